Source: an optimization exercise on an open RTL-to-GDS flow (aim: small area). Production flows keep margins and buffers that such runs may drop.
RTL that was checked went through simulation tests only; none was proved equivalent to the original.
Runs are listed by start time; runs that overlapped did not see each other's results, and the first one shown may already differ from the original design.
The series may have gaps, and a smaller design here may also do less where the tests do not look.
No functional check of the RTL was part of runs 3 and 4.
Power and IR drop assume default switching activity.

$ cat flow/config.mk
export PLATFORM = sky130hd
export DESIGN_NAME = i2c_counter_slave
export DESIGN_NICKNAME = i2c_counter_slave
export VERILOG_FILES = /design/flow/design.v
export SDC_FILE = /design/flow/constraint.sdc
export NUM_CORES = 4
export LEC_CHECK = 0
export CAP_MARGIN = 20
export CORE_MARGIN = 2
export CORE_UTILIZATION = 30
export PLACE_DENSITY = 0.45
export SLEW_MARGIN = 20
$ cat flow/constraint.sdc
create_clock -name core_clock -period 150.0 [get_ports {clk}]
set_input_delay 30.0000 -clock core_clock [delete_from_list [all_inputs] [get_ports {clk}]]
set_output_delay 30.0000 -clock core_clock [all_outputs]
set_load 0.01 [all_outputs]
$ cat flow/design.v
`timescale 1ns / 1ps
module counter_dp (
    input clk,
    input reset,
    input  logic run,      
    input  logic updn,     
    input  logic clr_cmd,   
    input  logic load_cmd,  
    input  logic [31:0]set_tim_num,
    output logic [31:0] counter  
);
    wire tick;  
    tick_10hz U_TICK_10HZ (
    .clk(clk),
    .reset(reset),
    .tick(tick)
);
cnt_max U_CNT_MAX (
    .clk(clk),
    .reset(reset),
    .run(run),
    .updn(updn),
    .clr_cmd(clr_cmd),
    .load_cmd(load_cmd),
    .set_tim_num(set_tim_num),
    .tick(tick),
    .counter(counter)
);
endmodule
module cnt_max(
    input  logic clk,
    input  logic reset,
    input  logic run,      
    input  logic updn,     
    input  logic clr_cmd,   
    input  logic load_cmd,  
    input  logic [31:0]set_tim_num,
    input  logic tick,  
    output logic [31:0] counter
);
parameter int MAX_NUM = 65535 * 10000 + 9999;   
always_ff @(posedge clk or posedge reset) begin
        if (reset) begin
            counter   <= 32'd0;
        end else begin
            if (clr_cmd) begin
                counter <= 32'd0;
            end else if (load_cmd) begin
                if( set_tim_num < MAX_NUM)
                    counter <= set_tim_num; 
                else begin  
                    counter <= MAX_NUM;
                end
            end else if (run) begin
                if(tick) begin
                    if (updn == 1) begin
                        if (counter == MAX_NUM) counter <= 0;
                        else counter <= counter + 1;
                    end else begin
                        if (counter == 0) counter <= MAX_NUM;
                        else counter <= counter - 1;
                    end
                end
            end
        end
    end
endmodule
module tick_10hz (
    input clk,
    input reset,
    output reg tick
);
reg [$clog2(1000)-1:0]cnt_reg ;
 always @(posedge clk or posedge reset) begin
    if(reset)begin
        tick <=0;
        cnt_reg <=0;
    end else begin
        if (cnt_reg ==1000 -1 ) begin
            cnt_reg <=0;
            tick <=1'b1;
        end else begin
            cnt_reg <= cnt_reg +1;
            tick <=0;
        end
    end 
 end
endmodule
`timescale 1ns / 1ps
module fnd_controller (
    input clk,
    input rst,
    input  [13:0]cnt10000,
    output [7:0] fnd_data,
    output [3:0] fnd_com
);
wire tick_1khz;
reg [3:0] fnd_data_4pick;
wire [3:0]digit1,digit10,digit100,digit1000;
wire [1:0]w_4_cnt;
tick_1khz U_1khz(
    .clk(clk),
    .rst(rst),
    .tick_1khz(tick_1khz)
);
    digit_spliter U_digit_splite(
    .cnt(cnt10000),
    .digit1(digit1),
    .digit10(digit10),
    .digit100(digit100),
    .digit1000(digit1000)
);
    always @(*) begin
        case (w_4_cnt)
          2'b00  : fnd_data_4pick = digit1;
          2'b01  : fnd_data_4pick = digit10;
          2'b10  : fnd_data_4pick = digit100;
          2'b11  : fnd_data_4pick = digit1000;
            default: fnd_data_4pick = digit1;
        endcase
    end
    bcd_docoder U_BCD_DECODER(
    .bcd(fnd_data_4pick),
    .fnd_data(fnd_data)
    );
    seg_com_sel U_SEGCOM(
    .cnt(w_4_cnt),
    .seg_com(fnd_com)
    );
    cnt_4 U_CNT_4(
    .clk(clk),
    .rst(rst),
    .tick(tick_1khz),  
    .cnt(w_4_cnt)
    );
endmodule
module cnt_4(
    input clk,
    input rst,
    input tick,
    output reg [1:0]cnt 
    );
    always @(posedge clk, posedge rst) begin
        if(rst) begin
            cnt <= 0;
        end else if(tick)begin
            if(cnt == 2'd3) begin
                cnt <= 0;
            end else begin
                cnt <= cnt +1;
            end
        end
    end
endmodule
module seg_com_sel (
    input [1:0]     cnt,
    output reg [3:0]seg_com
);
always @(*) begin
    case (cnt)
        2'b00: seg_com = 4'b1110;
        2'b01: seg_com = 4'b1101;
        2'b10: seg_com = 4'b1011;
        2'b11: seg_com = 4'b0110;
        default: seg_com = 4'b1110;
    endcase
end
endmodule
module tick_1khz (
    input clk,
    input rst,
    output reg tick_1khz
);
reg [$clog2(10)-1:0]cnt_reg ;
 always @(posedge clk, posedge rst) begin
    if(rst)begin
        tick_1khz <=0;
        cnt_reg <=0;
    end else begin
        if (cnt_reg ==10-1) begin
            cnt_reg <=0;
            tick_1khz <=1'b1;
        end else begin
            cnt_reg <= cnt_reg +1;
            tick_1khz <=0;
        end
    end
 end
endmodule
module digit_spliter (
    input  [13:0]cnt,
    output [3:0] digit1,
    output [3:0] digit10,
    output [3:0] digit100,
    output [3:0] digit1000
);
    assign digit1 = cnt%10 ;
    assign digit10 = (cnt/10)%10 ;
    assign digit100 = (cnt/100)%10 ;
    assign digit1000 = (cnt/1000)%10 ;
endmodule
module  bcd_docoder (
    input [3:0]bcd,
    output reg [7:0]fnd_data
);
    always @(*) begin
        case (bcd)
            4'd0: fnd_data = 8'hc0;
            4'd1: fnd_data = 8'hF9;
            4'd2: fnd_data = 8'hA4;
            4'd3: fnd_data = 8'hB0;
            4'd4: fnd_data = 8'h99;
            4'd5: fnd_data = 8'h92;
            4'd6: fnd_data = 8'h82;
            4'd7: fnd_data = 8'hF8;
            4'd8: fnd_data = 8'h80;
            4'd9: fnd_data = 8'h90;
            default: fnd_data = 8'hc0;
        endcase
    end
endmodule
`timescale 1ns / 1ps
module counter_slave(
    input  logic clk,
    input  logic reset,    
    output logic [31:0] counter,  
    input  logic run,     
    input  logic updn,     
    input  logic clr_cmd,  
    input  logic load_cmd, 
    input  logic [31:0] set_tim_num,
    output [7:0]  fnd_data,
    output [3:0]  fnd_com,
    output [15:0] led
);
    counter_dp U_counter_DP(
        .clk(clk),
        .reset(reset),
        .run(run),
        .updn(updn),
        .clr_cmd(clr_cmd),
        .load_cmd(load_cmd),
        .set_tim_num(set_tim_num),
        .counter(counter)
    );
    logic [13:0] cnt_fnd;    
    logic [15:0] cnt_led;    
    assign cnt_fnd = counter % 10000;    
    assign cnt_led = counter / 10000;
    assign led = cnt_led;    
    fnd_controller U_FND_CONTROLLER(
        .clk(clk),
        .rst(reset),
        .cnt10000(cnt_fnd),
        .fnd_data(fnd_data),
        .fnd_com(fnd_com)
    );
endmodule
`timescale 1ns / 1ps
module i2c_counter_slave_interface #(
    parameter [6:0] I2C_ADDR = 7'b111_1111   
) (
    input  logic clk,
    input  logic reset,    
    input  logic SCL,
    input  logic sda_i,    
    output logic sda_o,    
    output logic sda_oe,   
    input  logic [31:0]counter,  
    output logic run,      
    output logic updn,     
    output logic clr_cmd,  
    output logic load_cmd,
    output logic [31:0]set_tim_num
);
    logic  [7:0] temp_rx_data_reg, temp_rx_data_next;
    logic  [7:0] temp_tx_data_reg, temp_tx_data_next;
    logic  [7:0] temp_addr_reg,    temp_addr_next;
    logic  [7:0] reg_addr_reg,     reg_addr_next;
    logic  [3:0] bit_counter_reg,  bit_counter_next;
    logic  [1:0] byte_cnt_reg,     byte_cnt_next;
    logic        read_ack_reg,     read_ack_next;
    logic        o_data;
    logic [31:0] temp_reg_0_next,temp_reg_0_reg;  
    logic [31:0] temp_reg_1_next,temp_reg_1_reg;
    logic [31:0] temp_reg_2_next,temp_reg_2_reg;
logic [2:0] scl_pipe, sda_pipe;    
logic       scl_sync, sda_sync;    
logic       scl_prev, sda_prev;    
function automatic logic majority3(input logic [2:0] v);
    majority3 = (v[0] & v[1]) | (v[1] & v[2]) | (v[0] & v[2]);
endfunction
always_ff @(posedge clk or posedge reset) begin
    if (reset) begin
        scl_pipe <= 3'b111;
        sda_pipe <= 3'b111;
        scl_sync <= 1'b1;
        sda_sync <= 1'b1;
        scl_prev <= 1'b1;
        sda_prev <= 1'b1;
    end else begin
        scl_pipe <= {scl_pipe[1:0], SCL};
        sda_pipe <= {sda_pipe[1:0], sda_i};
        scl_sync <= majority3(scl_pipe);
        sda_sync <= majority3(sda_pipe);
        scl_prev <= scl_sync;
        sda_prev <= sda_sync;
    end
end
wire scl_rise = (scl_sync == 1'b1 && scl_prev == 1'b0);
wire scl_fall = (scl_sync == 1'b0 && scl_prev == 1'b1);
wire start_cond = (scl_sync == 1'b1 && sda_prev == 1'b1 && sda_sync == 1'b0);
wire stop_cond  = (scl_sync == 1'b1 && sda_prev == 1'b0 && sda_sync == 1'b1);
    logic sda_en;
    assign sda_oe = sda_en;
    assign sda_o  = o_data;
    logic [31:0] reg0_cr_reg, reg0_cr_next;    
    logic [31:0] reg1_set_reg, reg1_set_next;  
    logic [31:0] reg2_time;                    
    logic [31:0] reg0_cr, reg1_set;
    assign reg0_cr = reg0_cr_reg;
    assign reg1_set = reg1_set_reg;
    assign run      = reg0_cr[0];
    assign updn     = reg0_cr[1];
    assign clr_cmd  = reg0_cr[2];
    assign load_cmd = reg0_cr[3];
    assign set_tim_num = reg1_set;
    typedef enum logic [3:0] {
        ST_IDLE,
        ST_ADDR,       
        ST_ACK_ADDR,   
        ST_REG,        
        ST_ACK_REG,    
        ST_RX,         
        ST_ACK_RX,     
        ST_TX,         
        ST_MACK        
    } i2c_state_t;
    i2c_state_t state, state_next;
    always_ff @(posedge clk or posedge reset) begin
        if (reset) begin
            reg2_time <= 32'd0;
        end else begin
            reg2_time <= counter;  
        end
    end
    always_ff @(posedge clk or posedge reset) begin
        if (reset) begin
            state           <= ST_IDLE;
            temp_rx_data_reg <= 8'd0;
            temp_tx_data_reg <= 8'd0;
            temp_addr_reg    <= 8'd0;
            reg_addr_reg     <= 8'd0;
            bit_counter_reg  <= 4'd0;
            byte_cnt_reg     <= 2'd0;
            read_ack_reg     <= 1'b0;
            reg0_cr_reg      <= 32'd0;
            reg1_set_reg     <= 32'd0;
            temp_reg_0_reg <=32'd0;
            temp_reg_1_reg <=32'd0;
            temp_reg_2_reg <=32'd0;
        end else begin
            state           <= state_next;
            temp_rx_data_reg <= temp_rx_data_next;
            temp_tx_data_reg <= temp_tx_data_next;
            temp_addr_reg    <= temp_addr_next;
            reg_addr_reg     <= reg_addr_next;
            bit_counter_reg  <= bit_counter_next;
            byte_cnt_reg     <= byte_cnt_next;
            read_ack_reg     <= read_ack_next;
            reg0_cr_reg      <= reg0_cr_next;
            reg1_set_reg     <= reg1_set_next;
            temp_reg_0_reg <= temp_reg_0_next;
            temp_reg_1_reg <= temp_reg_1_next;
            temp_reg_2_reg <= temp_reg_2_next;
        end
    end
    always_comb begin
        state_next         = state;
        sda_en             = 1'b0;
        o_data             = 1'b0;
        temp_rx_data_next  = temp_rx_data_reg;
        temp_tx_data_next  = temp_tx_data_reg;
        temp_addr_next     = temp_addr_reg;
        reg_addr_next      = reg_addr_reg;
        bit_counter_next   = bit_counter_reg;
        byte_cnt_next      = byte_cnt_reg;
        read_ack_next      = read_ack_reg;
        reg0_cr_next       = reg0_cr_reg;
        reg1_set_next      = reg1_set_reg;
        temp_reg_0_next = temp_reg_0_reg;
        temp_reg_1_next = temp_reg_1_reg;
        temp_reg_2_next = temp_reg_2_reg;
        if (start_cond) begin
            state_next        = ST_ADDR;
            bit_counter_next  = 4'd0;
            byte_cnt_next     = 2'd0;
            temp_addr_next    = 8'd0;
            temp_rx_data_next = 8'd0;
            temp_tx_data_next = 8'd0;
            sda_en            = 1'b0;
            temp_reg_0_next = reg0_cr_reg;
            temp_reg_1_next = reg1_set_reg;
            temp_reg_2_next = reg2_time;
        end
        else if (stop_cond) begin
            state_next        = ST_IDLE;
            sda_en            = 1'b0;
        end
        else begin
            case (state)
                ST_IDLE: begin
                    sda_en  = 1'b0;
                end
                ST_ADDR: begin
                    sda_en = 1'b0;  
                    if (scl_rise) begin
                        temp_addr_next = {temp_addr_reg[6:0], sda_i};
                    end
                    if (scl_fall) begin
                        if (bit_counter_reg == 4'd8) begin  
                            bit_counter_next = 4'd0;
                            state_next       = ST_ACK_ADDR;
                        end else begin
                            bit_counter_next = bit_counter_reg + 4'd1;
                        end
                    end
                end
                ST_ACK_ADDR: begin
                    if (temp_addr_reg[7:1] == I2C_ADDR) begin
                        sda_en = 1'b1;
                        o_data = 1'b0;    
                        if (scl_fall) begin
                            byte_cnt_next = 2'd0;
                            if (temp_addr_reg[0] == 1'b1) begin  
                                state_next       = ST_TX;
                                bit_counter_next = 4'd0;
                                case (reg_addr_reg[1:0])
                                    2'd0: temp_tx_data_next = temp_reg_0_reg[31:24];
                                    2'd1: temp_tx_data_next = temp_reg_1_reg[31:24];
                                    2'd2: temp_tx_data_next = temp_reg_2_reg[31:24];
                                    default: temp_tx_data_next = 8'h00;
                                endcase
                                byte_cnt_next = byte_cnt_reg + 2'd1;
                            end else begin
                                state_next = ST_REG;
                            end
                        end
                    end else begin
                        state_next = ST_IDLE;
                    end
                end
                ST_REG: begin
                    sda_en = 1'b0;
                    if (scl_rise) begin
                        reg_addr_next = {reg_addr_reg[6:0], sda_i};
                    end
                    if (scl_fall) begin
                        if (bit_counter_reg == 4'd7) begin
                            bit_counter_next = 4'd0;
                            state_next       = ST_ACK_REG;
                        end else begin
                            bit_counter_next = bit_counter_reg + 4'd1;
                        end
                    end
                end
                ST_ACK_REG: begin
                    sda_en = 1'b1;
                    o_data = 1'b0;   
                    if (scl_fall) begin
                        state_next       = ST_RX;  
                        byte_cnt_next    = 2'd0;
                        bit_counter_next = 4'd0;
                    end
                end
                ST_RX: begin
                    sda_en = 1'b0;
                    if (scl_rise) begin
                        temp_rx_data_next = {temp_rx_data_reg[6:0], sda_i};
                    end
                    if (scl_fall) begin
                        if (bit_counter_reg == 4'd7) begin
                            bit_counter_next = 4'd0;
                            state_next       = ST_ACK_RX;
                            case (reg_addr_reg[1:0])
                                2'd0: begin
                                    case (byte_cnt_reg)
                                        2'd0: reg0_cr_next[31:24] = temp_rx_data_reg;
                                        2'd1: reg0_cr_next[23:16] = temp_rx_data_reg;
                                        2'd2: reg0_cr_next[15:8 ] = temp_rx_data_reg;
                                        2'd3: reg0_cr_next[7:0  ] = temp_rx_data_reg;
                                    endcase
                                end
                                2'd1: begin
                                    case (byte_cnt_reg)
                                        2'd0: reg1_set_next[31:24] = temp_rx_data_reg;
                                        2'd1: reg1_set_next[23:16] = temp_rx_data_reg;
                                        2'd2: reg1_set_next[15:8 ] = temp_rx_data_reg;
                                        2'd3: reg1_set_next[7:0  ] = temp_rx_data_reg;
                                    endcase
                                end
                                2'd2: begin
                                end
                            endcase
                            byte_cnt_next = byte_cnt_reg + 2'd1;
                        end else begin
                            bit_counter_next = bit_counter_reg + 4'd1;
                        end
                    end
                end
                ST_ACK_RX: begin
                    sda_en = 1'b1;
                    o_data = 1'b0;  
                    if (scl_fall) begin
                        state_next = ST_RX;  
                    end
                end
                ST_TX: begin
                    sda_en = 1'b1;
                    o_data = temp_tx_data_reg[7];
                    if (scl_fall) begin
                        if (bit_counter_reg == 4'd7) begin
                            bit_counter_next = 4'd0;
                            state_next       = ST_MACK;  
                        end else begin
                            temp_tx_data_next = {temp_tx_data_reg[6:0], 1'b0};
                            bit_counter_next  = bit_counter_reg + 4'd1;
                        end
                    end
                end
                ST_MACK: begin
                    sda_en = 1'b0;
                    if (scl_rise) begin
                        read_ack_next = sda_i;  
                    end
                    if (scl_fall) begin
                        if (read_ack_reg == 1'b1) begin
                            read_ack_next = 1'b0;
                            state_next    = ST_IDLE;
                        end else if (read_ack_reg == 1'b0) begin
                            read_ack_next  = 1'b0;
                            state_next     = ST_TX;
                            bit_counter_next = 4'd0;
                            case (reg_addr_reg[1:0])
                                2'd0: begin
                                    case (byte_cnt_reg)
                                        2'd0: temp_tx_data_next = temp_reg_0_reg[31:24];
                                        2'd1: temp_tx_data_next = temp_reg_0_reg[23:16];
                                        2'd2: temp_tx_data_next = temp_reg_0_reg[15:8 ];
                                        2'd3: temp_tx_data_next = temp_reg_0_reg[7:0  ];
                                        default: temp_tx_data_next = 8'h00;
                                    endcase
                                end
                                2'd1: begin
                                    case (byte_cnt_reg)
                                        2'd0: temp_tx_data_next = temp_reg_1_reg[31:24];
                                        2'd1: temp_tx_data_next = temp_reg_1_reg[23:16];
                                        2'd2: temp_tx_data_next = temp_reg_1_reg[15:8 ];
                                        2'd3: temp_tx_data_next = temp_reg_1_reg[7:0  ];
                                        default: temp_tx_data_next = 8'h00;
                                    endcase
                                end
                                2'd2: begin
                                    case (byte_cnt_reg)
                                        2'd0: temp_tx_data_next = temp_reg_2_reg[31:24];
                                        2'd1: temp_tx_data_next = temp_reg_2_reg[23:16];
                                        2'd2: temp_tx_data_next = temp_reg_2_reg[15:8 ];
                                        2'd3: temp_tx_data_next = temp_reg_2_reg[7:0  ];
                                        default: temp_tx_data_next = 8'h00;
                                    endcase
                                end
                                default: temp_tx_data_next = 8'h00;
                            endcase
                            byte_cnt_next = byte_cnt_reg + 2'd1;
                        end
                    end
                end
                default: begin
                    state_next = ST_IDLE;
                end
            endcase
        end
        if (reg0_cr[2])  reg0_cr_next[2] = 1'b0;  
        if (reg0_cr[3]) reg0_cr_next[3] = 1'b0;  
    end
endmodule
`timescale 1ns / 1ps
module    i2c_counter_slave #(
    parameter [6:0] I2C_ADDR = 7'b111_1111   
) (
    input  logic clk,
    input  logic reset,    
    input  logic SCL,
    input  logic sda_i,
    output logic sda_o,
    output logic sda_oe,
    output [7:0]  fnd_data,
    output [3:0]  fnd_com,
    output [15:0] led
);
    logic [31:0] counter;  
    logic run;     
    logic updn;    
    logic clr_cmd;  
    logic load_cmd; 
    logic [31:0] set_tim_num;
    counter_slave U_CNT(
        .clk(clk), .reset(reset), .counter(counter), .run(run), .updn(updn),
        .clr_cmd(clr_cmd), .load_cmd(load_cmd), .set_tim_num(set_tim_num),
        .fnd_data(fnd_data), .fnd_com(fnd_com), .led(led)
    );
    i2c_counter_slave_interface #(.I2C_ADDR(I2C_ADDR)) U_I2C_CNT_INF(
        .clk(clk), .reset(reset), .SCL(SCL), .sda_i(sda_i), .sda_o(sda_o), .sda_oe(sda_oe),
        .counter(counter), .run(run), .updn(updn), .clr_cmd(clr_cmd),
        .load_cmd(load_cmd), .set_tim_num(set_tim_num)
    );
endmodule
$ cat flow/run.sh
#!/bin/bash
# synth_recipe.tcl (not shown) runs the flow's synth.tcl, then flattens the netlist and writes it again
# the make line also repeats each setting of config.mk as NAME=value (left out here)
make -C /OpenROAD-flow-scripts/flow DESIGN_CONFIG=/design/flow/config.mk WORK_HOME=/design/flow/orfs CLKGATE_MAP_FILE= SYNTH_SCRIPT=/design/flow/synth_recipe.tcl finish
==> flow_summary.toml, run 1 <==
[synth]
yosys.cell_count.top_type = "nand2_1"
synth_seq_cells = 289
synth_top_cells_by_count = "766 x nand2_1, 621 x nor2_1, 384 x a21oi_1, 295 x o21ai_0, 279 x dfrtp_1"
synthFlopType = "dfrtp_1"
synth.avg_cell_area_sq_um = 7.886
synth.top_cell.area_share = 0.1402
seq_area_frac_synth = 0.1455
yosys_warnings = 8
syn_inst = 6315
synth_edf_count = 0
synthesis.area_sq_um = 49800
synth_area_leader_cell = "dfrtp_1"
synthDistinctLibCells = 218
async_flop_share = 1.000
yosys-top-cells-area = "dfrtp_1 14%, ha_1 6.1%, nand2_1 5.8%"

[floorplan]
dieWidth_um = 411.4
pin_count = 34
core.rowCount = 149
die_area_sq_um = 169300
coreArea_sq_um = 165000
initial_core_util = 0.3018
fp.dieH_um = 411.4

[hold_path]
min_from = "U_I2C_CNT_INF.scl_pipe[1]$_DFF_PP1_"
hold_path_depth = 0
min-delay-path-class = "flip-flop to flip-flop"
min_to = "U_I2C_CNT_INF.scl_pipe[2]$_DFF_PP1_"

[global_route]
grt_first_pass_wirelength_um = 263700
first_global_vias = 45837
grt_max_degree = 140
grt_overflow = 0
grt_antenna_before_repair = 2
grt_util_all_layers = 0.1874

[timing]
report.final.slew_viol_count = 0
min_period_ps = 116710
rsz0062_at_grt = "false"
fin_skew_ps = 28.08
relSlewSlack = 0.2946
worstMarginPinSlew_ps = 1055
finalHoldViolations = 0
period_share = 0.7781
setup_viol = 0
max_clock_freq_mhz = 8.568
finalSetupTns_ps = 0

[routing]
wl_per_cell_um = 19.68
drc_errors = 0
ant_nets = 0
vias_per_cell = 5.727
drtIter0Drc = 3523
vias = 48246
dr.pass1.iters = 25
totalWireLength_um = 165800

[critical_path]
reg2reg_depth = 15
cp_common_cell = "ha_1"
r2r_slack_ps = 144670
crit_arrival_ps = 86710
required_ps = 120000
reg2reg_from = "U_CNT.U_counter_DP.U_CNT_MAX.counter[6]$_DFFE_PP0P_"
cp_max_fo = 23
timing.rr.end = "U_CNT.U_counter_DP.U_CNT_MAX.counter[29]$_DFFE_PP0P_"
path_class = "flip-flop to primary output"
critical_path.slowest_cell = "xor2_1"
end_kind = "primary output"
critPathLaunchType = "flip-flop"
cpPeakStageDelay_ps = 860

[clock_network]
cts_root_buf = "clkbuf_16"
numCtsBuffers = 37
post_cts_resized = 0
hold_buffers = 0
clk-insertion-delay-late_ps = 560
clkTransAtPathRegs_ps = 60
cts_buffer_depth = 3
cts.sinks = 289
htreeDepth = 2
cts_tree = "yes"
cts_setup_buffers = 0

[finish]
fin_nets = 6455
n_antenna_cell = 0
syn_to_final_growth_pct = 5.852
layout-drive-gt1-share = 0.1726

[place]
portBuffers = 32
hpwlAfterDp_um = 128200
globalplace.congestion = 0.8658

[status]
outcome = "complete, no violations"

[flow_run]
cap_violations = 0
stage by stage:
step	setup WS (ps)	std cells	util	hold WS (ps)	area, sq um
finish	33290	8424	0.3195	360.0	52710
CTS	33770	8422	0.3193	359.9	52680
detailed placement	34640	8357	0.3120	359.2	51470
floorplan	47890	6333	-	351.9	49870
global route	26670	8424	0.3195	361.2	52710
global placement	36140	8357	0.3119	357.1	51460
logic make-up (layout without fill, tap and decap cells):
kind of cell	Yosys count	in the layout	synth area share
xor+xnor	410	410	0.07678
compound gates	1981	1981	0.3132
buf+inv	437	339	0.05289
mux	271	271	0.06193
fa+ha+maj	257	257	0.06384
other cells	2	20	0.0001508
flops	289	289	0.1455
simple gates	2668	2668	0.2857
routing by layer:
| metal | GRT usage | vias up | share of wire |
|---|---|---|---|
| met5 | 0 | - | 0.000078 |
| met4 | 0.02810 | 2 | 0.011 |
| met3 | 0.009929 | 128 | 0.033 |
| met2 | 0.3198 | 980 | 0.47 |
| met1 | 0.2638 | 23451 | 0.48 |
| li1 | - | 23685 | - |
worst max-delay path, delay by kind of cell (launching register included):
| kind | cells | cell delay [ps] |
|---|---|---|
| AO/OA/AOI/OAI | 147 | 39400 |
| AND/OR/NAND/NOR | 106 | 30270 |
| adder cells (fa/ha/maj) | 24 | 7730 |
| multiplexers | 10 | 3500 |
| XOR/XNOR | 4 | 2290 |
| buffers and inverters | 13 | 2200 |
| flip-flops | 1 | 600 |
layout make-up:
type | instances | area, sq um
fill | 17709 | 112300
multi-input combinational | 5607 | 40030
sequential | 289 | 7244
tap | 2189 | 2739
clock buffer | 54 | 1112
timing repair buffer | 92 | 792.0
inverter | 182 | 704.4
clock inverter | 11 | 93.84
cells in the final DEF, fill, tap and decap left out, types with 57 or more instances in the layout:
cell	instances
a21o_1	64
a21oi_1	384
a31oi_1	83
buf_4	57
dfrtp_1	279
ha_1	240
inv_1	157
mux2_2	134
mux2i_1	96
nand2_1	766
nand2b_1	63
nand3_1	176
nand4_1	99
nor2_1	619
nor3_1	206
o211ai_1	64
o21a_1	81
o21ai_0	293
xnor2_1	264
xor2_1	121
how the worst max path moves through the flow:
stage	start	end	cells after the start
after floorplan	U_CNT.U_counter_DP.U_CNT_MAX.counter[24]$_DFFE_PP0P_	fnd_data[4]	323
after global placement	U_CNT.U_counter_DP.U_CNT_MAX.counter[24]$_DFFE_PP0P_	fnd_data[4]	303
after detailed placement	U_CNT.U_counter_DP.U_CNT_MAX.counter[24]$_DFFE_PP0P_	fnd_data[3]	303
after CTS	U_CNT.U_counter_DP.U_CNT_MAX.counter[24]$_DFFE_PP0P_	fnd_data[3]	303
after global routing	U_CNT.U_counter_DP.U_CNT_MAX.counter[24]$_DFFE_PP0P_	fnd_data[0]	296
final	U_CNT.U_counter_DP.U_CNT_MAX.counter[24]$_DFFE_PP0P_	fnd_data[3]	304
Power of run 1 is not shown: default switching activity piles up to over one toggle a cycle in this logic, so the estimate is an artifact.
==> run 2: changes to the inputs <==
==> flow/design.v (replaced) <==
`timescale 1ns / 1ps
module i2c_counter_slave #(
    parameter [6:0] I2C_ADDR = 7'b111_1111
) (
    input  logic clk,
    input  logic reset,    
    input  logic SCL,
    input  logic sda_i,
    output logic sda_o,
    output logic sda_oe,
    output [7:0]  fnd_data,
    output [3:0]  fnd_com,
    output [15:0] led
);
    logic [2:0] scl_pipe, sda_pipe;
    logic       scl_sync, sda_sync, scl_prev, sda_prev;
    function automatic logic maj3(input logic [2:0] v);
        maj3 = (v[0] & v[1]) | (v[1] & v[2]) | (v[0] & v[2]);
    endfunction
    always_ff @(posedge clk or posedge reset) begin
        if (reset) begin
            scl_pipe <= 3'b111;
            sda_pipe <= 3'b111;
            scl_sync <= 1'b1;
            sda_sync <= 1'b1;
            scl_prev <= 1'b1;
            sda_prev <= 1'b1;
        end else begin
            scl_pipe <= {scl_pipe[1:0], SCL};
            sda_pipe <= {sda_pipe[1:0], sda_i};
            scl_sync <= maj3(scl_pipe);
            sda_sync <= maj3(sda_pipe);
            scl_prev <= scl_sync;
            sda_prev <= sda_sync;
        end
    end
    wire scl_rise = scl_sync & ~scl_prev;
    wire scl_fall = ~scl_sync & scl_prev;
    wire start    = scl_sync & sda_prev & ~sda_sync;
    wire stop     = scl_sync & ~sda_prev & sda_sync;
    wire start_nx = maj3(scl_pipe) & sda_sync & ~maj3(sda_pipe);
    localparam logic [3:0] S_IDLE = 4'd0, S_ADDR0 = 4'd1, S_ADDR = 4'd2,
                           S_ACKA = 4'd3, S_REG = 4'd4, S_ACKR = 4'd5,
                           S_RX = 4'd6, S_ACKX = 4'd7, S_TX = 4'd8,
                           S_MACK = 4'd9;
    logic [3:0]  state;
    logic [2:0]  bc;         
    logic [1:0]  bytec;      
    logic [7:0]  sh;         
    logic [1:0]  ra;         
    logic [31:0] reg0, reg1;
    logic [1:0]  snap0;      
    logic [32:0] wk;         
    logic [5:0]  wcnt;
    logic        wdiv;
    logic [15:0] hi;         
    logic [15:0] lo;         
    logic [3:0]  pv;         
    logic [6:0]  pw;         
    wire run  = reg0[0];
    wire updn = reg0[1];
    wire clr  = reg0[2];
    wire load = reg0[3];
    wire tick1k = (pv == 4'd10);
    wire tick   = tick1k & (pw == 7'd99);
    wire nss     = ~start & ~stop;
    wire addr_ok = (sh[7:1] == I2C_ADDR);
    wire st_tx   = (state == S_TX);
    assign sda_oe = nss & (((state == S_ACKA) & addr_ok) | (state == S_ACKR) |
                           (state == S_ACKX) | st_tx);
    assign sda_o  = st_tx & sh[7];
    wire wr      = nss & (state == S_RX) & scl_fall & (bc == 3'd7);
    wire txload  = nss & scl_fall & (((state == S_ACKA) & addr_ok & sh[0]) |
                                     ((state == S_MACK) & ~sh[0]));
    wire divgo   = nss & scl_fall & (state == S_ACKA) & addr_ok & ~sh[0];
    wire cap     = start_nx & ~((state == S_RX) & (ra == 2'd0));
    wire [31:0] r0v = {reg0[31:4], snap0, reg0[1:0]};
    logic [7:0] rdb;
    always_comb begin
        case (ra)
            2'd0: rdb = r0v[8*(3-bytec) +: 8];
            2'd1: rdb = reg1[8*(3-bytec) +: 8];
            2'd2: case (bytec)
                      2'd0: rdb = {2'b00, wk[15:10]};
                      2'd1: rdb = wk[9:2];
                      2'd2: rdb = wk[31:24];
                      default: rdb = wk[23:16];
                  endcase
            default: rdb = 8'h00;
        endcase
    end
    always_ff @(posedge clk or posedge reset) begin
        if (reset) begin
            state <= S_IDLE;
            ra    <= 2'd0;
        end else begin
            if (start) begin
                state <= S_ADDR0;
            end else if (stop) begin
                state <= S_IDLE;
            end else begin
                case (state)
                    S_ADDR0: if (scl_fall) state <= S_ADDR;
                    S_ADDR:  if (scl_fall && bc == 3'd7) state <= S_ACKA;
                    S_ACKA:  if (!addr_ok) state <= S_IDLE;
                             else if (scl_fall) state <= sh[0] ? S_TX : S_REG;
                    S_REG: begin
                        if (scl_rise) ra <= {ra[0], sda_i};
                        if (scl_fall && bc == 3'd7) state <= S_ACKR;
                    end
                    S_ACKR:  if (scl_fall) state <= S_RX;
                    S_RX:    if (scl_fall && bc == 3'd7) state <= S_ACKX;
                    S_ACKX:  if (scl_fall) state <= S_RX;
                    S_TX:    if (scl_fall && bc == 3'd7) state <= S_MACK;
                    S_MACK:  if (scl_fall) state <= sh[0] ? S_IDLE : S_TX;
                    default: ;
                endcase
            end
        end
    end
    always_ff @(posedge clk) begin
        if (start) begin
            bc    <= 3'd0;
            bytec <= 2'd0;
            snap0 <= reg0[3:2];
        end else if (!stop) begin
            if (scl_fall && (state == S_ADDR || state == S_REG ||
                             state == S_RX || state == S_TX))
                bc <= bc + 3'd1;
            if (wr || txload) bytec <= bytec + 2'd1;
            if (state == S_ACKR && scl_fall) bytec <= 2'd0;
            if (txload)
                sh <= rdb;
            else if (scl_rise && (state == S_ADDR || state == S_RX ||
                                  state == S_MACK))
                sh <= {sh[6:0], sda_i};
            else if (scl_fall && st_tx && bc != 3'd7)
                sh <= {sh[6:0], 1'b0};
        end
    end
    always_ff @(posedge clk or posedge reset) begin
        if (reset) begin
            reg0 <= 32'd0;
            reg1 <= 32'd0;
        end else begin
            if (wr && ra == 2'd0) reg0[8*(3-bytec) +: 8] <= sh;
            if (wr && ra == 2'd1) reg1[8*(3-bytec) +: 8] <= sh;
            if (reg0[2]) reg0[2] <= 1'b0;
            if (reg0[3]) reg0[3] <= 1'b0;
        end
    end
    function automatic logic [32:0] div_step(input logic [32:0] x, input logic b);
        logic [15:0] a;
        for (int i = 0; i < 4; i++)
            a[4*i +: 4] = (x[4*i +: 4] >= 4'd5) ? x[4*i +: 4] + 4'd3 : x[4*i +: 4];
        div_step = {x[32] | x[31], x[30:16], a[15], a[14:0], b};
    endfunction
    function automatic logic [31:0] half_step(input logic [31:0] x, input logic p1,
                                              input logic [2:0] e);
        logic [31:0] y;
        logic [3:0]  c, en;
        y[31:16] = p1 ? {x[0], x[31:17]} : x[31:16];
        c  = {p1 ? x[16] : x[0], x[12], x[8], x[4]};
        en = {p1, e | {3{p1}}};
        for (int j = 0; j < 4; j++)
            y[4*j +: 4] = en[j] ? ({1'b0, x[4*j+1 +: 3]} + (c[j] ? 4'd5 : 4'd0))
                                : {c[j], x[4*j+1 +: 3]};
        half_step = y;
    endfunction
    wire       p1 = ~wcnt[3];
    wire [2:0] en = {wcnt[3:0] <= 4'd9, wcnt[3:0] <= 4'd11, wcnt[3:0] <= 4'd13};
    always_ff @(posedge clk) begin
        if (cap) begin
            wk[31:0] <= {hi, lo};
            wdiv     <= 1'b0;
            wcnt     <= 6'd0;
        end else if (divgo) begin
            wk       <= 33'd0;
            wdiv     <= 1'b1;
            wcnt     <= 6'd0;
        end else if (wdiv) begin
            if (!wcnt[5]) begin
                wk   <= div_step(wk, reg1[~wcnt[4:0]]);
                wcnt <= wcnt + 6'd1;
            end
        end else if (wcnt[3:0] != 4'd15) begin
            wk[31:0] <= half_step(half_step(wk[31:0], p1, en), p1, en);
            wcnt     <= wcnt + 6'd1;
        end
    end
    logic [15:0] lo_n;
    logic [4:0]  cy;
    always_comb begin
        cy[0] = 1'b1;
        for (int i = 0; i < 4; i++) begin
            if (updn) begin
                lo_n[4*i +: 4] = (lo[4*i +: 4] == 4'd9) ? 4'd0 : lo[4*i +: 4] + 4'd1;
                cy[i+1] = cy[i] & (lo[4*i +: 4] == 4'd9);
            end else begin
                lo_n[4*i +: 4] = (lo[4*i +: 4] == 4'd0) ? 4'd9 : lo[4*i +: 4] - 4'd1;
                cy[i+1] = cy[i] & (lo[4*i +: 4] == 4'd0);
            end
        end
    end
    always_ff @(posedge clk or posedge reset) begin
        if (reset) begin
            hi <= 16'd0;
            lo <= 16'd0;
        end else if (clr) begin
            hi <= 16'd0;
            lo <= 16'd0;
        end else if (load) begin
            hi <= wk[32] ? 16'hFFFF : wk[31:16];
            lo <= wk[32] ? 16'h9999 : wk[15:0];
        end else if (run && tick) begin
            for (int i = 0; i < 4; i++)
                if (cy[i]) lo[4*i +: 4] <= lo_n[4*i +: 4];
            if (cy[4]) hi <= updn ? hi + 16'd1 : hi - 16'd1;
        end
    end
    always_ff @(posedge clk or posedge reset) begin
        if (reset) begin
            pv <= 4'd0;
            pw <= 7'd0;
        end else begin
            pv <= tick1k ? 4'd1 : pv + 4'd1;
            if (tick1k) pw <= (pw == 7'd99) ? 7'd0 : pw + 7'd1;
        end
    end
    assign led = hi;
    wire [1:0] dsel = pw[1:0];
    wire [3:0] digit = lo[4*dsel +: 4];
    logic [7:0] seg;
    always_comb begin
        case (digit)
            4'd0: seg = 8'hC0;
            4'd1: seg = 8'hF9;
            4'd2: seg = 8'hA4;
            4'd3: seg = 8'hB0;
            4'd4: seg = 8'h99;
            4'd5: seg = 8'h92;
            4'd6: seg = 8'h82;
            4'd7: seg = 8'hF8;
            4'd8: seg = 8'h80;
            4'd9: seg = 8'h90;
            default: seg = 8'hC0;
        endcase
    end
    assign fnd_data = seg;
    assign fnd_com  = (dsel == 2'd0) ? 4'b1110 :
                      (dsel == 2'd1) ? 4'b1101 :
                      (dsel == 2'd2) ? 4'b1011 : 4'b0110;
endmodule
==> run 2 against run 1 <==
Effect of this change: final cell count decreased by 78%; routed wire length decreased by 77%; worst hold slack improved by 6.0 ps; area after synthesis decreased by 75%; cell area decreased by 74%; die area decreased by 75%; clock-buffer cell count decreased by 36; core utilization increased by 1.9 points; first-iteration DRC count decreased by 77%; register-to-register slack improved by 1700 ps; global-route usage decreased by 0.36 points; critical endpoint unchanged.
==> flow_summary.toml, run 2 <==
[status]
outcome = "complete, no violations"

[timing]
max_clock_freq_mhz = 30.33
setup_slack_ps = 117030
finalHoldViolations = 0
worstMarginPinSlew_ps = 1040
finalSetupTns_ps = 0
period_share = 0.2198
fin_skew_ps = 15.20
report.final.slew_viol_count = 0
rsz0062_at_grt = "false"
min_period_ps = 32970
setup_viol = 0
relSlewSlack = 0.3008

[routing]
wl_per_cell_um = 20.67
vias = 10101
ant_nets = 0
dr.pass1.iters = 8
vias_per_cell = 5.502
drc_errors = 0
totalWireLength_um = 37950
drtIter0Drc = 797

[finish]
fin_nets = 1379
final_common_cell = "nand2_1"
regMostFlops = "wk"
reg_top3 = "wk x33, reg0 x32, reg1 x32"
final_cell_mix = "165 x nand2_1, 122 x nor2_1, 112 x dfrtp_1, 95 x a21oi_1, 93 x o21ai_0"
num-fill-cells = 4156
n_antenna_cell = 0
layout-drive-gt1-share = 0.08848
largest_reg_flops = 33
syn_to_final_growth_pct = 10.72

[pwr]
leakage_nw = 5.509
p_per_area_nw_per_um2 = 12.36
ir_drop_mv = 0.01036

[synth]
synth_seq_cells = 178
synth_simple_gate_area_share = 0.1613
seq_area_frac_synth = 0.3781
syn_inst = 1322
yosys-top-cells-area = "dfrtp_1 23%, edfxtp_1 11%, ha_1 7.8%"
synth_top_cells_by_count = "165 x nand2_1, 122 x nor2_1, 113 x dfrtp_1, 95 x a21oi_1, 94 x o21ai_0"
synthesis.area_sq_um = 12230
synth.avg_cell_area_sq_um = 9.248
synth_xor_area_frac = 0.02579
synth_area_leader_cell = "dfrtp_1"
synthMuxAreaShare = 0.09242
synth_top_family_by_area = "compound AO/OA/AOI/OAI gates"
synthDistinctLibCells = 82
synthAdderAreaFrac = 0.08106
yosys_warnings = 1
synth_compound_area_frac = 0.2159
synth.top_cell.area_share = 0.2313
async_flop_share = 0.6910
synth_edf_count = 43
yosys.cell_count.top_type = "nand2_1"
synthFlopType = "dfrtp_1"

[global_route]
grt_util_all_layers = 0.1838
grt_overflow = 0
grt_antenna_before_repair = 0
grt_max_degree = 73
grt_first_pass_wirelength_um = 59510
first_global_vias = 9790

[clock_network]
hold_buffers = 0
cts.sinks = 178
cts_tree = "yes"
cts_setup_buffers = 0
numCtsBuffers = 17
cts_root_buf = "clkbuf_16"
cts_buffer_depth = 2
clk-insertion-delay-late_ps = 460
clkTransAtPathRegs_ps = 70
post_cts_resized = 0
htreeDepth = 4

[floorplan]
die_area_sq_um = 42380
fp.dieH_um = 205.9
dieWidth_um = 205.9
initial_core_util = 0.3056
pin_count = 34
coreArea_sq_um = 40010
core.rowCount = 73

[place]
globalplace.congestion = 0.8149
pre_cts_slack_ps = 117290
portBuffers = 32
hpwlAfterDp_um = 26260

[critical_path]
critPathLaunchType = "flip-flop"
cp.depth = 6
path_delay_family = "buffers and inverters"
required_ps = 120000
crit_chain = "mux4_2 -> inv_1 -> ha_1 -> or2_2 -> a21oi_1 -> clkdlybuf4s50_1"
path_class = "flip-flop to primary output"
cp_max_fo = 9
reg2reg_depth = 10
end_kind = "primary output"
cpPeakStageDelay_ps = 620
timing.critical_path.buf_inv = 2
critical_path.slowest_cell = "mux4_2"
crit_arrival_ps = 2970

[hold_path]
hold_path_depth = 0
min-delay-path-class = "flip-flop to flip-flop"

[flow_run]
cap_violations = 0
-- run 2: cells by family (layout without fill, tap and decap cells) --
kind of cell             Yosys count  count (layout)
other                              1               1
flip-flops                       178             178
XOR/XNOR                          36              36
multiplexers                      79              79
buffers and inverters            137             126
AO/OA/AOI/OAI                    392             392
AND/OR/NAND/NOR                  420             420
adder cells (fa/ha/maj)           79              79
-- run 2: per-layer routing --
metal / global-route usage / share of wire
met5: 0 / 0
met4: 0.04668 / 0.012
met3: 0.03091 / 0.042
met2: 0.2912 / 0.46
met1: 0.2600 / 0.48
-- run 2: cell type report --
cell class | count | area [sq um] | share of cell area
flip-flops and latches | 178 | 4624 | 0.3417
repair buffers | 47 | 432.9 | 0.03198
well taps | 525 | 656.9 | 0.04853
multi-input cells | 1007 | 7081 | 0.5231
clock inverters | 14 | 130.1 | 0.009614
clock buffers | 18 | 429.2 | 0.03171
inverters | 47 | 181.4 | 0.01340
-- run 2: path summary, 6_finish.rpt --
kind / from / endpoint / slack (ps)
min in group asynchronous: reset / hi[2]$_DFFE_PP0P_ / 30060
min reg2reg: scl_pipe[0]$_DFF_PP1_ / scl_pipe[1]$_DFF_PP1_ / 370
max: pw[0]$_DFFE_PP0N_ / fnd_data[3] / 117030
max in group asynchronous: reset / reg0[3]$_DFFE_PP0P_ / 118720
max reg2reg: wcnt[0]$_SDFFE_PN0P_ / wk[6]$_DFFE_PP_ / 146370
min: scl_pipe[0]$_DFF_PP1_ / scl_pipe[1]$_DFF_PP1_ / 370
-- run 2: power by group --
part / switching (mW) / total [mW] / internal (mW) / leakage [nW]
clock: 0.0224 / 0.0442 / 0.0218 / 0.259
sequential: 0.0124 / 0.0700 / 0.0577 / 2.23
combinational: 0.0285 / 0.0530 / 0.0245 / 3.02
-- run 2: through the flow --
step | area, sq um | total power, mW | instances | util | hold slack (ps)
after detailed placement | 12960 | 0.1239 | 1804 | 0.3239 | 357.8
after global placement | 12960 | 0.1235 | 1804 | 0.3239 | 356.5
after floorplan | 12230 | 0.1084 | 1322 | - | 354.6
final | 13540 | 0.1673 | 1836 | 0.3383 | 366.0
after global routing | 13540 | 0.1792 | 1836 | 0.3383 | 370.6
after CTS | 13520 | 0.1686 | 1836 | 0.3379 | 368.1
-- run 2: worst register-to-register path, delay by kind of cell, from the launching register on --
family / cells / cell delay, ps
mux: 1 / 530
flops: 1 / 790
xor+xnor: 2 / 310
compound gates: 4 / 1210
fa+ha+maj: 2 / 490
simple gates: 1 / 60
==> run 3: changes to the inputs <==
--- a/flow/design.v
+++ b/flow/design.v
@@ -69,25 +69,12 @@
     assign sda_oe = nss & (((state == S_ACKA) & addr_ok) | (state == S_ACKR) |
                            (state == S_ACKX) | st_tx);
-    assign sda_o  = st_tx & sh[7];
+    assign sda_o  = st_tx & wk[31];
     wire wr      = nss & (state == S_RX) & scl_fall & (bc == 3'd7);
-    wire txload  = nss & scl_fall & (((state == S_ACKA) & addr_ok & sh[0]) |
+    wire acka    = nss & scl_fall & (state == S_ACKA) & addr_ok;
+    wire rdcap   = acka & sh[0] & (ra != 2'd2);
+    wire divgo   = acka & ~sh[0];
+    wire txsh    = nss & scl_fall & ((st_tx & (bc != 3'd7)) |
                                      ((state == S_MACK) & ~sh[0]));
-    wire divgo   = nss & scl_fall & (state == S_ACKA) & addr_ok & ~sh[0];
     wire cap     = start_nx & ~((state == S_RX) & (ra == 2'd0));
-    wire [31:0] r0v = {reg0[31:4], snap0, reg0[1:0]};
-    logic [7:0] rdb;
-    always_comb begin
-        case (ra)
-            2'd0: rdb = r0v[8*(3-bytec) +: 8];
-            2'd1: rdb = reg1[8*(3-bytec) +: 8];
-            2'd2: case (bytec)
-                      2'd0: rdb = {2'b00, wk[15:10]};
-                      2'd1: rdb = wk[9:2];
-                      2'd2: rdb = wk[31:24];
-                      default: rdb = wk[23:16];
-                  endcase
-            default: rdb = 8'h00;
-        endcase
-    end
     always_ff @(posedge clk or posedge reset) begin
         if (reset) begin
@@ -128,13 +115,8 @@
                              state == S_RX || state == S_TX))
                 bc <= bc + 3'd1;
-            if (wr || txload) bytec <= bytec + 2'd1;
-            if (state == S_ACKR && scl_fall) bytec <= 2'd0;
-            if (txload)
-                sh <= rdb;
-            else if (scl_rise && (state == S_ADDR || state == S_RX ||
-                                  state == S_MACK))
+            if (wr) bytec <= bytec + 2'd1;
+            if (scl_rise && (state == S_ADDR || state == S_RX ||
+                             state == S_MACK))
                 sh <= {sh[6:0], sda_i};
-            else if (scl_fall && st_tx && bc != 3'd7)
-                sh <= {sh[6:0], 1'b0};
         end
     end
@@ -144,30 +126,47 @@
             reg1 <= 32'd0;
         end else begin
-            if (wr && ra == 2'd0) reg0[8*(3-bytec) +: 8] <= sh;
-            if (wr && ra == 2'd1) reg1[8*(3-bytec) +: 8] <= sh;
+            if (wr && ra == 2'd0 && bytec == 2'd0) reg0[31:24] <= sh;
+            if (wr && ra == 2'd0 && bytec == 2'd1) reg0[23:16] <= sh;
+            if (wr && ra == 2'd0 && bytec == 2'd2) reg0[15:8]  <= sh;
+            if (wr && ra == 2'd0 && bytec == 2'd3) reg0[7:0]   <= sh;
+            if (wr && ra == 2'd1 && bytec == 2'd0) reg1[31:24] <= sh;
+            if (wr && ra == 2'd1 && bytec == 2'd1) reg1[23:16] <= sh;
+            if (wr && ra == 2'd1 && bytec == 2'd2) reg1[15:8]  <= sh;
+            if (wr && ra == 2'd1 && bytec == 2'd3) reg1[7:0]   <= sh;
             if (reg0[2]) reg0[2] <= 1'b0;
             if (reg0[3]) reg0[3] <= 1'b0;
         end
     end
-    function automatic logic [32:0] div_step(input logic [32:0] x, input logic b);
+    function automatic logic [3:0] add3(input logic [3:0] d);
+        logic ge5;
+        ge5 = d[3] | (d[2] & (d[1] | d[0]));
+        add3[3] = ge5;
+        add3[2] = (d[2] & ~d[1] & ~d[0]) | (d[3] & d[0]);
+        add3[1] = ge5 ? ((d[2] & d[1] & d[0]) | (d[3] & ~d[0])) : d[1];
+        add3[0] = d[0] ^ ge5;
+    endfunction
+    function automatic logic [3:0] half_dig(input logic [3:1] d, input logic c, input logic en);
+        logic big;
+        big = d[3] | (d[2] & d[1]);
+        half_dig[3] = c & (~en | big);
+        half_dig[2] = (c & en) ? ~big : d[3];
+        half_dig[1] = (c & en) ? (d[2] ^ d[1]) : d[2];
+        half_dig[0] = d[1] ^ (c & en);
+    endfunction
+    function automatic logic [31:0] half_step(input logic [31:0] x, input logic [3:0] en);
+        logic [31:0] y;
+        y[31:16] = {x[0], x[31:17]};
+        for (int j = 0; j < 4; j++)
+            y[4*j +: 4] = half_dig(x[4*j+1 +: 3], x[4*j+4], en[j]);
+        half_step = y;
+    endfunction
+    function automatic logic [32:0] shl(input logic [32:0] x, input logic b, input logic dv);
         logic [15:0] a;
         for (int i = 0; i < 4; i++)
-            a[4*i +: 4] = (x[4*i +: 4] >= 4'd5) ? x[4*i +: 4] + 4'd3 : x[4*i +: 4];
-        div_step = {x[32] | x[31], x[30:16], a[15], a[14:0], b};
-    endfunction
-    function automatic logic [31:0] half_step(input logic [31:0] x, input logic p1,
-                                              input logic [2:0] e);
-        logic [31:0] y;
-        logic [3:0]  c, en;
-        y[31:16] = p1 ? {x[0], x[31:17]} : x[31:16];
-        c  = {p1 ? x[16] : x[0], x[12], x[8], x[4]};
-        en = {p1, e | {3{p1}}};
-        for (int j = 0; j < 4; j++)
-            y[4*j +: 4] = en[j] ? ({1'b0, x[4*j+1 +: 3]} + (c[j] ? 4'd5 : 4'd0))
-                                : {c[j], x[4*j+1 +: 3]};
-        half_step = y;
-    endfunction
-    wire       p1 = ~wcnt[3];
-    wire [2:0] en = {wcnt[3:0] <= 4'd9, wcnt[3:0] <= 4'd11, wcnt[3:0] <= 4'd13};
+            a[4*i +: 4] = dv ? add3(x[4*i +: 4]) : x[4*i +: 4];
+        shl = {x[32] | x[31], x[30:16], a[15], a[14:0], dv ? b : x[31]};
+    endfunction
+    wire [3:0] en = {~wcnt[3], wcnt[3:0] <= 4'd9, wcnt[3:0] <= 4'd11, wcnt[3:0] <= 4'd13};
+    wire [31:0] r0v = {reg0[31:4], snap0, reg0[1:0]};
     always_ff @(posedge clk) begin
         if (cap) begin
@@ -175,46 +174,68 @@
             wdiv     <= 1'b0;
             wcnt     <= 6'd0;
-        end else if (divgo) begin
-            wk       <= 33'd0;
-            wdiv     <= 1'b1;
-            wcnt     <= 6'd0;
-        end else if (wdiv) begin
-            if (!wcnt[5]) begin
-                wk   <= div_step(wk, reg1[~wcnt[4:0]]);
-                wcnt <= wcnt + 6'd1;
-            end
-        end else if (wcnt[3:0] != 4'd15) begin
-            wk[31:0] <= half_step(half_step(wk[31:0], p1, en), p1, en);
+        end else if (rdcap || divgo) begin
+            wk       <= {1'b0, (ra == 2'd0 && sh[0]) ? r0v :
+                               (ra == 2'd1 && sh[0]) ? reg1 : 32'd0};
+            wdiv     <= divgo;
+            wcnt     <= {1'b0, ~divgo, 4'd0};
+        end else if (txsh) begin
+            wk       <= shl(wk, 1'b0, 1'b0);
+        end else if (wdiv && !wcnt[5]) begin
+            wk       <= shl(wk, reg1[~wcnt[4:0]], 1'b1);
             wcnt     <= wcnt + 6'd1;
-        end
-    end
+        end else if (!wdiv && !wcnt[4]) begin
+            wk[31:0] <= half_step(half_step(wk[31:0], en), en);
+            wcnt     <= wcnt + 6'd1;
+        end
+    end
+    function automatic logic [4:0] bcd_step(input logic [3:0] d, input logic up);
+        logic [3:0] n;
+        logic w;
+        if (up) begin
+            w    = d[3] & d[0];
+            n[0] = ~d[0];
+            n[1] = (d[1] ^ d[0]) & ~w;
+            n[2] = d[2] ^ (d[1] & d[0]);
+            n[3] = (d[3] & ~d[0]) | (d[2] & d[1] & d[0]);
+        end else begin
+            w    = ~(d[3] | d[2] | d[1] | d[0]);
+            n[0] = ~d[0];
+            n[1] = (d[1] ^ ~d[0]) & ~w;
+            n[2] = (d[2] ^ (~d[1] & ~d[0])) & ~w;
+            n[3] = w | (d[3] & d[0]);
+        end
+        bcd_step = {w, n};
+    endfunction
     logic [15:0] lo_n;
     logic [4:0]  cy;
+    logic [15:0] hi_n;
+    logic [16:0] hc;
     always_comb begin
-        cy[0] = 1'b1;
+        cy[0] = run & tick;
         for (int i = 0; i < 4; i++) begin
-            if (updn) begin
-                lo_n[4*i +: 4] = (lo[4*i +: 4] == 4'd9) ? 4'd0 : lo[4*i +: 4] + 4'd1;
-                cy[i+1] = cy[i] & (lo[4*i +: 4] == 4'd9);
-            end else begin
-                lo_n[4*i +: 4] = (lo[4*i +: 4] == 4'd0) ? 4'd9 : lo[4*i +: 4] - 4'd1;
-                cy[i+1] = cy[i] & (lo[4*i +: 4] == 4'd0);
-            end
-        end
-    end
+            logic [4:0] r;
+            r = bcd_step(lo[4*i +: 4], updn);
+            lo_n[4*i +: 4] = cy[i] ? r[3:0] : lo[4*i +: 4];
+            cy[i+1] = cy[i] & r[4];
+        end
+        hc[0] = cy[4];
+        for (int i = 0; i < 16; i++) begin
+            hi_n[i]  = hi[i] ^ hc[i];
+            hc[i+1] = hc[i] & (hi[i] ~^ updn);
+        end
+    end
+    wire        ovf   = wk[32];
+    wire [15:0] ld_hi = {16{~clr}} & (wk[31:16] | {16{ovf}});
+    wire [15:0] ld_lo = {16{~clr}} & ((wk[15:0] & {16{~ovf}}) | ({16{ovf}} & 16'h9999));
     always_ff @(posedge clk or posedge reset) begin
         if (reset) begin
             hi <= 16'd0;
             lo <= 16'd0;
-        end else if (clr) begin
-            hi <= 16'd0;
-            lo <= 16'd0;
-        end else if (load) begin
-            hi <= wk[32] ? 16'hFFFF : wk[31:16];
-            lo <= wk[32] ? 16'h9999 : wk[15:0];
-        end else if (run && tick) begin
-            for (int i = 0; i < 4; i++)
-                if (cy[i]) lo[4*i +: 4] <= lo_n[4*i +: 4];
-            if (cy[4]) hi <= updn ? hi + 16'd1 : hi - 16'd1;
+        end else if (clr || load) begin
+            hi <= ld_hi;
+            lo <= ld_lo;
+        end else begin
+            lo <= lo_n;
+            hi <= hi_n;
         end
     end
--- a/flow/config.mk
+++ b/flow/config.mk
@@ -8,5 +8,6 @@
 export CAP_MARGIN = 20
 export CORE_MARGIN = 2
-export CORE_UTILIZATION = 30
-export PLACE_DENSITY = 0.45
+export CORE_UTILIZATION = 65
+export CTS_BUF_LIST = sky130_fd_sc_hd__clkbuf_8
+export PLACE_DENSITY = 0.75
 export SLEW_MARGIN = 20
==> run 3 against run 2 <==
Effect of this change: sequential share of layout area increased by 4.0 points; via count decreased by 7.9%; highest routed layer unchanged; largest cell class unchanged; register-to-register slack got worse by 20 ps; critical endpoint unchanged; critical path depth increased by 1; global-route usage increased by 15 points; still clean on timing, DRC and antenna; clock skew increased by 9.0 ps; core utilization increased by 37 points; sequential power increased by 1%; routed wire length decreased by 21%; flip-flop and latch count unchanged; critical path type unchanged; setup slack got worse by 4.0 ps.
==> flow_summary.toml, run 3 <==
[status]
outcome = "complete, no violations"

[critical_path]
cpPeakStageDelay_ps = 680
reg2reg_depth = 12
cp.depth = 7
reg2reg_from = "wcnt[0]$_SDFFE_PP0P_"
timing.critical_path.buf_inv = 2
r2r_slack_ps = 146350
path_delay_family = "buffers and inverters"
critPathLaunchType = "flip-flop"
crit_arrival_ps = 2980
cp_max_fo = 11
critical_path.slowest_cell = "mux4_1"
end_kind = "primary output"
required_ps = 120000
crit_chain = "mux4_1 -> inv_1 -> ha_1 -> nand2_1 -> o21ai_0 -> nor2_1 -> clkdlybuf4s50_1"
path_class = "flip-flop to primary output"

[synth]
synth_seq_cells = 178
yosys.cell_count.top_type = "nand2_1"
synth.avg_cell_area_sq_um = 9.529
synth_edf_count = 43
syn_inst = 1186
synth.top_cell.area_share = 0.2502
yosys-top-cells-area = "dfrtp_1 25%, edfxtp_1 11%, mux2_2 8.0%"
synthesis.area_sq_um = 11300
async_flop_share = 0.6910
synth_area_leader_cell = "dfrtp_1"
yosys_warnings = 1
synth_top_cells_by_count = "130 x nand2_1, 113 x dfrtp_1, 94 x o21ai_0, 90 x nor2_1, 80 x mux2_2"
synthFlopType = "dfrtp_1"
seq_area_frac_synth = 0.4090
synthDistinctLibCells = 84

[routing]
vias_per_cell = 6.585
totalWireLength_um = 29960
drc_errors = 0
vias = 9298
wl_per_cell_um = 21.22
dr.pass1.iters = 6
drtIter0Drc = 1065
ant_nets = 0

[global_route]
first_global_vias = 8538
grt_first_pass_wirelength_um = 47320
grt_util_all_layers = 0.3322
grt_overflow = 0
use_met2 = 0.5255
use_met3 = 0.05779
grt_max_degree = 81
busiest_layer = "met2"
gr-usage-met1 = 0.4745
grt_antenna_before_repair = 0

[floorplan]
pin_count = 34
die_area_sq_um = 18460
coreArea_sq_um = 17120
dieWidth_um = 135.9
fp.dieH_um = 135.9
initial_core_util = 0.6602
core.rowCount = 48

[finish]
final_cell_mix = "130 x nand2_1, 111 x dfrtp_1, 94 x o21ai_0, 90 x nor2_1, 80 x mux2_2"
n_antenna_cell = 0
fin_nets = 1217
final_common_cell = "nand2_1"
layout-drive-gt1-share = 0.1508
fin_cells = 1412
reg_top3 = "reg0 x32, reg1 x32, wk x29"
syn_to_final_growth_pct = 7.252

[place]
portBuffers = 32
dp_cells = 1380
hpwlAfterDp_um = 20950
globalplace.congestion = 0.9302

[timing]
finalSetupTns_ps = 0
setup_viol = 0
relSlewSlack = 0.3191
worstMarginPinSlew_ps = 1021
period_share = 0.2198
rsz0062_at_grt = "false"
fin_skew_ps = 24.16
finalHoldViolations = 0
min_period_ps = 32980
max_clock_freq_mhz = 30.32
report.final.slew_viol_count = 0

[hold_path]
hold_path_depth = 0
min-delay-path-class = "flip-flop to flip-flop"
min_from = "scl_pipe[1]$_DFF_PP1_"
min_to = "scl_pipe[2]$_DFF_PP1_"

[pwr]
leakage_nw = 5.175
ir_drop_mv = 0.007977
p_per_area_nw_per_um2 = 12.67

[clock_network]
cts_root_buf = "clkbuf_8"
hold_buffers = 0
numCtsBuffers = 17
clk-insertion-delay-late_ps = 470
htreeDepth = 4
cts_setup_buffers = 0
cts.sinks = 178
clkTransAtPathRegs_ps = 120
cts_buffer_depth = 2
cts_tree = "yes"
post_cts_resized = 0

[flow_run]
cap_violations = 0
## run 3: cell count changes in the layout (fill, tap and decap cells not counted), sizes merged, moves of 31 or more
cell | previous run | this run
a21oi | 95 | 56
a22o | 59 | 2
mux2 | 11 | 80
ha | 76 | 39
nor2 | 122 | 91
nand2 | 165 | 131
## run 3: routing by layer
| metal | share of wire | vias up | wire, um |
|---|---|---|---|
| met4 | 0.019 | 0 | 584 |
| met5 | 0 | - | 0 |
| met2 | 0.47 | 427 | 14130 |
| li1 | - | 4292 | - |
| met3 | 0.078 | 46 | 2325 |
| met1 | 0.43 | 4533 | 12920 |
## run 3: cell families after synthesis
| logic type | after synthesis | share of synthesized area |
|---|---|---|
| AOI/OAI and AO/OA | 291 | 0.1676 |
| DFF | 178 | 0.4090 |
| buffers and inverters | 123 | 0.04395 |
| muxes | 126 | 0.1341 |
| adders and majority gates | 41 | 0.04495 |
| other | 1 | 0.0003318 |
| and+or+nand+nor | 385 | 0.1683 |
| xor gates and xnor gates | 41 | 0.03178 |
## run 3: worst register-to-register path: cells and delay by family (launching register included)
kind                       cells  cell delay [ps]
AOI/OAI and AO/OA              6              980
and+or+nand+nor                3              960
DFF                            1              830
adders and majority gates      2              520
buffers and inverters          1              100
## run 3: worst max path at each step
stage	start	endpoint	slack, ps
2_1_floorplan	reset	async pin	116750
3_3_place_gp	pw[0]$_DFFE_PP0N_	fnd_data[3]	117570
3_5_place_dp	pw[0]$_DFFE_PP0N_	fnd_data[3]	117510
4_1_cts	pw[0]$_DFFE_PP0N_	fnd_data[3]	117000
5_1_grt	pw[0]$_DFFE_PP0N_	fnd_data[3]	116880
6_report	pw[0]$_DFFE_PP0N_	fnd_data[3]	117020
## run 3: report_power, final
| group | switching (mW) | internal [mW] | leakage (nW) | total, mW |
|---|---|---|---|---|
| logic | 0.0257 | 0.0213 | 2.75 | 0.0470 |
| clock network | 0.0199 | 0.0157 | 0.214 | 0.0356 |
| registers | 0.0124 | 0.0585 | 2.21 | 0.0709 |
| total | 0.0581 | 0.0955 | 5.18 | 0.154 |
## run 3: final cells by class
type                    count  area (sq um)
repair buffers             45         421.7
fillers                  1347          4996
clock inverters            15         187.7
flip-flops and latches    178          4624
well taps                 225         281.5
inverters                  47         178.9
clock buffers              17         234.0
multi-input cells         885          6192
## run 3: stage by stage
stage / total power [mW] / cell area (sq um) / utilization / hold WS, ps / setup slack, ps
2_1_floorplan: 0.1042 / 11300 / - / 354.6 / 116750
3_3_place_gp: 0.1164 / 11700 / 0.6833 / 356.8 / 117570
3_5_place_dp: 0.1173 / 11700 / 0.6833 / 357.4 / 117510
4_1_cts: 0.1527 / 12120 / 0.7079 / 359.3 / 117000
5_1_grt: 0.1620 / 12120 / 0.7081 / 362.5 / 116880
6_report: 0.1535 / 12120 / 0.7081 / 351.2 / 117020
==> run 4: changes to the inputs <==
--- a/flow/config.mk
+++ b/flow/config.mk
@@ -9,5 +9,6 @@
 export CORE_MARGIN = 2
 export CORE_UTILIZATION = 65
-export CTS_BUF_LIST = sky130_fd_sc_hd__clkbuf_8
+export CTS_BUF_LIST = sky130_fd_sc_hd__clkbuf_4 sky130_fd_sc_hd__clkbuf_8
+export CTS_CLUSTER_SIZE = 8
 export PLACE_DENSITY = 0.75
 export SLEW_MARGIN = 20
==> run 4 against run 3 <==
Effect of this change: still clean; routed wire length unchanged; final cell count is the same; clock skew unchanged; power unchanged; first-iteration DRC count unchanged; register-to-register slack is essentially flat; die area unchanged; sequential power about the same; core utilization stayed put; combinational power about the same.
==> flow_summary.toml, run 4 <==
[status]
outcome = "complete, no violations"

[timing]
report.final.slew_viol_count = 0
rsz0062_at_grt = "false"
worstMarginPinSlew_ps = 1021
finalHoldViolations = 0
setup_viol = 0
period_share = 0.2198
min_period_ps = 32980
relSlewSlack = 0.3191
finalSetupTns_ps = 0
max_clock_freq_mhz = 30.32
fin_skew_ps = 24.16

[critical_path]
path_class = "flip-flop to primary output"
timing.critical_path.buf_inv = 2
path_delay_family = "buffers and inverters"
critical_path.slowest_cell = "mux4_1"
cpPeakStageDelay_ps = 680
crit_chain = "mux4_1 -> inv_1 -> ha_1 -> nand2_1 -> o21ai_0 -> nor2_1 -> clkdlybuf4s50_1"
critPathLaunchType = "flip-flop"
required_ps = 120000
reg2reg_depth = 12
reg2reg_from = "wcnt[0]$_SDFFE_PP0P_"
cp_max_fo = 11
end_kind = "primary output"
r2r_slack_ps = 146350
crit_arrival_ps = 2980

[finish]
syn_to_final_growth_pct = 7.252
reg_top3 = "reg0 x32, reg1 x32, wk x29"
n_antenna_cell = 0
layout-drive-gt1-share = 0.1508
final_common_cell = "nand2_1"
fin_nets = 1217
final_cell_mix = "130 x nand2_1, 111 x dfrtp_1, 94 x o21ai_0, 90 x nor2_1, 80 x mux2_2"

[clock_network]
numCtsBuffers = 17
cts_root_buf = "clkbuf_8"
cts.sinks = 178
htreeDepth = 4
hold_buffers = 0
cts_setup_buffers = 0
clkTransAtPathRegs_ps = 120
cts_buffer_depth = 2
clk-insertion-delay-late_ps = 470
post_cts_resized = 0
cts_tree = "yes"

[synth]
synth_top_cells_by_count = "130 x nand2_1, 113 x dfrtp_1, 94 x o21ai_0, 90 x nor2_1, 80 x mux2_2"
synth_edf_count = 43
synthDistinctLibCells = 84
seq_area_frac_synth = 0.4090
synth_seq_cells = 178
async_flop_share = 0.6910
yosys-top-cells-area = "dfrtp_1 25%, edfxtp_1 11%, mux2_2 8.0%"
yosys_warnings = 1
synthFlopType = "dfrtp_1"
syn_inst = 1186
synth.avg_cell_area_sq_um = 9.529
synth_area_leader_cell = "dfrtp_1"
synth.top_cell.area_share = 0.2502
yosys.cell_count.top_type = "nand2_1"
synthesis.area_sq_um = 11300

[hold_path]
min_to = "scl_pipe[2]$_DFF_PP1_"
hold_path_depth = 0
min_from = "scl_pipe[1]$_DFF_PP1_"
min-delay-path-class = "flip-flop to flip-flop"

[floorplan]
dieWidth_um = 135.9
pin_count = 34
core.rowCount = 48
initial_core_util = 0.6602
fp.dieH_um = 135.9
die_area_sq_um = 18460
coreArea_sq_um = 17120

[place]
portBuffers = 32
hpwlAfterDp_um = 20950
globalplace.congestion = 0.9302

[pwr]
power_mw = 0.1535
p_per_area_nw_per_um2 = 12.67
ir_drop_mv = 0.007977
leakage_nw = 5.175

[routing]
drc_errors = 0
drtIter0Drc = 1065
totalWireLength_um = 29960
vias_per_cell = 6.585
ant_nets = 0
vias = 9298
wl_per_cell_um = 21.22
dr.pass1.iters = 6

[global_route]
grt_first_pass_wirelength_um = 47320
grt_overflow = 0
grt_antenna_before_repair = 0
grt_max_degree = 81
grt_util_all_layers = 0.3322
first_global_vias = 8538

[flow_run]
cap_violations = 0
==> run 4: cell counts after synthesis <==
No cell type changed its count.
==> run 4: through the flow <==
| stage | utilization | instances | instance area [sq um] | hold WS (ps) | setup slack (ps) |
|---|---|---|---|---|---|
| after floorplan | - | 1186 | 11300 | 354.6 | 116750 |
| after global placement | 0.6833 | 1380 | 11700 | 356.8 | 117570 |
| after detailed placement | 0.6833 | 1380 | 11700 | 357.4 | 117510 |
| after CTS | 0.7079 | 1412 | 12120 | 359.3 | 117000 |
| after global routing | 0.7081 | 1412 | 12120 | 362.5 | 116880 |
| final | 0.7081 | 1412 | 12120 | 351.2 | 117020 |
==> run 4: worst reg2reg max path, stage by stage, from the launching register on <==
cell and delay, ps:
dfxtp_1 830, inv_1 100, ha_1 290, nor4bb_1 570, nand2b_1 300, nor3_1 90
a21o_1 170, ha_1 230, o211ai_1 190, a31oi_1 110, a311o_1 290, o211ai_1 100
a31oi_1 120
==> run 4: worst max-delay path by stage <==
stage	from	endpoint	slack (ps)	depth (start not counted)
4_1_cts	pw[0]$_DFFE_PP0N_	fnd_data[3]	117000	7
3_5_place_dp	pw[0]$_DFFE_PP0N_	fnd_data[3]	117510	7
6_report	pw[0]$_DFFE_PP0N_	fnd_data[3]	117020	7
3_3_place_gp	pw[0]$_DFFE_PP0N_	fnd_data[3]	117570	7
2_1_floorplan	reset	async pin	116750	1
5_1_grt	pw[0]$_DFFE_PP0N_	fnd_data[3]	116880	7
==> run 4: area by class of cell <==
type / count / area (sq um)
fill: 1347 / 4996
inverter: 47 / 178.9
sequential: 178 / 4624
clock buffer: 17 / 234.0
timing repair buffer: 45 / 421.7
multi-input combinational: 885 / 6192
clock inverter: 15 / 187.7
tap: 225 / 281.5
==> run 4: power by group <==
part | internal (mW) | switching, mW | total [mW]
registers | 0.0585 | 0.0124 | 0.0709
clock network | 0.0157 | 0.0199 | 0.0356
logic | 0.0213 | 0.0257 | 0.0470
total | 0.0955 | 0.0581 | 0.154
==> run 4: metal layers <==
metal	global-route usage	share of wire	wire length [um]
met1	0.4745	0.43	12920
met2	0.5255	0.47	14130
met3	0.05779	0.078	2325
met4	0.09433	0.019	584
met5	0	0	0
==> run 4: logic make-up after synthesis <==
logic type | count (synthesis) | synth area share
and+or+nand+nor | 385 | 0.1683
DFF | 178 | 0.4090
adders and majority gates | 41 | 0.04495
AOI/OAI and AO/OA | 291 | 0.1676
other | 1 | 0.0003318
xor gates and xnor gates | 41 | 0.03178
buffers and inverters | 123 | 0.04395
muxes | 126 | 0.1341
==> run 5: changes to the inputs <==
--- a/flow/design.v
+++ b/flow/design.v
@@ -13,6 +13,6 @@
     output [15:0] led
 );
-    logic [2:0] scl_pipe, sda_pipe;
-    logic       scl_sync, sda_sync, scl_prev, sda_prev;
+    logic [2:0] scl_pipe_n, sda_pipe_n;
+    logic       scl_sync_n, sda_sync_n, scl_prev_n, sda_prev_n;
     function automatic logic maj3(input logic [2:0] v);
         maj3 = (v[0] & v[1]) | (v[1] & v[2]) | (v[0] & v[2]);
@@ -20,24 +20,24 @@
     always_ff @(posedge clk or posedge reset) begin
         if (reset) begin
-            scl_pipe <= 3'b111;
-            sda_pipe <= 3'b111;
-            scl_sync <= 1'b1;
-            sda_sync <= 1'b1;
-            scl_prev <= 1'b1;
-            sda_prev <= 1'b1;
-        end else begin
-            scl_pipe <= {scl_pipe[1:0], SCL};
-            sda_pipe <= {sda_pipe[1:0], sda_i};
-            scl_sync <= maj3(scl_pipe);
-            sda_sync <= maj3(sda_pipe);
-            scl_prev <= scl_sync;
-            sda_prev <= sda_sync;
-        end
-    end
-    wire scl_rise = scl_sync & ~scl_prev;
-    wire scl_fall = ~scl_sync & scl_prev;
-    wire start    = scl_sync & sda_prev & ~sda_sync;
-    wire stop     = scl_sync & ~sda_prev & sda_sync;
-    wire start_nx = maj3(scl_pipe) & sda_sync & ~maj3(sda_pipe);
+            scl_pipe_n <= 3'b000;
+            sda_pipe_n <= 3'b000;
+            scl_sync_n <= 1'b0;
+            sda_sync_n <= 1'b0;
+            scl_prev_n <= 1'b0;
+            sda_prev_n <= 1'b0;
+        end else begin
+            scl_pipe_n <= {scl_pipe_n[1:0], ~SCL};
+            sda_pipe_n <= {sda_pipe_n[1:0], ~sda_i};
+            scl_sync_n <= maj3(scl_pipe_n);
+            sda_sync_n <= maj3(sda_pipe_n);
+            scl_prev_n <= scl_sync_n;
+            sda_prev_n <= sda_sync_n;
+        end
+    end
+    wire scl_rise = ~scl_sync_n & scl_prev_n;
+    wire scl_fall = scl_sync_n & ~scl_prev_n;
+    wire start    = ~scl_sync_n & ~sda_prev_n & sda_sync_n;
+    wire stop     = ~scl_sync_n & sda_prev_n & ~sda_sync_n;
+    wire start_nx = ~maj3(scl_pipe_n) & ~sda_sync_n & maj3(sda_pipe_n);
     localparam logic [3:0] S_IDLE = 4'd0, S_ADDR0 = 4'd1, S_ADDR = 4'd2,
                            S_ACKA = 4'd3, S_REG = 4'd4, S_ACKR = 4'd5,
@@ -50,5 +50,4 @@
     logic [1:0]  ra;         
     logic [31:0] reg0, reg1;
-    logic [1:0]  snap0;      
     logic [32:0] wk;         
     logic [5:0]  wcnt;
@@ -72,5 +71,4 @@
     wire wr      = nss & (state == S_RX) & scl_fall & (bc == 3'd7);
     wire acka    = nss & scl_fall & (state == S_ACKA) & addr_ok;
-    wire rdcap   = acka & sh[0] & (ra != 2'd2);
     wire divgo   = acka & ~sh[0];
     wire txsh    = nss & scl_fall & ((st_tx & (bc != 3'd7)) |
@@ -110,5 +108,4 @@
             bc    <= 3'd0;
             bytec <= 2'd0;
-            snap0 <= reg0[3:2];
         end else if (!stop) begin
             if (scl_fall && (state == S_ADDR || state == S_REG ||
@@ -168,15 +165,12 @@
     endfunction
     wire [3:0] en = {~wcnt[3], wcnt[3:0] <= 4'd9, wcnt[3:0] <= 4'd11, wcnt[3:0] <= 4'd13};
-    wire [31:0] r0v = {reg0[31:4], snap0, reg0[1:0]};
+    wire rcap = start & (ra != 2'd2);
     always_ff @(posedge clk) begin
-        if (cap) begin
-            wk[31:0] <= {hi, lo};
-            wdiv     <= 1'b0;
-            wcnt     <= 6'd0;
-        end else if (rdcap || divgo) begin
-            wk       <= {1'b0, (ra == 2'd0 && sh[0]) ? r0v :
-                               (ra == 2'd1 && sh[0]) ? reg1 : 32'd0};
+        if (cap || rcap || divgo) begin
+            wk       <= {1'b0, cap ? {hi, lo} :
+                               (rcap && ra == 2'd0) ? reg0 :
+                               (rcap && ra == 2'd1) ? reg1 : 32'd0};
             wdiv     <= divgo;
-            wcnt     <= {1'b0, ~divgo, 4'd0};
+            wcnt     <= {1'b0, rcap, 4'd0};
         end else if (txsh) begin
             wk       <= shl(wk, 1'b0, 1'b0);
@@ -251,5 +245,13 @@
     assign led = hi;
     wire [1:0] dsel = pw[1:0];
-    wire [3:0] digit = lo[4*dsel +: 4];
+    logic [3:0] digit;
+    always_comb begin
+        case (dsel)
+            2'd0: digit = lo[3:0];
+            2'd1: digit = lo[7:4];
+            2'd2: digit = lo[11:8];
+            default: digit = lo[15:12];
+        endcase
+    end
     logic [7:0] seg;
     always_comb begin
==> flow/config.mk (replaced) <==
export PLATFORM = sky130hd
export DESIGN_NAME = i2c_counter_slave
export DESIGN_NICKNAME = i2c_counter_slave
export VERILOG_FILES = /design/flow/design.v
export SDC_FILE = /design/flow/constraint.sdc
export NUM_CORES = 4
export LEC_CHECK = 0
export ABC_AREA = 1
export CAP_MARGIN = 20
export CORE_MARGIN = 2
export CORE_UTILIZATION = 70
export CTS_BUF_LIST = sky130_fd_sc_hd__clkbuf_8
export PLACE_DENSITY = 0.8
export SLEW_MARGIN = 20
==> run 5 against run 4 <==
Effect of this change: still clean on timing, DRC and antenna; power is 6.9% lower; worst hold slack improved by 32 ps; combinational power shrank 5.3%; synthesized cell count increased by 12%; setup slack worse by 110 ps; register-to-register slack worse by 260 ps; maximum frequency shrank 0.32%; highest routed layer unchanged.
==> flow_summary.toml, run 5 <==
[critical_path]
r2r_slack_ps = 146090
end_kind = "primary output"
crit_arrival_ps = 3080
reg2reg_depth = 14
required_ps = 120000
critPathLaunchType = "flip-flop"
reg2reg_from = "state[3]$_DFFE_PP0P_"
path_class = "flip-flop to primary output"
cp_max_fo = 8

[synth]
yosys_warnings = 1
synth.avg_cell_area_sq_um = 7.874
yosys-top-cells-area = "dfrtp_1 29%, edfxtp_1 12%, o21ai_0 10%"
async_flop_share = 0.6989
synth_edf_count = 42
synth.top_cell.area_share = 0.2937
synthDistinctLibCells = 47
synth_seq_cells = 176
synthesis.area_sq_um = 10480
synthFlopType = "dfrtp_1"
seq_area_frac_synth = 0.4351
synth_area_leader_cell = "dfrtp_1"
synth_top_cells_by_count = "231 x nand2_1, 211 x o21ai_0, 157 x inv_1, 123 x dfrtp_1, 113 x nand3_1"
yosys.cell_count.top_type = "nand2_1"
syn_inst = 1331

[routing]
ant_nets = 0
drtIter0Drc = 1448
vias_per_cell = 6.388
vias = 9831
totalWireLength_um = 29230
dr.pass1.iters = 7
wl_per_cell_um = 18.99
drc_errors = 0

[clock_network]
hold_buffers = 0
clk-insertion-delay-late_ps = 470
cts_tree = "yes"
numCtsBuffers = 17
cts_setup_buffers = 0
post_cts_resized = 0
htreeDepth = 4
cts.sinks = 176
cts_buffer_depth = 2
clkTransAtPathRegs_ps = 90
cts_root_buf = "clkbuf_8"

[place]
globalplace.congestion = 1.022
hpwlAfterDp_um = 21010
portBuffers = 32
dp_cells = 1507

[hold_path]
min_from = "sda_pipe_n[1]$_DFF_PP0_"
min_to = "sda_pipe_n[2]$_DFF_PP0_"
min-delay-path-class = "flip-flop to flip-flop"
hold_path_depth = 0

[global_route]
grt_antenna_before_repair = 0
grt_max_degree = 79
grt_first_pass_wirelength_um = 46880
grt_util_all_layers = 0.3754
grt_overflow = 0
first_global_vias = 8959

[finish]
num-fill-cells = 1082
seqCellArea_sq_um = 4559
fin_cells = 1539
n_antenna_cell = 0
syn_to_final_growth_pct = 7.688
multi_input_comb_area_sq_um = 5056
final_cell_mix = "231 x nand2_1, 211 x o21ai_0, 161 x inv_1, 123 x dfrtp_1, 113 x nand3_1"
reg_top3 = "reg0 x32, reg1 x32, wk x29"
finalCoreUtilization = 0.7736
fin_nets = 1384
layout-drive-gt1-share = 0.05609
final_common_cell = "nand2_1"

[pwr]
leakage_nw = 5.065
ir_drop_mv = 0.007857
p_per_area_nw_per_um2 = 12.66
power_mw = 0.1429

[floorplan]
core.rowCount = 44
dieWidth_um = 126.4
initial_core_util = 0.7184
fp.dieH_um = 126.4
die_area_sq_um = 15970
coreArea_sq_um = 14590
pin_count = 34

[timing]
max_clock_freq_mhz = 30.23
setup_viol = 0
period_share = 0.2206
min_period_ps = 33080
hold_slack_ps = 383.5
report.final.slew_viol_count = 0
finalHoldViolations = 0
rsz0062_at_grt = "false"
relSlewSlack = 0.2335
fin_skew_ps = 13.83
finalSetupTns_ps = 0
worstMarginPinSlew_ps = 1148

[status]
outcome = "complete, no violations"

[flow_run]
cap_violations = 0
run 5: cell count changes after synthesis, sizes merged, moves of 13 or more:
cell	delta
nand3	+89
clkbuf	-15
a211oi	-19
nor2	+13
nor3	-18
o221ai	+17
and3	-18
inv	+124
mux2i	-34
mux2	-80
o21ai	+123
xnor2	-18
nand2	+101
run 5: how the worst max path moves through the flow:
stage	endpoint	slack, ps	cells after the start	startpoint
2_1_floorplan	async pin	116730	1	reset
3_3_place_gp	fnd_data[4]	117650	9	pw[0]$_DFFE_PP0N_
3_5_place_dp	fnd_data[4]	117530	8	pw[0]$_DFFE_PP0N_
4_1_cts	fnd_data[4]	117030	8	pw[0]$_DFFE_PP0N_
5_1_grt	fnd_data[4]	116740	9	pw[0]$_DFFE_PP0N_
6_report	fnd_data[4]	116920	8	pw[0]$_DFFE_PP0N_
run 5: final cells by class:
class	instances	share of cell area
Timing Repair Buffer	43	0.03570
Clock buffer	17	0.02073
Sequential cell	176	0.4040
Tap cell	184	0.02040
Inverter	172	0.05743
Clock inverter	15	0.01375
Multi-Input combinational cell	932	0.4480
run 5: cells by family (layout without fill, tap and decap cells):
group / after synthesis / in the layout / share of synthesized area
xor gates and xnor gates: 21 / 21 / 0.01755
adders and majority gates: 40 / 40 / 0.04728
DFF: 176 / 176 / 0.4351
other: 1 / 1 / 0.0003578
buffers and inverters: 223 / 247 / 0.08274
and+or+nand+nor: 490 / 490 / 0.2099
AOI/OAI and AO/OA: 380 / 380 / 0.2071
run 5: metal layers:
layer | wire length (um) | vias up | share of wire | GRT usage
met1 | 11740 | 4560 | 0.40 | 0.5296
met3 | 3904 | 83 | 0.13 | 0.1400
met5 | 0 | - | 0 | 0
li1 | - | 4572 | - | -
met2 | 12780 | 616 | 0.44 | 0.5486
met4 | 800 | 0 | 0.027 | 0.1105
run 5: where the power goes:
group,leakage (nW),switching [mW],internal [mW]
Sequential,2.19,0.00865,0.0563
Clock,0.213,0.0173,0.0162
Combinational,2.66,0.0293,0.0151
run 5: metrics by stage:
step	area [sq um]	setup WS, ps
2_1_floorplan	10480	116730
3_3_place_gp	10900	117650
3_5_place_dp	10900	117530
4_1_cts	11290	117030
5_1_grt	11290	116740
6_report	11290	116920
run 5: critical path, cell delays in order, from the launching register on:
cell and delay (ps):
dfrtp_1 420, ha_1 260, inv_1 210, nand2_1 90, o22ai_1 330, inv_1 130
ha_1 240, a221oi_1 330, clkdlybuf4s50_1 610
==> run 6: changes to the inputs <==
==> flow/flow/run.sh (new file) <==
#!/bin/bash
# The standard layout with two changes to how the layout is built:
#  * the port buffers are the smallest buffer cell (sky130_fd_sc_hd__buf_1)
#    instead of the delay buffer buffer_ports picks by default;
#  * clock tree synthesis inserts no dummy loads (the clock buffers are the
#    same clkbuf_8 the flow settings ask for).
# Synthesis is the unchanged standard synthesis. Each step's full output
# goes to its own log file in this folder.
set -euo pipefail
bash standard.sh synth > synth_make.log 2>&1
BUFFER_PORTS_ARGS="-buffer_cell sky130_fd_sc_hd__buf_1" \
CTS_ARGS="-sink_clustering_enable -repair_clock_nets -buf_list sky130_fd_sc_hd__clkbuf_8 -dont_use_dummy_load" \
  bash standard.sh finish > layout_make.log 2>&1
==> flow/standard.sh (new file) <==
#!/bin/bash
# synth_recipe.tcl (not shown) runs the flow's synth.tcl, then flattens the netlist and writes it again
# the make line also repeats each setting of config.mk as NAME=value (left out here)
make -C /OpenROAD-flow-scripts/flow DESIGN_CONFIG=/design/flow/config.mk WORK_HOME=/design/flow/orfs CLKGATE_MAP_FILE= SYNTH_SCRIPT=/design/flow/synth_recipe.tcl "${@:-finish}"
removed: flow/run.sh
==> run 6 against run 5 <==
Effect of this change: clock skew grew 13 ps; global-route usage grew 0.052 points; clock-buffer cell count is the same; combinational power is essentially flat; sequential power is essentially flat; power shrank 6.0%; routed wire length grew 0.54%; synthesized cell count is the same.
==> flow_summary.toml, run 6 <==
[status]
outcome = "complete, no violations"

[place]
hpwlAfterDp_um = 21160
globalplace.congestion = 1.017
portBuffers = 32

[critical_path]
timing.critical_path.buf_inv = 3
cp_common_cell = "inv_1"
critical_path.slowest_cell = "dfrtp_1"
crit_chain = "inv_1 -> ha_1 -> inv_1 -> o22ai_1 -> a211oi_1 -> a21oi_1 -> nor2_1 -> a221oi_1 -> buf_1"
reg2reg_depth = 11
critPathLaunchType = "flip-flop"
cp_max_fo = 7
path_delay_family = "compound AO/OA/AOI/OAI gates"
reg2reg_from = "ra[1]$_DFFE_PP0P_"
end_kind = "primary output"
r2r_slack_ps = 146100
crit_arrival_ps = 2620
cpPeakStageDelay_ps = 420
path_class = "flip-flop to primary output"
required_ps = 120000

[timing]
setup_viol = 0
rsz0062_at_grt = "false"
relSlewSlack = 0.4187
fin_skew_ps = 27.11
worstMarginPinSlew_ps = 870.8
finalSetupTns_ps = 0
min_period_ps = 32620
finalHoldViolations = 0
period_share = 0.2175
max_clock_freq_mhz = 30.65
report.final.slew_viol_count = 0

[synth]
synthFlopType = "dfrtp_1"
synth_xor_area_frac = 0.01755
synth_top_family_by_area = "simple AND/OR/NAND/NOR gates"
synth_area_leader_cell = "dfrtp_1"
yosys-top-cells-area = "dfrtp_1 29%, edfxtp_1 12%, o21ai_0 10%"
yosys.cell_count.top_type = "nand2_1"
synthesis.area_sq_um = 10480
synth_seq_cells = 176
seq_area_frac_synth = 0.4351
yosys_warnings = 1
synth_top_cells_by_count = "231 x nand2_1, 211 x o21ai_0, 157 x inv_1, 123 x dfrtp_1, 113 x nand3_1"
async_flop_share = 0.6989
synth_edf_count = 42
synth_simple_gate_area_share = 0.2099
syn_inst = 1331
synth.top_cell.area_share = 0.2937
synthMuxAreaShare = 0
synthDistinctLibCells = 47
synth.avg_cell_area_sq_um = 7.874
synthAdderAreaFrac = 0.04728
synth_compound_area_frac = 0.2071

[floorplan]
fp.dieH_um = 126.4
pin_count = 34
die_area_sq_um = 15970
core.rowCount = 44
initial_core_util = 0.7184
dieWidth_um = 126.4
coreArea_sq_um = 14590

[global_route]
first_global_vias = 8859
grt_antenna_before_repair = 1
grt_max_degree = 64
grt_first_pass_wirelength_um = 47120
grt_overflow = 0
grt_util_all_layers = 0.3759

[clock_network]
cts_buffer_depth = 2
hold_buffers = 0
numCtsBuffers = 17
clk-insertion-delay-late_ps = 470
post_cts_resized = 0
cts.sinks = 176
cts_tree = "yes"
htreeDepth = 4
cts_root_buf = "clkbuf_8"
cts_setup_buffers = 0
clkTransAtPathRegs_ps = 80

[finish]
layout-drive-gt1-share = 0.05000
num-fill-cells = 1117
multi_input_comb_area_sq_um = 5056
seqCellArea_sq_um = 4561
syn_to_final_growth_pct = 4.310
final_cell_mix = "231 x nand2_1, 211 x o21ai_0, 156 x inv_1, 123 x dfrtp_1, 113 x nand3_1"
fin_nets = 1384
final_common_cell = "nand2_1"
reg_top3 = "reg0 x32, reg1 x32, wk x29"
n_antenna_cell = 0

[routing]
dr.pass1.iters = 6
vias = 9871
ant_nets = 0
totalWireLength_um = 29380
vias_per_cell = 6.477
wl_per_cell_um = 19.28
drc_errors = 0
drtIter0Drc = 1636

[pwr]
power_switching_mw = 0.05294
clock_power_share = 0.187
swShare = 0.3941
ir_drop_mv = 0.007602
leakage_nw = 4.898
pwr-share-comb = 0.329
p_seq_frac = 0.484
p_per_area_nw_per_um2 = 12.29
power_mw = 0.1343
p_int_mw = 0.08140

[hold_path]
min_from = "sda_pipe_n[1]$_DFF_PP0_"
min_to = "sda_pipe_n[2]$_DFF_PP0_"
hold_path_depth = 0
min-delay-path-class = "flip-flop to flip-flop"

[flow_run]
cap_violations = 0
-- run 6: changes by cell type in the layout (fill, tap and decap cells not counted), moves of 3 or more --
cell             delta
buf_1              +32
bufinv_16           -3
clkdlybuf4s50_1    -32
inv_1               -5
-- run 6: power by group through the flow --
stage / sequential, mW / combinational [mW] / clock (mW)
final: 0.0650 / 0.0442 / 0.0251
after global routing: 0.0658 / 0.0496 / 0.0268
after CTS: 0.0645 / 0.0430 / 0.0251
after detailed placement: 0.0655 / 0.0426 / 0
after global placement: 0.0653 / 0.0421 / 0
after floorplan: 0.0608 / 0.0347 / 0
-- run 6: logic make-up (layout without fill, tap and decap cells) --
| logic type | after synthesis | in the layout |
|---|---|---|
| fa+ha+maj | 40 | 40 |
| compound gates | 380 | 380 |
| xor+xnor | 21 | 21 |
| other cells | 1 | 1 |
| buf+inv | 223 | 232 |
| flops | 176 | 176 |
| simple gates | 490 | 490 |
-- run 6: layout make-up --
| class | instances | area share |
|---|---|---|
| sequential | 176 | 0.4172 |
| tap | 184 | 0.02106 |
| multi-input combinational | 932 | 0.4625 |
| inverter | 172 | 0.05929 |
| clock buffer | 17 | 0.02140 |
| timing repair buffer | 43 | 0.01854 |
-- run 6: metrics by stage --
| step | hold slack (ps) | util | setup slack, ps | instances | area [sq um] |
|---|---|---|---|---|---|
| floorplan | 355.9 | - | 116730 | 1331 | 10480 |
| global placement | 368.3 | 0.7332 | 118060 | 1507 | 10700 |
| detailed placement | 368.3 | 0.7332 | 117900 | 1507 | 10700 |
| CTS | 393.2 | 0.7492 | 117430 | 1524 | 10930 |
| global route | 399.6 | 0.7493 | 117230 | 1524 | 10930 |
| finish | 392.3 | 0.7493 | 117380 | 1524 | 10930 |
-- run 6: how the worst max path moves through the flow --
stage / startpoint / endpoint / slack, ps / cells after the start
floorplan: reset / async pin / 116730 / 1
global placement: pw[0]$_DFFE_PP0N_ / fnd_data[4] / 118060 / 8
detailed placement: pw[0]$_DFFE_PP0N_ / fnd_data[4] / 117900 / 9
CTS: pw[0]$_DFFE_PP0N_ / fnd_data[4] / 117430 / 9
global route: pw[0]$_DFFE_PP0N_ / fnd_data[4] / 117230 / 9
finish: pw[0]$_DFFE_PP0N_ / fnd_data[4] / 117380 / 9
-- run 6: layer usage --
layer	wire length [um]	global-route usage
met2	12830	0.5514
met1	12160	0.5504
met4	734	0.1073
met3	3645	0.1101
met5	13	0
-- run 6: worst register-to-register path, stage by stage (launching register included) --
cell and delay (ps):
dfrtp_1 430, nor2_2 90, buf_4 390, nand2_1 250
nand3_1 140, buf_4 360, nand2_1 180, nor2_4 650
nand2_1 510, buf_4 390, inv_1 150, a21oi_1 70
==> run 7: changes to the inputs <==
--- a/flow/design.v
+++ b/flow/design.v
@@ -173,9 +173,7 @@
             wdiv     <= divgo;
             wcnt     <= {1'b0, rcap, 4'd0};
-        end else if (txsh) begin
-            wk       <= shl(wk, 1'b0, 1'b0);
-        end else if (wdiv && !wcnt[5]) begin
-            wk       <= shl(wk, reg1[~wcnt[4:0]], 1'b1);
-            wcnt     <= wcnt + 6'd1;
+        end else if (txsh || (wdiv && !wcnt[5])) begin
+            wk       <= shl(wk, reg1[~wcnt[4:0]], wdiv);
+            if (wdiv) wcnt <= wcnt + 6'd1;
         end else if (!wdiv && !wcnt[4]) begin
             wk[31:0] <= half_step(half_step(wk[31:0], en), en);
==> run 7 against run 6 <==
Effect of this change: maximum frequency grew 0.39%; core utilization decreased by 0.32 points; die area shrank 1.2%; flip-flop and latch count stayed put; clock-buffer cell count is the same; final cell count shrank 2.1%; power fell by 5.2%; sequential share of layout area rose by 0.49 points; via count fell by 4.6%; register-to-register slack improved by 310 ps; critical path type unchanged.
==> flow_summary.toml, run 7 <==
[finish]
final_common_cell = "nand2_1"
syn_to_final_growth_pct = 4.351
final_cell_mix = "253 x nand2_1, 157 x o21ai_0, 126 x inv_1, 123 x dfrtp_1, 103 x nand3_1"
layout-drive-gt1-share = 0.06804
reg_top3 = "reg0 x32, reg1 x32, wk x29"
fin_nets = 1352
n_antenna_cell = 0

[routing]
wl_per_cell_um = 18.62
dr.pass1.iters = 7
drc_errors = 0
vias = 9414
vias_per_cell = 6.310
totalWireLength_um = 27780
ant_nets = 0
drtIter0Drc = 936

[place]
globalplace.congestion = 0.9537
hpwlAfterDp_um = 20150
portBuffers = 32

[synth]
seq_area_frac_synth = 0.4404
synth_seq_cells = 176
async_flop_share = 0.6989
synth.avg_cell_area_sq_um = 7.970
synth_edf_count = 42
synthesis.area_sq_um = 10350
synthFlopType = "dfrtp_1"
synth_top_cells_by_count = "253 x nand2_1, 157 x o21ai_0, 127 x inv_1, 123 x dfrtp_1, 103 x nand3_1"
yosys_warnings = 1
yosys-top-cells-area = "dfrtp_1 30%, edfxtp_1 12%, nand2_1 9.2%"
syn_inst = 1299
synth.top_cell.area_share = 0.2973
yosys.cell_count.top_type = "nand2_1"
synth_area_leader_cell = "dfrtp_1"
synthDistinctLibCells = 56

[hold_path]
min_to = "sda_pipe_n[1]$_DFF_PP0_"
hold_path_depth = 0
min_from = "sda_pipe_n[0]$_DFF_PP0_"
min-delay-path-class = "flip-flop to flip-flop"

[status]
outcome = "complete, no violations"

[timing]
worstMarginPinSlew_ps = 973.5
max_clock_freq_mhz = 30.77
period_share = 0.2166
report.final.slew_viol_count = 0
rsz0062_at_grt = "false"
min_period_ps = 32500
finalHoldViolations = 0
hold_slack_ps = 396.0
finalSetupTns_ps = 0
setup_viol = 0
relSlewSlack = 0.3501
fin_skew_ps = 43.58

[clock_network]
cts_tree = "yes"
cts_root_buf = "clkbuf_8"
cts_setup_buffers = 0
numCtsBuffers = 17
clkTransAtPathRegs_ps = 90
cts.sinks = 176
hold_buffers = 0
clk-insertion-delay-late_ps = 480
post_cts_resized = 0
cts_buffer_depth = 2
htreeDepth = 4

[global_route]
grt_antenna_before_repair = 0
grt_first_pass_wirelength_um = 45200
first_global_vias = 8642
grt_max_degree = 85
grt_overflow = 0
grt_util_all_layers = 0.3630

[critical_path]
reg2reg_depth = 12
crit_arrival_ps = 2500
crit_chain = "inv_1 -> ha_1 -> inv_1 -> o22ai_1 -> o22ai_1 -> inv_1 -> ha_1 -> o21ai_0 -> nor2_1 -> buf_1"
path_delay_family = "compound AO/OA/AOI/OAI gates"
cp_max_fo = 5
critPathLaunchType = "flip-flop"
required_ps = 120000
cpPeakStageDelay_ps = 410
reg2reg_from = "ra[1]$_DFFE_PP0P_"
timing.critical_path.buf_inv = 4
r2r_slack_ps = 146410
path_class = "flip-flop to primary output"
end_kind = "primary output"
critical_path.slowest_cell = "dfrtp_1"
cp_common_cell = "inv_1"

[flow_run]
cap_violations = 0

[floorplan]
pin_count = 34
coreArea_sq_um = 14480
core.rowCount = 44
initial_core_util = 0.7150
dieWidth_um = 125.6
fp.dieH_um = 125.6
die_area_sq_um = 15780

[pwr]
leakage_nw = 4.845
ir_drop_mv = 0.01199
p_per_area_nw_per_um2 = 11.79
[run 7: per-layer routing]
layer	wire [um]	up-vias	GRT usage
li1	-	4439	-
met2	12620	506	0.5542
met3	2799	68	0.09006
met1	11650	4401	0.5170
met4	720	0	0.1163
met5	0	-	0
[run 7: power breakdown]
group / internal, mW / switching [mW]
registers: 0.0558 / 0.00757
logic: 0.0141 / 0.0248
clock network: 0.0100 / 0.0151
[run 7: worst max-delay path by stage]
stage,from,end,slack [ps],cells past startpoint
2_1_floorplan,reset,async pin,116730,1
3_3_place_gp,pw[0]$_DFFE_PP0N_,fnd_data[1],118050,8
3_5_place_dp,pw[0]$_DFFE_PP0N_,fnd_data[4],118000,8
4_1_cts,pw[0]$_DFFE_PP0N_,fnd_data[3],117510,10
5_1_grt,pw[0]$_DFFE_PP0N_,fnd_data[4],117300,9
6_report,pw[0]$_DFFE_PP0N_,fnd_data[3],117510,10
[run 7: kinds of logic (layout without fill, tap and decap cells)]
group / after synthesis / count (layout) / share of synthesized area
flip-flops: 176 / 176 / 0.4404
other: 1 / 1 / 0.0003622
buffers and inverters: 205 / 214 / 0.07783
multiplexers: 4 / 4 / 0.004230
AND/OR/NAND/NOR: 495 / 495 / 0.2148
adder cells (fa/ha/maj): 40 / 40 / 0.04810
AO/OA/AOI/OAI: 352 / 352 / 0.1923
XOR/XNOR: 26 / 26 / 0.02200
[run 7: final cells by class]
class                           instances  area, sq um
Multi-Input combinational cell        918         5000
Sequential cell                       176         4559
Fill cell                            1144         3676
Inverter                              156        588.1
Clock buffer                           17        234.0
Tap cell                              184        230.2
Timing Repair Buffer                   41        191.4
[run 7: per-stage QoR]
| stage | instances | util | area [sq um] | setup slack [ps] | total power [mW] |
|---|---|---|---|---|---|
| 3_5_place_dp | 1475 | 0.7297 | 10570 | 118000 | 0.1019 |
| 3_3_place_gp | 1475 | 0.7297 | 10570 | 118050 | 0.1012 |
| 4_1_cts | 1492 | 0.7459 | 10800 | 117510 | 0.1263 |
| 2_1_floorplan | 1299 | - | 10350 | 116730 | 0.09142 |
| 5_1_grt | 1492 | 0.7461 | 10800 | 117300 | 0.1352 |
| 6_report | 1492 | 0.7461 | 10800 | 117510 | 0.1274 |
==> run 8: changes to the inputs <==
--- a/flow/config.mk
+++ b/flow/config.mk
@@ -9,6 +9,6 @@
 export CAP_MARGIN = 20
 export CORE_MARGIN = 2
-export CORE_UTILIZATION = 70
+export CORE_UTILIZATION = 75
 export CTS_BUF_LIST = sky130_fd_sc_hd__clkbuf_8
-export PLACE_DENSITY = 0.8
+export PLACE_DENSITY = 0.85
 export SLEW_MARGIN = 20
==> run 8 against run 7 <==
Effect of this change: still clean on timing, DRC and antenna; first-iteration DRC count grew 56%; sequential share of layout area rose by 0.054 points; core utilization up 6.2 points; die area is 6.5% lower; area after synthesis is the same; sequential power barely moved; largest cell class unchanged; highest routed layer unchanged.
==> flow_summary.toml, run 8 <==
[floorplan]
die_area_sq_um = 14760
coreArea_sq_um = 13350
initial_core_util = 0.7756
core.rowCount = 42
pin_count = 34
fp.dieH_um = 121.5
dieWidth_um = 121.5

[place]
dp_cells = 1467
portBuffers = 32
hpwlAfterDp_um = 20470
globalplace.congestion = 1.017

[routing]
drtIter0Drc = 1462
wl_per_cell_um = 19.12
ant_nets = 0
dr.pass1.iters = 6
totalWireLength_um = 28370
drc_errors = 0
vias = 9679
vias_per_cell = 6.522

[pwr]
p_int_mw = 0.07996
power_switching_mw = 0.04783
ir_drop_mv = 0.009116
p_seq_frac = 0.498
leakage_nw = 4.843
clock_power_share = 0.194
pwr-share-comb = 0.307
swShare = 0.3743
p_per_area_nw_per_um2 = 11.85

[clock_network]
clkTransAtPathRegs_ps = 90
numCtsBuffers = 17
cts_setup_buffers = 0
cts_buffer_depth = 2
htreeDepth = 4
cts_root_buf = "clkbuf_8"
clk-insertion-delay-late_ps = 480
post_cts_resized = 0
cts_tree = "yes"
hold_buffers = 0
cts.sinks = 176

[synth]
synth_top_cells_by_count = "253 x nand2_1, 157 x o21ai_0, 127 x inv_1, 123 x dfrtp_1, 103 x nand3_1"
yosys.cell_count.top_type = "nand2_1"
seq_area_frac_synth = 0.4404
yosys_warnings = 1
synth_edf_count = 42
synthesis.area_sq_um = 10350
synth.avg_cell_area_sq_um = 7.970
synthFlopType = "dfrtp_1"
synth.top_cell.area_share = 0.2973
yosys-top-cells-area = "dfrtp_1 30%, edfxtp_1 12%, nand2_1 9.2%"
synth_seq_cells = 176
syn_inst = 1299
async_flop_share = 0.6989
synthDistinctLibCells = 56
synth_area_leader_cell = "dfrtp_1"

[timing]
finalHoldViolations = 0
period_share = 0.2178
relSlewSlack = 0.3185
finalSetupTns_ps = 0
min_period_ps = 32660
fin_skew_ps = 33.41
rsz0062_at_grt = "false"
max_clock_freq_mhz = 30.62
setup_viol = 0
report.final.slew_viol_count = 0
worstMarginPinSlew_ps = 1021

[critical_path]
critical_path.slowest_cell = "dfrtp_1"
cp.depth = 9
crit_arrival_ps = 2660
required_ps = 120000
reg2reg_from = "state[0]$_DFFE_PP0P_"
path_delay_family = "buffers and inverters"
path_class = "flip-flop to primary output"
cp_common_cell = "inv_1"
cp-startpoint = "pw[0]$_DFFE_PP0N_"
cp_max_fo = 5
cpPeakStageDelay_ps = 440
r2r_slack_ps = 146510
timing.critical_path.buf_inv = 4
crit_chain = "inv_1 -> ha_1 -> inv_1 -> o22ai_1 -> o22ai_1 -> inv_1 -> ha_1 -> nor3_1 -> buf_1"
critPathLaunchType = "flip-flop"
reg2reg_depth = 13
end_kind = "primary output"
endpoint = "fnd_data[1]"

[finish]
fin_nets = 1352
syn_to_final_growth_pct = 4.218
finalCoreUtilization = 0.8083
layout-drive-gt1-share = 0.06804
fin_cells = 1484
final_cell_mix = "253 x nand2_1, 157 x o21ai_0, 126 x inv_1, 123 x dfrtp_1, 103 x nand3_1"
num-fill-cells = 923
final_common_cell = "nand2_1"
n_antenna_cell = 0
reg_top3 = "reg0 x32, reg1 x32, wk x29"

[global_route]
grt_max_degree = 70
first_global_vias = 8988
grt_first_pass_wirelength_um = 45560
grt_overflow = 0
grt_antenna_before_repair = 0
grt_util_all_layers = 0.4023

[status]
outcome = "complete, no violations"

[flow_run]
cap_violations = 0

[hold_path]
min-delay-path-class = "flip-flop to flip-flop"
-- run 8: changes by cell type in the layout (fill, tap and decap cells not counted) --
cell | previous run | this run
buf_6 | 1 | 0
buf_4 | 8 | 9
-- run 8: final cells by class --
cell class	instances	area, sq um	share of cell area
Clock buffer	17	234.0	0.02169
Timing Repair Buffer	41	187.7	0.01740
Multi-Input combinational cell	918	5000	0.4634
Inverter	156	588.1	0.05451
Sequential cell	176	4559	0.4226
Tap cell	176	220.2	0.02041
-- run 8: cell families (layout without fill, tap and decap cells) --
| family | Yosys count | after routing | share of synthesized area |
|---|---|---|---|
| AO/OA/AOI/OAI | 352 | 352 | 0.1923 |
| flip-flops | 176 | 176 | 0.4404 |
| AND/OR/NAND/NOR | 495 | 495 | 0.2148 |
| other | 1 | 1 | 0.0003622 |
| buffers and inverters | 205 | 214 | 0.07783 |
| adder cells (fa/ha/maj) | 40 | 40 | 0.04810 |
| XOR/XNOR | 26 | 26 | 0.02200 |
| multiplexers | 4 | 4 | 0.004230 |
-- run 8: worst min-delay path by stage --
stage                                 start                       to  slack (ps)  depth (start not counted)
detailed placement  scl_pipe_n[0]$_DFF_PP0_  scl_pipe_n[1]$_DFF_PP0_         370                          0
global placement    scl_pipe_n[0]$_DFF_PP0_  scl_pipe_n[1]$_DFF_PP0_         370                          0
global route        scl_pipe_n[0]$_DFF_PP0_  scl_pipe_n[1]$_DFF_PP0_         400                          0
floorplan           scl_pipe_n[0]$_DFF_PP0_  scl_pipe_n[1]$_DFF_PP0_         360                          0
CTS                 scl_pipe_n[0]$_DFF_PP0_  scl_pipe_n[1]$_DFF_PP0_         400                          0
finish              scl_pipe_n[0]$_DFF_PP0_  scl_pipe_n[1]$_DFF_PP0_         390                          0
-- run 8: worst reg2reg max path: cells and delay by family (launching register included) --
family / cells / cell delay [ps]
flip-flops: 1 / 400
AND/OR/NAND/NOR: 5 / 1250
buffers and inverters: 6 / 1190
AO/OA/AOI/OAI: 2 / 420
-- run 8: power by group through the flow --
stage / logic (mW) / registers, mW / clock network, mW
floorplan: 0.0313 / 0.0602 / 0
global placement: 0.0367 / 0.0640 / 0
detailed placement: 0.0378 / 0.0641 / 0
CTS: 0.0382 / 0.0632 / 0.0247
global route: 0.0442 / 0.0643 / 0.0264
finish: 0.0393 / 0.0637 / 0.0248
-- run 8: routing by layer --
metal  global-route usage  part of all wire
met1               0.5636              0.39
met2               0.6120              0.45
met3               0.1029              0.13
met4               0.1444             0.031
met5                    0                 0
-- run 8: metrics by stage --
stage               power (mW)  setup slack [ps]  hold WS, ps  cell area, sq um
floorplan              0.09142            116730        360.1             10350
global placement        0.1007            118070        370.6             10560
detailed placement      0.1019            117930        370.2             10560
CTS                     0.1261            117410        395.7             10790
global route            0.1349            117220        402.4             10790
finish                  0.1278            117340        392.1             10790
==> run 9: changes to the inputs <==
==> flow/flow/run.sh (replaced) <==
#!/bin/bash
# The standard layout with three changes to how the layout is built:
#  * the port buffers are the smallest buffer cell (sky130_fd_sc_hd__buf_1)
#    instead of the delay buffer buffer_ports picks by default;
#  * before detailed placement the resizer's power recovery downsizes cells
#    that have timing slack to spare (flow/downsize.tcl);
#  * clock tree synthesis inserts no dummy loads (the clock buffers are the
#    same clkbuf_8 the flow settings ask for).
# Synthesis is the unchanged standard synthesis. Each step's full output
# goes to its own log file in this folder.
set -euo pipefail
here=$(pwd)
bash standard.sh synth > synth_make.log 2>&1
BUFFER_PORTS_ARGS="-buffer_cell sky130_fd_sc_hd__buf_1" \
PRE_DETAIL_PLACE_TCL="$here/flow/downsize.tcl" \
CTS_ARGS="-sink_clustering_enable -repair_clock_nets -buf_list sky130_fd_sc_hd__clkbuf_8 -dont_use_dummy_load" \
  bash standard.sh finish > layout_make.log 2>&1
==> flow/flow/downsize.tcl (new file) <==
# Runs before detailed placement: with the clock period far above every path
# delay, let the resizer's power recovery move cells to their smallest sizes
# that still meet timing (registers keep their cell type).
source $::env(PLATFORM_DIR)/setRC.tcl
set_dont_use $::env(DONT_USE_CELLS)
estimate_parasitics -placement
repair_timing -recover_power 100
==> run 9 against run 8 <==
Effect of this change: combinational power shrank 1%; clock power is essentially flat; cell area shrank 0.48%; setup slack gained 53 ps; critical path depth is the same; largest power group unchanged; maximum frequency grew 0.16%; via count shrank 0.61%; non-clock buffer count grew 4; synthesized cell count is the same.
==> flow_summary.toml, run 9 <==
[global_route]
first_global_vias = 8804
grt_overflow = 0
grt_util_all_layers = 0.3998
grt_first_pass_wirelength_um = 45330
grt_max_degree = 70
grt_antenna_before_repair = 0

[floorplan]
dieWidth_um = 121.5
coreArea_sq_um = 13350
initial_core_util = 0.7756
die_area_sq_um = 14760
pin_count = 34
fp.dieH_um = 121.5
core.rowCount = 42

[critical_path]
path_delay_family = "buffers and inverters"
reg2reg_depth = 11
required_ps = 120000
critPathLaunchType = "flip-flop"
path_class = "flip-flop to primary output"
cp_max_fo = 5
end_kind = "primary output"
r2r_slack_ps = 145780
timing.critical_path.buf_inv = 4
cpPeakStageDelay_ps = 420
crit_chain = "inv_1 -> ha_1 -> inv_1 -> o22ai_1 -> o22ai_1 -> inv_1 -> ha_1 -> nor3_1 -> buf_1"
reg2reg_from = "sda_prev_n$_DFF_PP0_"
cp_common_cell = "inv_1"
crit_arrival_ps = 2610
critical_path.slowest_cell = "dfrtp_1"

[timing]
rsz0062_at_grt = "false"
setup_slack_ps = 117390
finalHoldViolations = 0
relSlewSlack = 0.3034
setup_viol = 0
max_clock_freq_mhz = 30.67
finalSetupTns_ps = 0
period_share = 0.2174
min_period_ps = 32610
report.final.slew_viol_count = 0
fin_skew_ps = 24.11
worstMarginPinSlew_ps = 1044

[synth]
syn_inst = 1299
async_flop_share = 0.6989
synth_top_cells_by_count = "253 x nand2_1, 157 x o21ai_0, 127 x inv_1, 123 x dfrtp_1, 103 x nand3_1"
synthDistinctLibCells = 56
synth_edf_count = 42
synth_xor_area_frac = 0.02200
synthFlopType = "dfrtp_1"
yosys.cell_count.top_type = "nand2_1"
synth_compound_area_frac = 0.1923
synthMuxAreaShare = 0.004230
synth_top_family_by_area = "simple AND/OR/NAND/NOR gates"
synthAdderAreaFrac = 0.04810
yosys_warnings = 1
synth_seq_cells = 176
synth.avg_cell_area_sq_um = 7.970
seq_area_frac_synth = 0.4404
yosys-top-cells-area = "dfrtp_1 30%, edfxtp_1 12%, nand2_1 9.2%"
synth.top_cell.area_share = 0.2973
synthesis.area_sq_um = 10350
synth_area_leader_cell = "dfrtp_1"
synth_simple_gate_area_share = 0.2148

[pwr]
power_switching_mw = 0.04766
power_mw = 0.1277
swShare = 0.3733
p_int_mw = 0.08001
p_seq_frac = 0.499
p_per_area_nw_per_um2 = 11.89
clock_power_share = 0.196
pwr-share-comb = 0.305
ir_drop_mv = 0.01019
leakage_nw = 4.857

[place]
portBuffers = 32
pre_cts_slack_ps = 115230
hpwlAfterDp_um = 20330
globalplace.congestion = 1.017

[routing]
vias = 9620
totalWireLength_um = 28370
vias_per_cell = 6.465
drc_errors = 0
drtIter0Drc = 1306
ant_nets = 0
wl_per_cell_um = 19.07
dr.pass1.iters = 9

[finish]
final_cell_mix = "254 x nand2_1, 203 x o21ai_0, 131 x inv_1, 123 x dfrtp_1, 104 x nand3_1"
fin_nets = 1356
syn_to_final_growth_pct = 3.723
layout-drive-gt1-share = 0.05259
num-fill-cells = 948
final_common_cell = "nand2_1"
n_antenna_cell = 0
reg_top3 = "reg0 x32, reg1 x32, wk x29"

[clock_network]
htreeDepth = 4
cts_tree = "yes"
cts_buffer_depth = 2
clkTransAtPathRegs_ps = 80
cts.sinks = 176
post_cts_resized = 0
clk-insertion-delay-late_ps = 470
cts_root_buf = "clkbuf_8"
numCtsBuffers = 17
cts_setup_buffers = 0
hold_buffers = 0

[hold_path]
min_to = "scl_pipe_n[2]$_DFF_PP0_"
min-delay-path-class = "flip-flop to flip-flop"
hold_path_depth = 0
min_from = "scl_pipe_n[1]$_DFF_PP0_"

[flow_run]
cap_violations = 0

[status]
outcome = "complete, no violations"
-- run 9: routing by layer --
| layer | track usage | part of all wire | wire, um | vias to the layer above |
|---|---|---|---|---|
| met3 | 0.09305 | 0.12 | 3389 | 79 |
| met4 | 0.1451 | 0.030 | 841 | 0 |
| li1 | - | - | - | 4438 |
| met1 | 0.5638 | 0.39 | 11180 | 4448 |
| met5 | 0 | 0 | 0 | - |
| met2 | 0.6103 | 0.46 | 12960 | 655 |
-- run 9: layout make-up --
type	count	area (sq um)	area share
well taps	176	220.2	0.02051
multi-input cells	918	4876	0.4541
clock buffers	17	234.0	0.02179
repair buffers	45	259.0	0.02412
flip-flops and latches	176	4559	0.4246
inverters	156	589.3	0.05488
-- run 9: power groups by stage --
stage               clock (mW)  combinational, mW  sequential (mW)
CTS                     0.0247             0.0376           0.0632
detailed placement           0             0.0373           0.0642
finish                  0.0250             0.0389           0.0638
global route            0.0264             0.0439           0.0644
floorplan                    0             0.0313           0.0602
global placement             0             0.0367           0.0640
-- run 9: logic make-up after synthesis --
family | Yosys count
AOI/OAI and AO/OA | 352
xor gates and xnor gates | 26
adders and majority gates | 40
buffers and inverters | 205
DFF | 176
muxes | 4
other | 1
and+or+nand+nor | 495
-- run 9: how the worst max path moves through the flow --
stage | start | endpoint | slack (ps) | cells after the start
floorplan | reset | async pin | 116730 | 1
global placement | pw[0]$_DFFE_PP0N_ | fnd_data[1] | 118070 | 8
detailed placement | reset | reg0[11]$_DFFE_PP0P_ | 115230 | 3
CTS | reset | reg0[14]$_DFFE_PP0P_ | 115730 | 3
global route | pw[0]$_DFFE_PP0N_ | fnd_data[4] | 117270 | 10
finish | pw[0]$_DFFE_PP0N_ | fnd_data[1] | 117390 | 9
-- run 9: per-stage QoR --
stage                     instances  hold WS, ps  utilization  area, sq um
final                          1488        389.7       0.8045        10740
after global routing           1488        399.6       0.8045        10740
after CTS                      1484        392.4       0.7976        10650
after detailed placement       1467        370.4       0.7801        10410
after global placement         1467        370.6       0.7908        10560
after floorplan                1299        360.1            -        10350
==> run 10: changes to the inputs <==
--- a/flow/design.v
+++ b/flow/design.v
@@ -68,5 +68,6 @@
     assign sda_oe = nss & (((state == S_ACKA) & addr_ok) | (state == S_ACKR) |
                            (state == S_ACKX) | st_tx);
-    assign sda_o  = st_tx & wk[31];
+    wire   rd_bit = reg1[~wcnt[4:0]];    
+    assign sda_o  = st_tx & ((ra == 2'd1) ? rd_bit : wk[31]);
     wire wr      = nss & (state == S_RX) & scl_fall & (bc == 3'd7);
     wire acka    = nss & scl_fall & (state == S_ACKA) & addr_ok;
@@ -169,12 +170,12 @@
         if (cap || rcap || divgo) begin
             wk       <= {1'b0, cap ? {hi, lo} :
-                               (rcap && ra == 2'd0) ? reg0 :
-                               (rcap && ra == 2'd1) ? reg1 : 32'd0};
+                               (rcap && ra == 2'd0) ? reg0 : 32'd0};
             wdiv     <= divgo;
-            wcnt     <= {1'b0, rcap, 4'd0};
+            wcnt     <= {rcap, 5'd0};
         end else if (txsh || (wdiv && !wcnt[5])) begin
-            wk       <= shl(wk, reg1[~wcnt[4:0]], wdiv);
+            wk       <= shl(wk, rd_bit, wdiv);
             if (wdiv) wcnt <= wcnt + 6'd1;
-        end else if (!wdiv && !wcnt[4]) begin
+            else if (ra == 2'd1) wcnt[4:0] <= wcnt[4:0] + 5'd1;
+        end else if (!wdiv && !wcnt[5] && !wcnt[4]) begin
             wk[31:0] <= half_step(half_step(wk[31:0], en), en);
             wcnt     <= wcnt + 6'd1;
==> run 10 against run 9 <==
Effect of this change: synthesized cell count down 3.5%; clock power about the same; global-route usage down 3.6 points; critical path depth down 1; first-iteration DRC count down 13%; flip-flop and latch count unchanged; final cell count down 2.7%; worst hold slack worse by 2.2 ps; non-clock buffer count down 4; via count down 6.6%; die area down 3.3%.
==> flow_summary.toml, run 10 <==
[finish]
fin_cells = 1448
syn_to_final_growth_pct = 4.230
fin_nets = 1316
final_cell_mix = "289 x nand2_1, 218 x o21ai_0, 133 x inv_1, 123 x dfrtp_1, 99 x nor2_1"
num-fill-cells = 990
n_antenna_cell = 0
layout-drive-gt1-share = 0.04245
finalCoreUtilization = 0.7930
final_common_cell = "nand2_1"
reg_top3 = "reg0 x32, reg1 x32, wk x29"

[synth]
yosys.cell_count.top_type = "nand2_1"
yosys-top-cells-area = "dfrtp_1 31%, edfxtp_1 13%, nand2_1 11%"
synthMuxAreaShare = 0.002128
synthFlopType = "dfrtp_1"
synth.top_cell.area_share = 0.3079
synthAdderAreaFrac = 0.04957
syn_inst = 1254
synth_simple_gate_area_share = 0.2044
async_flop_share = 0.6989
synth_xor_area_frac = 0.02278
synth_edf_count = 42
synthDistinctLibCells = 50
yosys_warnings = 1
synthesis.area_sq_um = 9996
synth_area_leader_cell = "dfrtp_1"
synth.avg_cell_area_sq_um = 7.971
synth_seq_cells = 176
synth_top_family_by_area = "simple AND/OR/NAND/NOR gates"
synth_compound_area_frac = 0.1914
synth_top_cells_by_count = "288 x nand2_1, 212 x o21ai_0, 131 x inv_1, 123 x dfrtp_1, 95 x nor2_1"
seq_area_frac_synth = 0.4561

[critical_path]
cp_max_fo = 22
critPathLaunchType = "flip-flop"
timing.rr.end = "hi[15]$_DFF_PP0_"
reg2reg_depth = 11
end_kind = "primary output"
cpPeakStageDelay_ps = 820
crit_arrival_ps = 3140
endpoint = "sda_o"
path_delay_family = "compound AO/OA/AOI/OAI gates"
cp.depth = 8
path_class = "flip-flop to primary output"
critical_path.slowest_cell = "dfxtp_1"
required_ps = 120000
cp-startpoint = "wcnt[0]$_SDFFE_PN0P_"
timing.critical_path.buf_inv = 2
reg2reg_from = "reg0[1]$_DFFE_PP0P_"
crit_chain = "clkinv_1 -> o21ai_0 -> o211ai_1 -> nand3_1 -> nand3_1 -> o21ai_0 -> a21oi_1 -> buf_1"
r2r_slack_ps = 146000

[timing]
finalHoldViolations = 0
min_period_ps = 33140
setup_viol = 0
rsz0062_at_grt = "false"
fin_skew_ps = 22.37
setup_slack_ps = 116860
period_share = 0.2209
report.final.slew_viol_count = 0
worstMarginPinSlew_ps = 948.9
relSlewSlack = 0.3667
finalSetupTns_ps = 0
max_clock_freq_mhz = 30.18

[pwr]
p_per_area_nw_per_um2 = 12.92
ir_drop_mv = 0.008767
leakage_nw = 4.768

[routing]
dr.pass1.iters = 6
drtIter0Drc = 1130
vias_per_cell = 6.208
ant_nets = 0
wl_per_cell_um = 17.33
totalWireLength_um = 25100
vias = 8989
drc_errors = 0

[clock_network]
cts_tree = "yes"
clkTransAtPathRegs_ps = 80
post_cts_resized = 0
clk-insertion-delay-late_ps = 470
cts.sinks = 176
numCtsBuffers = 17
htreeDepth = 4
cts_buffer_depth = 2
cts_setup_buffers = 0
cts_root_buf = "clkbuf_8"
hold_buffers = 0

[place]
hpwlAfterDp_um = 17470
globalplace.congestion = 0.9888
portBuffers = 32
pre_cts_slack_ps = 115320
dp_cells = 1428

[floorplan]
pin_count = 34
core.rowCount = 42
initial_core_util = 0.7609
fp.dieH_um = 119.4
coreArea_sq_um = 13140
dieWidth_um = 119.4
die_area_sq_um = 14270

[hold_path]
min-delay-path-class = "flip-flop to flip-flop"

[global_route]
grt_util_all_layers = 0.3641
grt_max_degree = 80
use_met2 = 0.5721
first_global_vias = 8273
use_met3 = 0.06657
grt_antenna_before_repair = 0
grt_overflow = 0
grt_first_pass_wirelength_um = 41140
busiest_layer = "met2"
gr-usage-met1 = 0.5176

[flow_run]
cap_violations = 0

[status]
outcome = "complete, no violations"
-- run 10: changes by cell type in the layout (fill, tap and decap cells not counted), sizes merged, moves of 10 or more --
| cell | delta |
|---|---|
| nand3 | -68 |
| nand2 | +34 |
| a21oi | -13 |
| o2111ai | +12 |
| nor2 | +10 |
| o21ai | +10 |
-- run 10: kinds of logic after synthesis --
group / Yosys count
AO/OA/AOI/OAI: 344
XOR/XNOR: 26
adder cells (fa/ha/maj): 40
buffers and inverters: 189
flip-flops: 176
multiplexers: 2
other: 1
AND/OR/NAND/NOR: 476
-- run 10: metal layers --
metal / vias up / part of all wire
li1: 4250 / -
met2: 510 / 0.46
met3: 69 / 0.10
met1: 4160 / 0.41
met4: 0 / 0.023
met5: - / 0
-- run 10: report_power, final --
group	switching [mW]	internal [mW]	leakage, nW
clock network	0.0149	0.0100	0.122
registers	0.00840	0.0574	2.18
logic	0.0275	0.0163	2.46
total	0.0508	0.0838	4.77
-- run 10: how the worst min path moves through the flow --
stage / startpoint / end / slack (ps) / cells past startpoint
detailed placement: scl_pipe_n[1]$_DFF_PP0_ / scl_pipe_n[2]$_DFF_PP0_ / 370 / 0
finish: sda_pipe_n[1]$_DFF_PP0_ / sda_pipe_n[2]$_DFF_PP0_ / 390 / 0
global placement: scl_pipe_n[0]$_DFF_PP0_ / scl_pipe_n[1]$_DFF_PP0_ / 360 / 0
CTS: sda_pipe_n[1]$_DFF_PP0_ / sda_pipe_n[2]$_DFF_PP0_ / 390 / 0
global route: scl_pipe_n[0]$_DFF_PP0_ / scl_pipe_n[1]$_DFF_PP0_ / 400 / 0
floorplan: scl_pipe_n[0]$_DFF_PP0_ / scl_pipe_n[1]$_DFF_PP0_ / 360 / 0
-- run 10: final cells by class --
type	instances	area, sq um	share of cell area
multi-input combinational	889	4617	0.4431
sequential	176	4559	0.4376
inverter	149	563.0	0.05404
clock buffer	17	234.0	0.02246
timing repair buffer	41	225.2	0.02162
tap	176	220.2	0.02114
-- run 10: metrics by stage --
step	hold WS [ps]	power, mW	cell area [sq um]
after floorplan	355.9	0.09701	9996
after global placement	361.1	0.1067	10210
after detailed placement	370.2	0.1084	10100
after CTS	389.1	0.1327	10340
after global routing	398.5	0.1429	10420
final	387.5	0.1346	10420
-- run 10: worst reg2reg max path, stage by stage, from the launching register on --
cell     delay, ps
dfrtp_1        880
inv_1          580
nand2_1        270
nand2_1         70
nor2_1         190
nand4_1        300
nor2_1         330
nand4_1        320
nor3_1         600
nand4_1        160
nand3_1        120
nand2_1         70
==> run 11: changes to the inputs <==
--- a/flow/config.mk
+++ b/flow/config.mk
@@ -7,8 +7,8 @@
 export LEC_CHECK = 0
 export ABC_AREA = 1
-export CAP_MARGIN = 20
+export CAP_MARGIN = 0
 export CORE_MARGIN = 2
 export CORE_UTILIZATION = 75
 export CTS_BUF_LIST = sky130_fd_sc_hd__clkbuf_8
 export PLACE_DENSITY = 0.85
-export SLEW_MARGIN = 20
+export SLEW_MARGIN = 0
==> run 11 against run 10 <==
Effect of this change: still clean; cell area fell by 0.36%; non-clock buffer count decreased by 1; clock-buffer cell count unchanged; via count shrank 0.24%; final cell count barely moved; critical endpoint unchanged; highest routed layer unchanged.
==> flow_summary.toml, run 11 <==
[timing]
min_period_ps = 33180
max_clock_freq_mhz = 30.14
hold_slack_ps = 388.7
finalHoldViolations = 0
report.final.slew_viol_count = 0
rsz0062_at_grt = "false"
relSlewSlack = 0.08979
fin_skew_ps = 22.93
finalSetupTns_ps = 0
worstMarginPinSlew_ps = 1365
setup_viol = 0
period_share = 0.2212

[floorplan]
coreArea_sq_um = 13140
initial_core_util = 0.7609
pin_count = 34
core.rowCount = 42
die_area_sq_um = 14270
fp.dieH_um = 119.4
dieWidth_um = 119.4

[finish]
final_common_cell = "nand2_1"
finalCoreUtilization = 0.7902
fin_nets = 1315
reg_top3 = "reg0 x32, reg1 x32, wk x29"
layout-drive-gt1-share = 0.03934
syn_to_final_growth_pct = 3.855
multi_input_comb_area_sq_um = 4612
num-fill-cells = 989
seqCellArea_sq_um = 4559
n_antenna_cell = 0
final_cell_mix = "289 x nand2_1, 218 x o21ai_0, 133 x inv_1, 123 x dfrtp_1, 99 x nor2_1"
fin_cells = 1447

[synth]
syn_inst = 1254
synth_seq_cells = 176
yosys-top-cells-area = "dfrtp_1 31%, edfxtp_1 13%, nand2_1 11%"
synthDistinctLibCells = 50
synth_area_leader_cell = "dfrtp_1"
yosys.cell_count.top_type = "nand2_1"
seq_area_frac_synth = 0.4561
synth.top_cell.area_share = 0.3079
synth.avg_cell_area_sq_um = 7.971
yosys_warnings = 1
synth_top_cells_by_count = "288 x nand2_1, 212 x o21ai_0, 131 x inv_1, 123 x dfrtp_1, 95 x nor2_1"
synthFlopType = "dfrtp_1"
async_flop_share = 0.6989
synth_edf_count = 42
synthesis.area_sq_um = 9996

[pwr]
leakage_nw = 4.749
ir_drop_mv = 0.008973
p_per_area_nw_per_um2 = 12.90
power_mw = 0.1339

[place]
globalplace.congestion = 0.9888
dp_cells = 1428
portBuffers = 32
hpwlAfterDp_um = 17470

[clock_network]
cts.sinks = 176
hold_buffers = 0
htreeDepth = 4
cts_tree = "yes"
clk-insertion-delay-late_ps = 460
cts_root_buf = "clkbuf_8"
numCtsBuffers = 17
cts_setup_buffers = 0
clkTransAtPathRegs_ps = 80
post_cts_resized = 0
cts_buffer_depth = 2

[critical_path]
critical_path.slowest_cell = "dfxtp_1"
crit_chain = "clkinv_1 -> o21ai_0 -> o211ai_1 -> nand3_1 -> nand3_1 -> o21ai_0 -> a21oi_1 -> buf_1"
end_kind = "primary output"
timing.critical_path.buf_inv = 2
path_delay_family = "compound AO/OA/AOI/OAI gates"
path_class = "flip-flop to primary output"
cp_max_fo = 22
required_ps = 120000
crit_arrival_ps = 3180
critPathLaunchType = "flip-flop"
cpPeakStageDelay_ps = 820

[global_route]
busiest_layer = "met2"
grt_max_degree = 80
grt_util_all_layers = 0.3641
grt_overflow = 0
use_met3 = 0.06657
use_met2 = 0.5721
grt_first_pass_wirelength_um = 41140
gr-usage-met1 = 0.5176
grt_antenna_before_repair = 0
first_global_vias = 8273

[routing]
drc_errors = 0
vias_per_cell = 6.197
drtIter0Drc = 1153
wl_per_cell_um = 17.15
ant_nets = 0
totalWireLength_um = 24810
vias = 8967
dr.pass1.iters = 6

[flow_run]
cap_violations = 0

[hold_path]
min-delay-path-class = "flip-flop to flip-flop"

[status]
outcome = "complete, no violations"
## run 11: cell counts after synthesis
No cell type changed its count.
## run 11: through the flow
stage | setup slack [ps] | instance area [sq um]
finish | 116820 | 10380
global route | 116690 | 10380
CTS | 115790 | 10340
detailed placement | 115320 | 10100
global placement | 117650 | 10210
floorplan | 116730 | 9996
## run 11: layout make-up
| type | count | share of cell area |
|---|---|---|
| Clock buffer | 17 | 0.02254 |
| Inverter | 149 | 0.05424 |
| Multi-Input combinational cell | 889 | 0.4443 |
| Sequential cell | 176 | 0.4392 |
| Tap cell | 176 | 0.02121 |
| Timing Repair Buffer | 40 | 0.01856 |
## run 11: routing by layer
metal / part of all wire / wire length (um)
met1: 0.42 / 10350
met3: 0.095 / 2362
met5: 0 / 0
met4: 0.021 / 531
met2: 0.47 / 11560
## run 11: where the power goes
group / switching [mW] / internal (mW)
sequential: 0.00844 / 0.0575
clock: 0.0148 / 0.0100
combinational: 0.0271 / 0.0159
total: 0.0504 / 0.0834
## run 11: logic make-up (layout without fill, tap and decap cells)
logic type      count (synthesis)  after routing  share of synthesized area
compound gates                344            344                     0.1914
xor+xnor                       26             26                    0.02278
fa+ha+maj                      40             40                    0.04957
buf+inv                       189            206                    0.07323
flops                         176            176                     0.4561
mux                             2              2                   0.002128
other cells                     1              1                  0.0003752
simple gates                  476            476                     0.2044
## run 11: path summary, 6_finish.rpt
check / to / start / slack, ps / depth (start not counted)
setup reg to reg: flip-flop / state[3]$_DFFE_PP0P_ / 144970 / 12
hold / removal: sda_pipe_n[2]$_DFF_PP0_ / sda_pipe_n[1]$_DFF_PP0_ / 390 / 0
min in group asynchronous: reg1[7]$_DFFE_PP0P_ / reset / 29680 / 2
max in group asynchronous: async pin / reset / 119240 / 4
hold reg to reg: sda_pipe_n[2]$_DFF_PP0_ / sda_pipe_n[1]$_DFF_PP0_ / 390 / 0
setup / recovery: sda_o / wcnt[0]$_SDFFE_PN0P_ / 116820 / 8
==> run 12: changes to the inputs <==
==> flow/run.sh (new file) <==
#!/bin/bash
# synth_recipe.tcl (not shown) runs the flow's synth.tcl, then flattens the netlist and writes it again
# the make line also repeats each setting of config.mk as NAME=value (left out here)
make -C /OpenROAD-flow-scripts/flow DESIGN_CONFIG=/design/flow/config.mk WORK_HOME=/design/flow/orfs CLKGATE_MAP_FILE= SYNTH_SCRIPT=/design/flow/synth_recipe.tcl finish
removed: flow/flow/run.sh
removed: flow/flow/downsize.tcl
removed: flow/standard.sh
==> run 12 against run 11 <==
Effect of this change: critical path depth stayed put; sequential share of layout area shrank 1.7 points; first-iteration DRC count decreased by 1.1%; flip-flop and latch count unchanged; routed wire length up 3.2%; register-to-register slack improved by 1300 ps; synthesized cell count stayed put; clock skew shrank 0.85 ps; die area did not move; power increased by 5.6%; highest routed layer unchanged.
==> flow_summary.toml, run 12 <==
[status]
outcome = "complete, no violations"

[synth]
synth.avg_cell_area_sq_um = 7.971
synthesis.area_sq_um = 9996
yosys-top-cells-area = "dfrtp_1 31%, edfxtp_1 13%, nand2_1 11%"
synth_area_leader_cell = "dfrtp_1"
synth_top_cells_by_count = "288 x nand2_1, 212 x o21ai_0, 131 x inv_1, 123 x dfrtp_1, 95 x nor2_1"
yosys_warnings = 1
synth_edf_count = 42
async_flop_share = 0.6989
yosys.cell_count.top_type = "nand2_1"
synth.top_cell.area_share = 0.3079
seq_area_frac_synth = 0.4561
synthDistinctLibCells = 50
syn_inst = 1254
synth_seq_cells = 176
synthFlopType = "dfrtp_1"

[clock_network]
clk-insertion-delay-late_ps = 500
htreeDepth = 4
clkTransAtPathRegs_ps = 110
hold_buffers = 0
cts_buffer_depth = 2
cts_tree = "yes"
cts_setup_buffers = 0
numCtsBuffers = 17
post_cts_resized = 0
cts_root_buf = "clkbuf_8"
cts.sinks = 176

[finish]
syn_to_final_growth_pct = 7.923
reg_top3 = "reg0 x32, reg1 x32, wk x29"
seqCellArea_sq_um = 4559
layout-drive-gt1-share = 0.05919
num-fill-cells = 848
post-route-cell-area_sq_um = 10790
multi_input_comb_area_sq_um = 4705
final_cell_mix = "288 x nand2_1, 212 x o21ai_0, 132 x inv_1, 123 x dfrtp_1, 95 x nor2_1"
n_antenna_cell = 0
fin_nets = 1313
fin_cells = 1460
final_common_cell = "nand2_1"

[floorplan]
coreArea_sq_um = 13140
pin_count = 34
initial_core_util = 0.7609
fp.dieH_um = 119.4
dieWidth_um = 119.4
core.rowCount = 42
die_area_sq_um = 14270

[timing]
relSlewSlack = 0.3653
finalSetupTns_ps = 0
rsz0062_at_grt = "false"
finalHoldViolations = 0
fin_skew_ps = 22.08
worstMarginPinSlew_ps = 951.0
setup_slack_ps = 116530
max_clock_freq_mhz = 29.87
period_share = 0.2232
min_period_ps = 33470
setup_viol = 0
report.final.slew_viol_count = 0

[place]
portBuffers = 32
hpwlAfterDp_um = 17280
globalplace.congestion = 0.9574
dp_cells = 1428
dpl_cell_area_sq_um = 10410
pre_cts_slack_ps = 117160

[pwr]
leakage_nw = 4.899
p_per_area_nw_per_um2 = 13.11
power_mw = 0.1414
ir_drop_mv = 0.01055

[critical_path]
critPathLaunchType = "flip-flop"
crit_arrival_ps = 3470
r2r_slack_ps = 146290
cp_max_fo = 22
path_class = "flip-flop to primary output"
cp-startpoint = "wcnt[0]$_SDFFE_PN0P_"
required_ps = 120000
end_kind = "primary output"
reg2reg_from = "wcnt[0]$_SDFFE_PN0P_"

[global_route]
use_met3 = 0.06370
use_met2 = 0.5779
grt_overflow = 0
grt_first_pass_wirelength_um = 41570
grt_util_all_layers = 0.3705
busiest_layer = "met2"
grt_antenna_before_repair = 0
first_global_vias = 8293
gr-usage-met1 = 0.5219
grt_max_degree = 69

[hold_path]
min-delay-path-class = "flip-flop to flip-flop"
min_from = "sda_pipe_n[1]$_DFF_PP0_"

[routing]
dr.pass1.iters = 12
vias = 9137
ant_nets = 0
drtIter0Drc = 1140
totalWireLength_um = 25600
vias_per_cell = 6.258
drc_errors = 0
wl_per_cell_um = 17.54

[flow_run]
cap_violations = 0
-- run 12: area by class of cell --
type | instances | area share
multi-input cells | 889 | 0.4361
flip-flops and latches | 176 | 0.4226
inverters | 149 | 0.05208
repair buffers | 38 | 0.03387
clock buffers | 18 | 0.02296
well taps | 176 | 0.02041
clock inverters | 14 | 0.01195
-- run 12: kinds of logic (layout without fill, tap and decap cells) --
group	count (synthesis)	in the layout	share of synthesized area
and+or+nand+nor	476	476	0.2044
AOI/OAI and AO/OA	344	344	0.1914
buffers and inverters	189	219	0.07323
DFF	176	176	0.4561
adders and majority gates	40	40	0.04957
xor gates and xnor gates	26	26	0.02278
muxes	2	2	0.002128
other	1	1	0.0003752
-- run 12: per-layer routing --
| layer | vias up | part of all wire |
|---|---|---|
| li1 | 4264 | - |
| met1 | 4250 | 0.41 |
| met4 | 0 | 0.030 |
| met2 | 552 | 0.46 |
| met5 | - | 0 |
| met3 | 71 | 0.097 |
-- run 12: worst paths after layout --
kind | cells after the start | endpoint
min | 0 | sda_pipe_n[2]$_DFF_PP0_
min in group asynchronous | 2 | reg1[7]$_DFFE_PP0P_
min reg2reg | 0 | sda_pipe_n[2]$_DFF_PP0_
max | 8 | sda_o
max in group asynchronous | 3 | lo[0]$_DFFE_PP0P_
max reg2reg | 14 | flip-flop
-- run 12: metrics by stage --
| step | hold WS [ps] | utilization |
|---|---|---|
| after floorplan | 355.9 | - |
| after global placement | 359.7 | 0.7925 |
| after detailed placement | 366.3 | 0.7925 |
| after CTS | 378.7 | 0.8211 |
| after global routing | 400.4 | 0.8211 |
| final | 375.5 | 0.8211 |
-- run 12: power breakdown --
| part | leakage, nW | total, mW | internal, mW | switching (mW) |
|---|---|---|---|---|
| clock | 0.193 | 0.0324 | 0.0138 | 0.0186 |
| combinational | 2.52 | 0.0433 | 0.0160 | 0.0273 |
| sequential | 2.18 | 0.0656 | 0.0574 | 0.00823 |
| total | 4.90 | 0.141 | 0.0872 | 0.0542 |
-- run 12: worst max-delay path, cell delays in order, from the launching register on --
cell and delay (ps):
dfxtp_1 760, clkinv_1 580, o21ai_0 410, o22ai_1 120, nand2_1 80, nand3_1 60, o21ai_0 330, a21oi_1 140
clkdlybuf4s50_1 500

[re-timing with driven ports]
In the flow no input, the clock included, has a driving cell. The finished layouts below were timed again as built, in two steps. Step 1 sets driving cells, clkbuf_16 on the clock port and buf_2 on the other inputs (assumed; they add their load-dependent delay and slew). Step 2 also shifts input and output timing later by t, the mid clock arrival at the registers, as if the neighbouring blocks saw the same clock. Slacks: ideal / step 1 / step 2; pairs: ideal / step 1.
run | shift t [ns] | slack for setup (ns) | worst register clock-pin slew, ns
run 1 | 0.595 | 33.288 / 33.236 / 33.831 | 0.06 / 0.06
run 2 | 0.503 | 117.027 / 116.974 / 117.477 | 0.08 / 0.08
run 3 | 0.498 | 117.023 / 116.983 / 117.481 | 0.12 / 0.12
run 4 | 0.498 | 117.023 / 116.983 / 117.481 | 0.12 / 0.12
run 5 | 0.506 | 116.917 / 116.876 / 117.382 | 0.10 / 0.10
run 6 | 0.502 | 117.378 / 117.337 / 117.839 | 0.09 / 0.09
run 7 | 0.504 | 117.505 / 117.461 / 117.965 | 0.11 / 0.11
run 8 | 0.501 | 117.337 / 117.295 / 117.796 | 0.09 / 0.09
run 9 | 0.501 | 117.390 / 117.350 / 117.851 | 0.09 / 0.09
run 10 | 0.497 | 116.861 / 116.825 / 117.323 | 0.09 / 0.09
run 11 | 0.492 | 116.822 / 116.785 / 117.277 | 0.09 / 0.09
run 12 | 0.525 | 116.526 / 116.487 / 117.012 | 0.11 / 0.11
After both steps setup and hold are still met in every run listed.
